This is an optimization exercise on Yosys and OpenROAD, whose aim is small area, not a production implementation.
Only simulation tests tie the RTL to the original design; equivalence was not proved.
Order is by start time. A run may have started before the one above it ended, and the first run may already hold edits.
The series may have gaps, and a smaller design here may also do less where the tests do not look.
Power and IR drop assume default switching activity.

### design/flow/config.mk
export PLATFORM = sky130hd
export DESIGN_NAME = cpe_cpu
export DESIGN_NICKNAME = cpe_cpu
export VERILOG_FILES = /design/flow/design.v
export SDC_FILE = /design/flow/constraint.sdc
export NUM_CORES = 4
export LEC_CHECK = 0
export CAP_MARGIN = 20
export CORE_MARGIN = 2
export CORE_UTILIZATION = 30
export PLACE_DENSITY = 0.45
export SLEW_MARGIN = 20
### design/flow/constraint.sdc
create_clock -name core_clock -period 20.0 [get_ports {clk_w_i}]
set_input_delay 4.0000 -clock core_clock [delete_from_list [all_inputs] [get_ports {clk_w_i}]]
set_output_delay 4.0000 -clock core_clock [all_outputs]
set_load 0.01 [all_outputs]
### design/flow/design.v
module alu ( 
   alu_res_w_o,
   a_data_w_i, b_data_w_i, alu_control_w_i, addi_sub_flag_w_i,
   store_force_add_flag_w_i, branch_force_add_flag_w_i
   ) ;
   input wire [31:0] a_data_w_i;
   input wire [31:0] b_data_w_i;
   input wire [3:0]  alu_control_w_i;
   input wire        addi_sub_flag_w_i;
   input wire        store_force_add_flag_w_i;
   input wire        branch_force_add_flag_w_i;
   output wire [31:0] alu_res_w_o;
   reg [31:0] alu_res_r;
   always @ (*) begin
      if (store_force_add_flag_w_i | branch_force_add_flag_w_i) begin
         alu_res_r = a_data_w_i + b_data_w_i;  
      end else begin
         case (alu_control_w_i)
            4'b0000: alu_res_r = a_data_w_i + b_data_w_i;  
            4'b0001: alu_res_r = a_data_w_i << b_data_w_i[4:0];  
            4'b0010: alu_res_r = ($signed(a_data_w_i) < $signed(b_data_w_i)) ? 1 : 0;  
            4'b0011: alu_res_r = (a_data_w_i < b_data_w_i) ? 1 : 0;  
            4'b0100: alu_res_r = a_data_w_i ^ b_data_w_i;  
            4'b0101: alu_res_r = a_data_w_i >> b_data_w_i[4:0];  
            4'b0110: alu_res_r = a_data_w_i | b_data_w_i;  
            4'b0111: alu_res_r = a_data_w_i & b_data_w_i;  
            4'b1000: begin
               if (addi_sub_flag_w_i) begin
                  alu_res_r = a_data_w_i - b_data_w_i;  
               end else begin
                  alu_res_r = a_data_w_i + b_data_w_i;  
               end
            end
            4'b1001: alu_res_r = a_data_w_i << b_data_w_i[4:0];  
            4'b1010: alu_res_r = ($signed(a_data_w_i) < $signed(b_data_w_i)) ? 1 : 0;  
            4'b1011: alu_res_r = (a_data_w_i < b_data_w_i) ? 1 : 0;  
            4'b1100: alu_res_r = a_data_w_i ^ b_data_w_i;  
            4'b1101: alu_res_r = $signed(a_data_w_i) >>> b_data_w_i[4:0];  
            4'b1110: alu_res_r = a_data_w_i | b_data_w_i;  
            4'b1111: alu_res_r = a_data_w_i & b_data_w_i;  
            default: alu_res_r = a_data_w_i + b_data_w_i;  
         endcase
      end
   end
   assign alu_res_w_o = alu_res_r;
endmodule  
module cmp_gen ( 
   eq_w_o_h, gteu_w_o_h, ltu_w_o_h, gtes_w_o_h, lts_w_o_h,
   rd_data_1_w_i, rd_data_2_w_i
   ) ;
   input wire [31:0] rd_data_1_w_i;
   input wire [31:0] rd_data_2_w_i;
   output wire        eq_w_o_h;
   output wire        gteu_w_o_h;
   output wire        ltu_w_o_h;
   output wire        gtes_w_o_h;
   output wire        lts_w_o_h;
   assign eq_w_o_h = (rd_data_1_w_i == rd_data_2_w_i);
   assign gteu_w_o_h = ((rd_data_1_w_i >= rd_data_2_w_i) ? 1 : 0);
   assign ltu_w_o_h = ((rd_data_1_w_i < rd_data_2_w_i) ? 1 : 0);
   assign gtes_w_o_h = (($signed(rd_data_1_w_i) >= $signed(rd_data_2_w_i)) ? 1 : 0);
   assign lts_w_o_h = (($signed(rd_data_1_w_i) < $signed(rd_data_2_w_i)) ? 1 : 0);
endmodule  
module cond_branch_control ( 
   cond_branch_w_o_h,
   funct_3_w_i, eq_w_i_h, gteu_w_i_h, gtes_w_i_h, ltu_w_i_h, lts_w_i_h,
   cmp_branch_w_i_h
   ) ;
   input wire [2:0] funct_3_w_i;
   input wire        eq_w_i_h;
   input wire        gteu_w_i_h;
   input wire        gtes_w_i_h;
   input wire        ltu_w_i_h;
   input wire        lts_w_i_h;
   input wire        cmp_branch_w_i_h;
   output wire       cond_branch_w_o_h;
   wire [5:0]        internal_value;
   wire              inter_res;
   reg [5:0]        compare_mask;
   always @ (*) begin
      case (funct_3_w_i)
         3'b000: begin           
            compare_mask = 6'b10_0000;
         end
         3'b001: begin           
            compare_mask = 6'b01_0000;
         end
         3'b100: begin           
            compare_mask = 6'b00_1000;
         end
         3'b101: begin           
            compare_mask = 6'b00_0100;
         end
         3'b110: begin           
            compare_mask = 6'b00_0010;
         end
         3'b111: begin           
            compare_mask = 6'b00_0001;
         end
         default: begin
            compare_mask = 6'b00_0000;
         end
      endcase  
   end
   assign internal_value[5] = (compare_mask[5] & eq_w_i_h);
   assign internal_value[4] = (compare_mask[4] & (~eq_w_i_h));
   assign internal_value[3] = (compare_mask[3] & lts_w_i_h);
   assign internal_value[2] = (compare_mask[2] & gtes_w_i_h);
   assign internal_value[1] = (compare_mask[1] & ltu_w_i_h);
   assign internal_value[0] = (compare_mask[0] & gteu_w_i_h);
   assign inter_res = |internal_value;
   assign cond_branch_w_o_h = inter_res & cmp_branch_w_i_h;
endmodule  
module control ( 
   reg_write_w_o_h, alu_src_a_w_o, alu_src_b_w_o, mem_wr_w_o_h, mem_rd_w_o_h,
   branch_w_o_h, mem_to_reg_w_o_h, jal_w_o_h, imm_to_reg_w_o_h, pc_to_reg_w_o,
   cmp_branch_w_o_h,
   opcode_w_i
   ) ;
   input wire [6:0] opcode_w_i;
   output wire      reg_write_w_o_h;
   output wire      alu_src_a_w_o;
   output wire      alu_src_b_w_o;
   output wire      mem_wr_w_o_h;
   output wire      mem_rd_w_o_h;
   output wire      branch_w_o_h;
   output wire      mem_to_reg_w_o_h;
   output wire      jal_w_o_h;
   output wire      imm_to_reg_w_o_h;
   output wire      pc_to_reg_w_o;
   output wire      cmp_branch_w_o_h;
   reg reg_write_r_h;
   reg alu_src_a_r;
   reg alu_src_b_r;
   reg mem_wr_r_h;
   reg mem_rd_r_h;
   reg branch_r_h;
   reg mem_to_reg_r_h;
   reg jal_r_h;
   reg imm_to_reg_r_h;
   reg pc_to_reg_r;
   reg cmp_branch_r_h;
   always @ (*) begin
      case (opcode_w_i)
         7'b1101111: begin       
            reg_write_r_h  = 1'b1;
            mem_wr_r_h     = 1'b0;
            mem_rd_r_h     = 1'b0;
            branch_r_h     = 1'b1;
            mem_to_reg_r_h = 1'b0;
            jal_r_h        = 1'b1;
            imm_to_reg_r_h = 1'b0;
            alu_src_a_r    = 1'b1;
            alu_src_b_r    = 1'b1;
            pc_to_reg_r    = 1'b1;
            cmp_branch_r_h = 1'b0;
         end
         7'b0110111: begin       
            reg_write_r_h  = 1'b1;
            mem_wr_r_h     = 1'b0;
            mem_rd_r_h     = 1'b0;
            branch_r_h     = 1'b0;
            mem_to_reg_r_h = 1'b0;
            jal_r_h        = 1'b0;
            imm_to_reg_r_h = 1'b1;
            alu_src_a_r    = 1'b0;
            alu_src_b_r    = 1'b1;
            pc_to_reg_r    = 1'b0;
            cmp_branch_r_h = 1'b0;
         end
         7'b0010111: begin       
            reg_write_r_h = 1'b1;
            mem_wr_r_h = 1'b0;
            mem_rd_r_h = 1'b0;
            branch_r_h = 1'b0;
            mem_to_reg_r_h = 1'b0;
            jal_r_h = 1'b0;
            imm_to_reg_r_h = 1'b0;
            alu_src_a_r    = 1'b1;
            alu_src_b_r    = 1'b1;
            pc_to_reg_r    = 1'b0;
            cmp_branch_r_h = 1'b0;
         end
         7'b1100011: begin       
            reg_write_r_h = 1'b0;
            mem_wr_r_h = 1'b0;
            mem_rd_r_h = 1'b0;
            branch_r_h = 1'b1;
            mem_to_reg_r_h = 1'b0;
            jal_r_h = 1'b0;
            imm_to_reg_r_h = 1'b0;
            alu_src_a_r    = 1'b1;
            alu_src_b_r    = 1'b1;
            pc_to_reg_r    = 1'b0;
            cmp_branch_r_h = 1'b1;
         end
         7'b0100011: begin       
            reg_write_r_h = 1'b0;
            mem_wr_r_h = 1'b1;
            mem_rd_r_h = 1'b0;
            branch_r_h = 1'b0;
            mem_to_reg_r_h = 1'b0;
            jal_r_h = 1'b0;
            imm_to_reg_r_h = 1'b0;
            alu_src_a_r    = 1'b0;
            alu_src_b_r    = 1'b1;
            pc_to_reg_r    = 1'b0;
            cmp_branch_r_h = 1'b0;
         end
         7'b1100111: begin       
            reg_write_r_h = 1'b1;
            mem_wr_r_h = 1'b0;
            mem_rd_r_h = 1'b0;
            branch_r_h = 1'b1;
            mem_to_reg_r_h = 1'b0;
            jal_r_h = 1'b1;
            imm_to_reg_r_h = 1'b0;
            alu_src_a_r    = 1'b0;
            alu_src_b_r    = 1'b1;
            pc_to_reg_r    = 1'b1;
            cmp_branch_r_h = 1'b0;
         end
         7'b0000011: begin       
            reg_write_r_h = 1'b1;
            mem_wr_r_h = 1'b0;
            mem_rd_r_h = 1'b1;
            branch_r_h = 1'b0;
            mem_to_reg_r_h = 1'b1;
            jal_r_h = 1'b0;
            imm_to_reg_r_h = 1'b0;
            alu_src_a_r    = 1'b0;
            alu_src_b_r    = 1'b1;
            pc_to_reg_r    = 1'b0;
            cmp_branch_r_h = 1'b0;
         end
         7'b0010011: begin       
            reg_write_r_h = 1'b1;
            mem_wr_r_h = 1'b0;
            mem_rd_r_h = 1'b0;
            branch_r_h = 1'b0;
            mem_to_reg_r_h = 1'b0;
            jal_r_h = 1'b0;
            imm_to_reg_r_h = 1'b0;
            alu_src_a_r    = 1'b0;
            alu_src_b_r    = 1'b1;
            pc_to_reg_r    = 1'b0;
            cmp_branch_r_h = 1'b0;
         end
         7'b0110011: begin       
            reg_write_r_h = 1'b1;
            mem_wr_r_h = 1'b0;
            mem_rd_r_h = 1'b0;
            branch_r_h = 1'b0;
            mem_to_reg_r_h = 1'b0;
            jal_r_h = 1'b0;
            imm_to_reg_r_h = 1'b0;
            alu_src_a_r    = 1'b0;
            alu_src_b_r    = 1'b0;
            pc_to_reg_r    = 1'b0;
            cmp_branch_r_h = 1'b0;
         end
         default: begin
            reg_write_r_h = 1'b0;
            mem_wr_r_h = 1'b0;
            mem_rd_r_h = 1'b0;
            branch_r_h = 1'b0;
            mem_to_reg_r_h = 1'b0;
            jal_r_h = 1'b0;
            imm_to_reg_r_h = 1'b0;
            alu_src_a_r    = 1'b0;
            alu_src_b_r    = 1'b0;
            pc_to_reg_r    = 1'b0;
            cmp_branch_r_h = 1'b0;
         end
      endcase  
   end
   assign reg_write_w_o_h = reg_write_r_h;
   assign mem_wr_w_o_h = mem_wr_r_h;
   assign mem_rd_w_o_h = mem_rd_r_h;
   assign branch_w_o_h = branch_r_h;
   assign mem_to_reg_w_o_h = mem_to_reg_r_h;
   assign jal_w_o_h = jal_r_h;
   assign imm_to_reg_w_o_h = imm_to_reg_r_h;
   assign alu_src_a_w_o = alu_src_a_r;
   assign alu_src_b_w_o = alu_src_b_r;
   assign pc_to_reg_w_o = pc_to_reg_r;
   assign cmp_branch_w_o_h = cmp_branch_r_h;
endmodule  
module imm_gen ( 
   imm_w_o,
   instr_w_i
   ) ;
   input [31:0] instr_w_i;
   output [31:0] imm_w_o;
   parameter J_TYPE = 7'b1101111,  
      U_TYPE      = 6'b010111,
      S_TYPE      = 7'b0100011,
      B_TYPE      = 7'b1100011,
      I_TYPE      = 2'b11;            
   parameter SLLI = 4'b0001,
      SRLI = 4'b0101,
      SRAI = 4'b1101;
   reg [6:0]    opcode_r;
   reg [31:0]   imm_r;
   always @ (*) begin
      opcode_r = instr_w_i[6:0];
      if (opcode_r == J_TYPE) begin
         imm_r = {{11{instr_w_i[31]}}, instr_w_i[31], instr_w_i[19:12], instr_w_i[20], instr_w_i[30:21], 1'b0};
      end else if ({opcode_r[6], opcode_r[4:0]} == U_TYPE) begin
         imm_r = {instr_w_i[31:12], {12{1'b0}}};
      end else if (opcode_r == S_TYPE) begin
         imm_r = {{20{instr_w_i[31]}}, instr_w_i[31:25], instr_w_i[11:7]};
      end else if (opcode_r == B_TYPE) begin
         imm_r = {{19{instr_w_i[31]}}, instr_w_i[31], instr_w_i[7], instr_w_i[30:25], instr_w_i[11:8], 1'b0};
      end else begin  
         imm_r = {{20{instr_w_i[31]}}, instr_w_i[31:20]};
      end
   end  
   assign imm_w_o = imm_r;
 endmodule  
module pc ( 
   instr_w_o,
   pc_w_i, clk_w_i, res_w_i_h
   ) ;
   input wire [31:0] pc_w_i;
   input wire        clk_w_i;
   input wire        res_w_i_h;
   output wire [31:0] instr_w_o;
   reg [31:0] curr_instr_r;
   always @ (posedge clk_w_i or posedge res_w_i_h) begin
      if (res_w_i_h) begin
         curr_instr_r <= 0;
      end else begin
         curr_instr_r <= pc_w_i;
      end
   end
   assign instr_w_o = curr_instr_r;
endmodule  
module registers ( 
   rd_data_1_w_o, rd_data_2_w_o,
   clk_w_i, res_w_i_h, rd_reg_1_w_i, rd_reg_2_w_i, wr_reg_w_i, wr_data_w_i,
   reg_wr_flag_w_i
   ) ;
   input wire clk_w_i;
   input wire res_w_i_h;
   input wire [4:0] rd_reg_1_w_i;
   input wire [4:0] rd_reg_2_w_i;
   input wire [4:0] wr_reg_w_i;
   input wire [31:0] wr_data_w_i;
   input wire        reg_wr_flag_w_i;
   output wire [31:0] rd_data_1_w_o;
   output wire [31:0] rd_data_2_w_o;
   reg [31:0]         register [31:0];
   integer            i;
   always @ (posedge clk_w_i or posedge res_w_i_h) begin
      if (res_w_i_h) begin
         for (i = 0; i < 32; i = i + 1) begin
            register[i] <= 0;
         end
      end else begin
         if (reg_wr_flag_w_i) begin
            if (wr_reg_w_i != 0) begin 
               register[wr_reg_w_i] <= wr_data_w_i;
            end
         end
      end
   end
   assign rd_data_1_w_o = register[rd_reg_1_w_i];
   assign rd_data_2_w_o = register[rd_reg_2_w_i];
endmodule  
module cpe_cpu ( 
   mem_data_in_w_o, mem_addr_in_w_o, instr_w_o, mem_wr_w_o_h, mem_rd_w_o_h,
   mem_wr_byte_sel_w_o, mem_rd_byte_sel_w_o,
   clk_w_i, res_w_i_h, instr_w_i, mem_data_w_i
   ) ;
   input wire clk_w_i;
   input wire res_w_i_h;
   input wire [31:0] instr_w_i;
   input wire [31:0] mem_data_w_i;
   output wire [31:0] mem_data_in_w_o;
   output wire [31:0] mem_addr_in_w_o;
   output wire [31:0] instr_w_o;
   output wire                             mem_wr_w_o_h;
   output wire                             mem_rd_w_o_h;
   output wire [1:0]                       mem_wr_byte_sel_w_o;
   output wire [2:0]                       mem_rd_byte_sel_w_o;
   wire [31:0]                             pc_w_i;
   wire [4:0]                              rd_reg_1_w_i;
   wire [4:0]                              rd_reg_2_w_i;
   wire [4:0]                              wr_reg_w_i;
   wire [31:0]                             wr_data_w_i;
   wire [31:0]                             rd_data_1_w_o;
   wire [31:0]                             rd_data_2_w_o;
   wire [31:0]                             imm_w_o;
   wire [6:0]                              opcode_w_i;
   wire                                    reg_write_w_o_h;
   wire                                    reg_wr_flag_w_i;
   wire                                    branch_res;
   wire                                    alu_src_a_w_o;
   wire                                    alu_src_b_w_o;
   wire                                    branch_w_o_h;
   wire                                    mem_to_reg_w_o_h;
   wire                                    jal_w_o_h;
   wire                                    imm_to_reg_w_o_h;
   wire                                    pc_to_reg_w_o;
   wire                                    cmp_branch_w_o_h;
   wire [31:0]                             a_data_w_i;
   wire [31:0]                             b_data_w_i;
   wire [3:0]                              alu_control_w_i;
   wire                                    addi_sub_flag_w_i;
   wire                                    store_force_add_flag_w_i;
   wire                                    branch_force_add_flag_w_i;
   wire [31:0]                             alu_res_w_o;
   wire [31:0] rd_data_1_w_i;
   wire [31:0] rd_data_2_w_i;
   wire                                    eq_w_o_h;
   wire                                    gteu_w_o_h;
   wire                                    ltu_w_o_h;
   wire                                    gtes_w_o_h;
   wire                                    lts_w_o_h;
   wire [2:0]                              funct_3_w_i;
   wire                                    eq_w_i_h;
   wire                                    gteu_w_i_h;
   wire                                    gtes_w_i_h;
   wire                                    ltu_w_i_h;
   wire                                    lts_w_i_h;
   wire                                    cmp_branch_w_i_h;
   wire                                    cond_branch_w_o_h;
   wire [31:0]                             alu_mem_w_i;
   wire [31:0]                             imm_or_res_w_i;
   alu alu_0( 
             .alu_res_w_o               (alu_res_w_o),
             .a_data_w_i                (a_data_w_i),
             .b_data_w_i                (b_data_w_i),
             .alu_control_w_i           (alu_control_w_i),
             .addi_sub_flag_w_i         (addi_sub_flag_w_i),
             .store_force_add_flag_w_i  (store_force_add_flag_w_i),
             .branch_force_add_flag_w_i (branch_force_add_flag_w_i));
   cmp_gen cmp_gen_0( 
                     .eq_w_o_h          (eq_w_o_h),
                     .gteu_w_o_h        (gteu_w_o_h),
                     .ltu_w_o_h         (ltu_w_o_h),
                     .gtes_w_o_h        (gtes_w_o_h),
                     .lts_w_o_h         (lts_w_o_h),
                     .rd_data_1_w_i     (rd_data_1_w_i),
                     .rd_data_2_w_i     (rd_data_2_w_i));
   cond_branch_control cbc_0( 
                             .cond_branch_w_o_h (cond_branch_w_o_h),
                             .funct_3_w_i       (funct_3_w_i),
                             .eq_w_i_h          (eq_w_i_h),
                             .gteu_w_i_h        (gteu_w_i_h),
                             .gtes_w_i_h        (gtes_w_i_h),
                             .ltu_w_i_h         (ltu_w_i_h),
                             .lts_w_i_h         (lts_w_i_h),
                             .cmp_branch_w_i_h  (cmp_branch_w_i_h));
   imm_gen imm_gen_0( 
                     .imm_w_o           (imm_w_o),
                     .instr_w_i         (instr_w_i));
   pc pc_0( 
           .instr_w_o                   (instr_w_o),
           .pc_w_i                      (pc_w_i),
           .clk_w_i                     (clk_w_i),
           .res_w_i_h                   (res_w_i_h));
   registers registers_0( 
                         .rd_data_1_w_o         (rd_data_1_w_o),
                         .rd_data_2_w_o         (rd_data_2_w_o),
                         .clk_w_i               (clk_w_i),
                         .res_w_i_h             (res_w_i_h),
                         .rd_reg_1_w_i          (rd_reg_1_w_i),
                         .rd_reg_2_w_i          (rd_reg_2_w_i),
                         .wr_reg_w_i            (wr_reg_w_i),
                         .wr_data_w_i           (wr_data_w_i),
                         .reg_wr_flag_w_i       (reg_wr_flag_w_i));
   control control_0( 
                     .reg_write_w_o_h   (reg_write_w_o_h),
                     .alu_src_a_w_o     (alu_src_a_w_o),
                     .alu_src_b_w_o     (alu_src_b_w_o),
                     .mem_wr_w_o_h      (mem_wr_w_o_h),
                     .mem_rd_w_o_h      (mem_rd_w_o_h),
                     .branch_w_o_h      (branch_w_o_h),
                     .mem_to_reg_w_o_h  (mem_to_reg_w_o_h),
                     .jal_w_o_h         (jal_w_o_h),
                     .imm_to_reg_w_o_h  (imm_to_reg_w_o_h),
                     .pc_to_reg_w_o     (pc_to_reg_w_o),
                     .cmp_branch_w_o_h  (cmp_branch_w_o_h),
                     .opcode_w_i        (opcode_w_i));
   assign pc_w_i = branch_res ? {alu_res_w_o[31:1], 1'b0} : (instr_w_o + 4);
   assign branch_res = branch_w_o_h & (jal_w_o_h | cond_branch_w_o_h);
   assign rd_reg_1_w_i = instr_w_i[19:15];
   assign rd_reg_2_w_i = instr_w_i[24:20];
   assign wr_reg_w_i = instr_w_i[11:7];
   assign opcode_w_i = instr_w_i[6:0];
   assign reg_wr_flag_w_i = reg_write_w_o_h;
   assign a_data_w_i = alu_src_a_w_o ? instr_w_o : rd_data_1_w_o;
   assign b_data_w_i = alu_src_b_w_o ? imm_w_o : rd_data_2_w_o;
   assign alu_control_w_i = {instr_w_i[30], instr_w_i[14:12]};
   assign addi_sub_flag_w_i = instr_w_i[5];
   assign store_force_add_flag_w_i = ((instr_w_i[6:0] == 7'b0100011) |
                                      (instr_w_i[6:0] == 7'b0000011) |
                                      (instr_w_i[6:0] == 7'b0110111) |
                                      (instr_w_i[6:0] == 7'b0010111));
   assign branch_force_add_flag_w_i = branch_res;
   assign rd_data_1_w_i = rd_data_1_w_o;
   assign rd_data_2_w_i = rd_data_2_w_o;
   assign funct_3_w_i = instr_w_i[14:12];
   assign eq_w_i_h = eq_w_o_h;
   assign gteu_w_i_h = gteu_w_o_h;
   assign gtes_w_i_h = gtes_w_o_h;
   assign ltu_w_i_h = ltu_w_o_h;
   assign lts_w_i_h = lts_w_o_h;
   assign cmp_branch_w_i_h = cmp_branch_w_o_h;
   assign wr_data_w_i = imm_to_reg_w_o_h ? imm_w_o : imm_or_res_w_i;
   assign imm_or_res_w_i = pc_to_reg_w_o ? (instr_w_o + 4) : alu_mem_w_i;
   assign alu_mem_w_i = mem_to_reg_w_o_h ? mem_data_w_i : alu_res_w_o;
   assign mem_wr_byte_sel_w_o = instr_w_i[13:12];
   assign mem_rd_byte_sel_w_o = instr_w_i[14:12];
   assign mem_addr_in_w_o = alu_res_w_o;
   assign mem_data_in_w_o = rd_data_2_w_o;
endmodule  
### design/flow/run.sh
#!/bin/bash
# synth_recipe.tcl (not shown) runs the flow's synth.tcl, then flattens the netlist and writes it again
# the make line also repeats each setting of config.mk as NAME=value (left out here)
make -C /OpenROAD-flow-scripts/flow DESIGN_CONFIG=/design/flow/config.mk WORK_HOME=/design/flow/orfs CLKGATE_MAP_FILE= SYNTH_SCRIPT=/design/flow/synth_recipe.tcl finish
==> summary.txt, run 1 <==
status=timing/DRC/antenna clean; Worst-Skew Late Latency=0.87 ns; Root Driver=clkbuf_16; Seq pwr share=38.2%; Setup TNS=0 ns; die width=474 µm; CTS Buffer Depth=3; Chip Height=474 µm; CP Class=primary input to output pin; IO Pins=169; drt wl/cell=45.5 µm; H-tree depth=4; CP Launch Type=primary input; Cells after Synth=7627; Psw=2.10 mW; Post-Syn Nets=7825; reg-to-reg slack, setup=10.98 ns; Internal Power=3.98 mW; Sw Ratio=34.5%; row count=172; worst r2r path cells=22; clk slew on worst S/H paths=0.06 ns; CP arrival=14.13 ns; initial core utilization=30.2%; setup violators final=0; Synth top area share=38.7%; mapped cell area=66200 µm²; Seq cells post-synth=1023; Port-buffer cells=167; P&R area growth vs syn=15.5%; initial antenna violation count=64; CP endpoint kind=output pin; total grt overflow=0; post-route ant nets=0; most frequent cell after synthesis=dfrtp_1; clock power share=41.7%; Via density=6.96; Combinational Power Share=20.1%; HP Start=registers_0.register[11][11]$_DFFE_PP0P_; Ys Warns=7; CTS-repair resized insts=0; worst hold path class=register to register; postcts setup bufs=0; Mapped Avg Cell Area=8.68 µm²; Total Power=6.08 mW; Netlist cell types=115; clk sinks=1023; Synth async-reset ratio=100%; RSZ-0062 raised after global routing=no; worst r2r dst=registers_0.register[15][19]$_DFFE_PP0P_; largest net degree at the start of global routing=150; Hold Path Sink=registers_0.register[11][11]$_DFFE_PP0P_; hold slack final=0.502 ns; Max Clock Skew=0.0609 ns; Post-DP HPWL=330000 µm; synth top area cells=dfrtp_1 39%, a22oi_1 5.9%, nand2_1 5.4%; fin nets=7703; number of global-route vias before repair=67400; Worst-Margin Slew=1.32 ns; Max Fclk=0.0552 GHz; final design utilization=34.9%; Synth area leader=dfrtp_1; first-pass GRT wire length=631000 µm; die area=225000 µm²; ys flop type=dfrtp_1; Power per Cell Area=79.5 nW/µm²; Max-slew headroom=11.9%; sequential area share after synthesis=38.7%; Max Slew Vio Count=0; Fin. Hold Viols=0; Post-synth EDFFs=0; CP max FO=15; hold_buf cts=0; LEAKAGE=34.0 nW; Max Cap Viol=0; required time worst endpoint=16.00 ns; gr usage total=41.2%; Initial DRC Count=13400; GPL Wtd Cong=1.06; synth cell count leaders=1023 x dfrtp_1, 945 x nand2_1, 524 x a22oi_1, 524 x clkbuf_1, 508 x and3_1; CTS tree=done; final cycle utilization of the critical path=90.6%; layout cell share with drive strength beyond 1=14.8%; VDD IR-drop max=0.0883 mV; Reg2Reg Launch Point=registers_0.register[9][21]$_DFFE_PP0P_; CTS buffer count=132; hold path depth=2; Min Clock Period, post-route=18.13 ns; DRC errors left=0; Routed Wire Length=478000 µm; DR vias=73100; Initial DRT Pass Iterations=12; Core ar.=220000 µm²
==> worst max-delay path by stage <==
| stage | start | end | slack (ns) | cells past startpoint |
|---|---|---|---|---|
| 2_1_floorplan | res_w_i_h | pc_0.curr_instr_r[10]$_DFF_PP0_ | 1.90 | 1 |
| 3_3_place_gp | instr_w_i[21] | mem_addr_in_w_o[19] | 2.34 | 23 |
| 3_5_place_dp | instr_w_i[21] | mem_addr_in_w_o[19] | 2.67 | 24 |
| 4_1_cts | instr_w_i[21] | mem_addr_in_w_o[19] | 2.63 | 24 |
| 5_1_grt | instr_w_i[21] | mem_addr_in_w_o[19] | 2.16 | 24 |
| 6_report | instr_w_i[21] | mem_addr_in_w_o[19] | 1.87 | 24 |
==> cells in the final DEF (no fill, tap or decap), drive strengths merged, types with 197 or more instances in the layout <==
| master | count |
|---|---|
| nor2 | 513 |
| nand3 | 325 |
| mux2 | 273 |
| dfrtp | 1023 |
| clkbuf | 197 |
| o21ai | 449 |
| a22oi | 524 |
| buf | 349 |
| nand2 | 947 |
| a21oi | 265 |
| and3 | 508 |
| a31oi | 198 |
==> area by class of cell <==
class	instances	area [µm²]
flip-flops and latches	1023	25600
well taps	2871	3590
clock buffers	197	3960
inverters	167	633
multi-input cells	5673	37800
clock inverters	36	538
fillers	22600	143000
repair buffers	508	4280
diodes	31	77.6
==> critical path, stage by stage <==
cell and delay, ns:
clkdlybuf4s50_1 0.86, or3b_1 0.73, nor2_4 0.93, buf_4 0.58
a22oi_1 0.12, and3_1 0.19, nand3_1 0.54, inv_1 0.29
ha_1 0.40, and4_1 0.21, nand4_1 0.23, a21oi_1 0.10
a2111oi_1 0.78, buf_4 0.24, o21ai_0 0.12, mux2i_1 0.18
nand3b_1 0.61, buf_8 0.40, buf_4 0.18, a31oi_1 0.50
o221ai_1 0.23, a2111oi_0 0.56, a22oi_1 0.47, clkdlybuf4s50_1 0.60
==> per-stage QoR <==
| stage | setup slack [ns] | instances | area (µm²) |
|---|---|---|---|
| global route | 2.16 | 10500 | 76500 |
| floorplan | 1.90 | 7627 | 66200 |
| CTS | 2.63 | 10500 | 76400 |
| global placement | 2.34 | 10200 | 71900 |
| detailed placement | 2.67 | 10200 | 71900 |
| finish | 1.87 | 10500 | 76500 |
==> registers in the layout, summed over array words and instances (netlist names) <==
signal and count:
registers_0.register 992, pc_0.curr_instr_r 31
==> metal layers <==
metal	vias up	track usage, %	share of wire, %
li1	28200	-	-
met1	36600	51.7	38
met2	6377	57.6	40
met3	1833	16.1	13
met4	32	28.4	8.3
met5	-	0.757	0.074
==> power by group through the flow <==
stage	clock network [mW]	logic, mW	registers, mW
after floorplan	0	0.611	2.28
after global placement	0	1.16	2.35
after detailed placement	0	1.16	2.35
after CTS	2.55	1.16	2.31
after global routing	2.63	1.24	2.32
final	2.54	1.22	2.32
==> cells by family (layout without fill, tap and decap cells) <==
group                    count (synthesis)  in the layout  share of synthesized area [%]
other                                    1             32                        0.00566
flip-flops                            1023           1023                           38.7
XOR/XNOR                                84             84                           1.11
multiplexers                           417            417                           6.84
AO/OA/AOI/OAI                         2292           2292                           24.7
adder cells (fa/ha/maj)                132            132                           2.52
AND/OR/NAND/NOR                       2747           2747                           20.4
buffers and inverters                  931            908                           5.83
==> inputs of run 2 (changes only) <==
==> design/flow/design.v (replaced) <==
module alu (
   input  wire [31:0] a_data_w_i,
   input  wire [31:0] b_data_w_i,
   input  wire [2:0]  funct_3_w_i,
   input  wire        sub_w_i,      
   input  wire        arith_w_i,    
   input  wire        logic_w_i,    
   output wire [31:0] sum_w_o,
   output reg  [31:0] alu_res_w_o,
   output wire        eq_w_o,
   output wire        lts_w_o,
   output wire        ltu_w_o
   );
   wire [31:0] b_inv = b_data_w_i ^ {32{sub_w_i}};
   wire [32:0] sum   = {1'b0, a_data_w_i} + {1'b0, b_inv} + {32'd0, sub_w_i};
   assign sum_w_o = sum[31:0];
   assign ltu_w_o = ~sum[32];
   assign lts_w_o = (a_data_w_i[31] ^ b_data_w_i[31]) ? a_data_w_i[31] : sum[31];
   wire [31:0] x = a_data_w_i ^ b_data_w_i;
   assign eq_w_o = ~|x;
   wire        left = ~funct_3_w_i[2];
   reg  [31:0] a_rev;
   reg  [31:0] sh_rev;
   integer     i;
   always @ (*)
      for (i = 0; i < 32; i = i + 1) a_rev[i] = a_data_w_i[31-i];
   wire [31:0] sh_in  = left ? a_rev : a_data_w_i;
   wire        fill   = arith_w_i & a_data_w_i[31];
   wire [31:0] sh_out = $signed({fill, sh_in}) >>> b_data_w_i[4:0];
   always @ (*)
      for (i = 0; i < 32; i = i + 1) sh_rev[i] = sh_out[31-i];
   wire [31:0] sh = left ? sh_rev : sh_out;
   always @ (*) begin
      if (!logic_w_i)
         alu_res_w_o = sum_w_o;
      else
         case (funct_3_w_i)
            3'b000: alu_res_w_o = sum_w_o;
            3'b001: alu_res_w_o = sh;
            3'b010: alu_res_w_o = {31'd0, lts_w_o};
            3'b011: alu_res_w_o = {31'd0, ltu_w_o};
            3'b100: alu_res_w_o = x;
            3'b101: alu_res_w_o = sh;
            3'b110: alu_res_w_o = a_data_w_i | b_data_w_i;
            default: alu_res_w_o = a_data_w_i & b_data_w_i;
         endcase
   end
endmodule  
module cmp_gen (
   input  wire [2:0] funct_3_w_i,
   input  wire       eq_w_i,
   input  wire       lts_w_i,
   input  wire       ltu_w_i,
   output wire       cond_w_o
   );
   wire c = funct_3_w_i[2] ? (funct_3_w_i[1] ? ltu_w_i : lts_w_i) : eq_w_i;
   assign cond_w_o = c ^ funct_3_w_i[0];
endmodule  
module cond_branch_control (
   input  wire        branch_w_i,
   input  wire        cond_w_i,
   input  wire        jal_w_i,
   input  wire        jalr_w_i,
   input  wire [31:1] pc_plus_imm_w_i,
   input  wire [31:1] pc_plus_4_w_i,
   input  wire [31:1] jalr_target_w_i,
   output wire [31:1] next_pc_w_o
   );
   assign next_pc_w_o = jalr_w_i ? jalr_target_w_i :
                        ((branch_w_i & cond_w_i) | jal_w_i) ? pc_plus_imm_w_i :
                        pc_plus_4_w_i;
endmodule  
module control (
   input  wire [6:0] opcode_w_i,
   output wire       lui_w_o,
   output wire       auipc_w_o,
   output wire       jal_w_o,
   output wire       jalr_w_o,
   output wire       branch_w_o,
   output wire       load_w_o,
   output wire       store_w_o,
   output wire       op_imm_w_o,
   output wire       op_w_o,
   output wire       reg_write_w_o
   );
   assign lui_w_o    = (opcode_w_i == 7'b0110111);
   assign auipc_w_o  = (opcode_w_i == 7'b0010111);
   assign jal_w_o    = (opcode_w_i == 7'b1101111);
   assign jalr_w_o   = (opcode_w_i == 7'b1100111);
   assign branch_w_o = (opcode_w_i == 7'b1100011);
   assign load_w_o   = (opcode_w_i == 7'b0000011);
   assign store_w_o  = (opcode_w_i == 7'b0100011);
   assign op_imm_w_o = (opcode_w_i == 7'b0010011);
   assign op_w_o     = (opcode_w_i == 7'b0110011);
   assign reg_write_w_o = lui_w_o | auipc_w_o | jal_w_o | jalr_w_o |
                          load_w_o | op_imm_w_o | op_w_o;
endmodule  
module imm_gen (
   input  wire [31:0] instr_w_i,
   input  wire        store_w_i,
   input  wire        branch_w_i,
   input  wire        jal_w_i,
   output wire [31:0] alu_imm_w_o,
   output reg  [31:0] pc_imm_w_o
   );
   assign alu_imm_w_o = {{20{instr_w_i[31]}}, instr_w_i[31:25],
                         store_w_i ? instr_w_i[11:7] : instr_w_i[24:20]};
   always @ (*) begin
      if (branch_w_i)
         pc_imm_w_o = {{20{instr_w_i[31]}}, instr_w_i[7], instr_w_i[30:25], instr_w_i[11:8], 1'b0};
      else if (jal_w_i)
         pc_imm_w_o = {{12{instr_w_i[31]}}, instr_w_i[19:12], instr_w_i[20], instr_w_i[30:21], 1'b0};
      else
         pc_imm_w_o = {instr_w_i[31:12], 12'd0};
   end
endmodule  
module pc (
   input  wire        clk_w_i,
   input  wire        res_w_i_h,
   input  wire [31:1] pc_w_i,
   output wire [31:0] instr_w_o
   );
   reg [31:1] curr_instr_r;
   always @ (posedge clk_w_i or posedge res_w_i_h) begin
      if (res_w_i_h)
         curr_instr_r <= 31'd0;
      else
         curr_instr_r <= pc_w_i;
   end
   assign instr_w_o = {curr_instr_r, 1'b0};
endmodule  
module registers (
   input  wire        clk_w_i,
   input  wire        res_w_i_h,
   input  wire [4:0]  rd_reg_1_w_i,
   input  wire [4:0]  rd_reg_2_w_i,
   input  wire [4:0]  wr_reg_w_i,
   input  wire [31:0] wr_data_w_i,
   input  wire        reg_wr_flag_w_i,
   output reg  [31:0] rd_data_1_w_o,
   output reg  [31:0] rd_data_2_w_o
   );
   reg [31:0] register [1:31];
   reg [31:1] valid_r;
   integer    i;
   wire [31:1] wr_sel;
   wire [31:1] rd_sel_1;
   wire [31:1] rd_sel_2;
   genvar g;
   generate
      for (g = 1; g < 32; g = g + 1) begin : sel
         assign wr_sel[g]   = reg_wr_flag_w_i & (wr_reg_w_i == g);
         assign rd_sel_1[g] = valid_r[g] & (rd_reg_1_w_i == g);
         assign rd_sel_2[g] = valid_r[g] & (rd_reg_2_w_i == g);
      end
   endgenerate
   always @ (posedge clk_w_i or posedge res_w_i_h) begin
      if (res_w_i_h)
         valid_r <= 31'd0;
      else
         valid_r <= valid_r | wr_sel;
   end
   always @ (posedge clk_w_i) begin
      for (i = 1; i < 32; i = i + 1)
         if (wr_sel[i])
            register[i] <= wr_data_w_i;
   end
   always @ (*) begin
      rd_data_1_w_o = 32'd0;
      rd_data_2_w_o = 32'd0;
      for (i = 1; i < 32; i = i + 1) begin
         rd_data_1_w_o = rd_data_1_w_o | ({32{rd_sel_1[i]}} & register[i]);
         rd_data_2_w_o = rd_data_2_w_o | ({32{rd_sel_2[i]}} & register[i]);
      end
   end
endmodule  
module cpe_cpu (
   input  wire        clk_w_i,
   input  wire        res_w_i_h,
   input  wire [31:0] instr_w_i,
   input  wire [31:0] mem_data_w_i,
   output wire [31:0] mem_data_in_w_o,
   output wire [31:0] mem_addr_in_w_o,
   output wire [31:0] instr_w_o,
   output wire        mem_wr_w_o_h,
   output wire        mem_rd_w_o_h,
   output wire [1:0]  mem_wr_byte_sel_w_o,
   output wire [2:0]  mem_rd_byte_sel_w_o
   );
   wire lui, auipc, jal, jalr, branch, load, store, op_imm, op, reg_write;
   wire [2:0] f3 = instr_w_i[14:12];
   control control_0 (
      .opcode_w_i(instr_w_i[6:0]), .lui_w_o(lui), .auipc_w_o(auipc),
      .jal_w_o(jal), .jalr_w_o(jalr), .branch_w_o(branch), .load_w_o(load),
      .store_w_o(store), .op_imm_w_o(op_imm), .op_w_o(op),
      .reg_write_w_o(reg_write));
   wire [31:0] alu_imm, pc_imm;
   imm_gen imm_gen_0 (
      .instr_w_i(instr_w_i), .store_w_i(store), .branch_w_i(branch),
      .jal_w_i(jal), .alu_imm_w_o(alu_imm), .pc_imm_w_o(pc_imm));
   wire [31:0] rs1, rs2, wr_data;
   registers registers_0 (
      .clk_w_i(clk_w_i), .res_w_i_h(res_w_i_h),
      .rd_reg_1_w_i(instr_w_i[19:15]), .rd_reg_2_w_i(instr_w_i[24:20]),
      .wr_reg_w_i(instr_w_i[11:7]), .wr_data_w_i(wr_data),
      .reg_wr_flag_w_i(reg_write),
      .rd_data_1_w_o(rs1), .rd_data_2_w_o(rs2));
   wire reg_b = op | branch;
   wire [31:0] b = reg_b ? rs2 : alu_imm;
   wire sub = branch | ((op | op_imm) & ~f3[2] & f3[1]) |
              (op & instr_w_i[30] & (f3 == 3'b000));
   wire [31:0] sum, alu_res;
   wire eq, lts, ltu;
   alu alu_0 (
      .a_data_w_i(rs1), .b_data_w_i(b), .funct_3_w_i(f3), .sub_w_i(sub),
      .arith_w_i(instr_w_i[30]), .logic_w_i(op | op_imm),
      .sum_w_o(sum), .alu_res_w_o(alu_res), .eq_w_o(eq), .lts_w_o(lts),
      .ltu_w_o(ltu));
   wire cond;
   cmp_gen cmp_gen_0 (
      .funct_3_w_i(f3), .eq_w_i(eq), .lts_w_i(lts), .ltu_w_i(ltu),
      .cond_w_o(cond));
   wire [31:0] pc;
   wire [31:1] next_pc;
   wire [31:0] pc_plus_4   = pc + 32'd4;
   wire [31:0] pc_plus_imm = pc + pc_imm;
   cond_branch_control cbc_0 (
      .branch_w_i(branch), .cond_w_i(cond), .jal_w_i(jal), .jalr_w_i(jalr),
      .pc_plus_imm_w_i(pc_plus_imm[31:1]), .pc_plus_4_w_i(pc_plus_4[31:1]),
      .jalr_target_w_i(sum[31:1]), .next_pc_w_o(next_pc));
   pc pc_0 (
      .clk_w_i(clk_w_i), .res_w_i_h(res_w_i_h), .pc_w_i(next_pc),
      .instr_w_o(pc));
   assign wr_data = load ? mem_data_w_i :
                    lui ? pc_imm :
                    auipc ? pc_plus_imm :
                    (jal | jalr) ? pc_plus_4 :
                    alu_res;
   assign instr_w_o           = pc;
   assign mem_wr_w_o_h        = store;
   assign mem_rd_w_o_h        = load;
   assign mem_addr_in_w_o     = sum;
   assign mem_data_in_w_o     = rs2;
   assign mem_wr_byte_sel_w_o = instr_w_i[13:12];
   assign mem_rd_byte_sel_w_o = instr_w_i[14:12];
endmodule  
==> run 2 against run 1 <==
Against the previous run: still clean on timing, DRC and antenna; worst setup slack better by 1.9 ns; final cell count is 29% lower; synthesized area is 16% lower; sequential share of layout area is 15 points higher; cell area is 15% lower; wire length is 32% lower; worst hold slack better by 0.15 ns; critical path type unchanged.
==> summary.txt, run 2 <==
Max-slew headroom=10.4% (was 11.9%); Synth async-reset ratio=5.88% (was 100%); Setup TNS=0 ns (unchanged); Max Cap Viol=0 (unchanged); final design utilization=35.1% (was 34.9%); cell at the slowest stage of the critical path=clkdlybuf4s50_1 (was nor2_4); Top Registers=registers_0.register: 992 flops, pc_0.curr_instr_r: 31 flops, registers_0.valid_r: 31 flops (was registers_0.register: 992 flops, pc_0.curr_instr_r: 31 flops); CP top delay family=compound AO/OA/AOI/OAI gates (was simple AND/OR/NAND/NOR gates); Chip Height=435 µm (was 474 µm); Synth area leader=edfxtp_1 (was dfrtp_1); sequential area share after synthesis=56.2% (was 38.7%); synth cell count leaders=992 x edfxtp_1, 735 x a22oi_1, 431 x nand2_1 (was 1023 x dfrtp_1, 945 x nand2_1, 524 x a22oi_1, 524 x clkbuf_1, 508 x and3_1); CTS buffer count=112 (was 132); Worst-Skew Late Latency=0.80 ns (was 0.87 ns); H-tree depth=3 (was 4); hold_buf cts=0 (unchanged); Mapped Avg Cell Area=11.7 µm² (was 8.68 µm²); CTS-repair resized insts=0 (unchanged); fin nets=5057 (was 7703); Buf/Inv on CP=4 (was 7); drt wl/cell=43.5 µm (was 45.5 µm); Power per Cell Area=90.6 nW/µm² (was 79.5 nW/µm²); register area=31300 µm² (was 25600 µm²); VDD IR-drop max=0.0744 mV (was 0.0883 mV); CP arrival=12.26 ns (was 14.13 ns); DRC errors left=0 (unchanged); initial core utilization=30.1% (was 30.2%); Cell Count, Final, Fillers Out=7461 (was 10500); required time worst endpoint=16.00 ns (about the same); commonest non-fill, non-tap cell in the layout=edfxtp_1 (was dfrtp_1); Max Slew Vio Count=0 (unchanged); most frequent cell after synthesis=edfxtp_1 (was dfrtp_1); Min Clock Period, post-route=16.26 ns (was 18.13 ns); Fin. Hold Viols=0 (unchanged); setup violators final=0 (unchanged); clk sinks=1054 (was 1023); mapped cell area=55700 µm² (was 66200 µm²); Top reg by flops=registers_0.register (unchanged); clk slew on worst S/H paths=0.06 ns (about the same); Post-synth EDFFs=992 (was 0); number of global-route vias before repair=47200 (was 67400); total grt overflow=0 (unchanged); Synth top area share=53.4% (was 38.7%); status=timing/DRC/antenna clean (unchanged); final cycle utilization of the critical path=81.3% (was 90.6%); CTS tree=done (unchanged); CTS Buffer Depth=3 (unchanged); layout cell share with drive strength beyond 1=13.0% (was 14.8%); IO Pins=169 (unchanged); Root Driver=clkbuf_16 (unchanged); initial antenna violation count=22 (was 64); gr usage total=33.0% (was 41.2%); LEAKAGE=22.6 nW (was 34.0 nW); Fillers=18300 (was 22600); Routed Wire Length=324000 µm (was 478000 µm); CP max FO=23 (was 15); CP endpoint kind=output pin (unchanged); P&R area growth vs syn=16.5% (was 15.5%); Post-DP HPWL=199000 µm (was 330000 µm); CP Class=primary input to output pin (unchanged); area of the multi-input gates=22900 µm² (was 37800 µm²); die area=189000 µm² (was 225000 µm²); Most Frequent Cell on Critical Path=o21ai_0 (was buf_4); placed cell area=60900 µm² (was 71900 µm²); Seq cells post-synth=1054 (was 1023); Core ar.=185000 µm² (was 220000 µm²); Post-Syn Nets=4950 (was 7825); first-pass GRT wire length=430000 µm (was 631000 µm); Initial DRT Pass Iterations=9 (was 12); Post-Place Cells=7229 (was 10200); Max Clock Skew=0.0538 ns (was 0.0609 ns); Max Fclk=0.0615 GHz (was 0.0552 GHz); DR vias=50900 (was 73100); Port-buffer cells=167 (unchanged); worst hold path class=register to register (unchanged); RSZ-0062 raised after global routing=no (unchanged); post-route ant nets=0 (unchanged); Initial DRC Count=10700 (was 13400); Ys Warns=5 (was 7); die width=435 µm (was 474 µm); CP Launch Type=primary input (unchanged); CP cell instances=clkdlybuf4s50_1 -> nor3b_1 -> and3_2 -> buf_4 -> a22oi_1 -> nand3_1 -> or4_1 -> ha_1 -> o21a_1 -> o21ai_0 -> a31oi_1 -> o21ai_0 -> a31oi_1 -> a41o_1 -> a21oi_1 -> o21ai_0 -> a211o_1 -> nand2_1 -> inv_1 -> clkdlybuf4s50_1 (was clkdlybuf4s50_1 -> or3b_1 -> nor2_4 -> buf_4 -> a22oi_1 -> and3_1 -> nand3_1 -> inv_1 -> ha_1 -> and4_1 -> nand4_1 -> a21oi_1 -> a2111oi_1 -> buf_4 -> o21ai_0 -> mux2i_1 -> nand3b_1 -> buf_8 -> buf_4 -> a31oi_1 -> o221ai_1 -> a2111oi_0 -> a22oi_1 -> clkdlybuf4s50_1); most frequent cells in the layout=992 x edfxtp_1, 735 x a22oi_1, 431 x nand2_1, 189 x buf_4, 180 x nand4_1 (was 1023 x dfrtp_1, 915 x nand2_1, 524 x a22oi_1, 507 x and3_1, 409 x nor2_1); Netlist cell types=101 (was 115); ys flop type=edfxtp_1 (was dfrtp_1); Worst-Margin Slew=1.34 ns (was 1.32 ns); max reg flops=992 (unchanged); synth top area cells=edfxtp_1 53%, a22oi_1 9.9%, nand2_1 2.9% (was dfrtp_1 39%, a22oi_1 5.9%, nand2_1 5.4%); largest net degree at the start of global routing=55 (was 150); GPL Wtd Cong=0.991 (was 1.06); Via density=6.83 (was 6.96); postcts setup bufs=0 (unchanged); max incr delay on CP=1.25 ns (was 0.93 ns); Post-Layout Inst Area=64900 µm² (was 76500 µm²); Total Power=5.89 mW (was 6.08 mW); row count=158 (was 172); Cells after Synth=4756 (was 7627)
## run 2: changes by cell type after synthesis, moves of 160 or more
cell / before / now
clkbuf_1: 524 / 216
nand3_1: 324 / 99
and3_1: 508 / 104
nand2_1: 945 / 431
a22oi_1: 524 / 735
a31oi_1: 193 / 33
edfxtp_1: 0 / 992
mux2_2: 272 / 15
nor2_1: 498 / 198
o21ai_0: 401 / 88
dfrtp_1: 1023 / 62
## run 2: logic make-up (layout without fill, tap and decap cells)
logic type,Yosys count,in the layout,synth area share (%)
adder cells (fa/ha/maj),128,128,2.90
XOR/XNOR,116,116,1.82
AO/OA/AOI/OAI,1444,1444,19.4
other,1,22,0.00673
multiplexers,152,152,3.53
buffers and inverters,491,695,3.64
flip-flops,1054,1054,56.2
AND/OR/NAND/NOR,1370,1370,12.5
## run 2: area by class of cell
cell class / count / share of cell area [%]
clock inverter: 76 / 1.62
antenna: 21 / 0.0809
timing repair buffer: 356 / 4.74
clock buffer: 135 / 4.53
tap: 2480 / 4.78
multi-input combinational: 3211 / 35.2
inverter: 128 / 0.744
sequential: 1054 / 48.3
## run 2: where the power goes
group / leakage, nW / internal (mW) / switching [mW]
clock network: 1.95 / 1.34 / 0.963
registers: 9.69 / 2.53 / 0.0763
logic: 11.0 / 0.326 / 0.648
## run 2: worst register-to-register path, delay by kind of cell (launching register included)
kind            cells  cell delay (ns)
compound gates     15             3.86
flops               1             0.61
simple gates        5             1.79
buf+inv             3             1.12
fa+ha+maj           1             0.36
xor+xnor            1             0.13
## run 2: worst paths after layout
| path | from | to | slack (ns) | cells past startpoint |
|---|---|---|---|---|
| worst max-delay path | instr_w_i[15] | mem_addr_in_w_o[30] | 3.74 | 20 |
| worst min-delay path | registers_0.valid_r[29]$_DFF_PP0_ | registers_0.valid_r[29]$_DFF_PP0_ | 0.65 | 2 |
| worst max register to register | registers_0.valid_r[10]$_DFF_PP0_ | pc_0.curr_instr_r[27]$_DFF_PP0_ | 12.06 | 25 |
| worst min register to register | registers_0.valid_r[29]$_DFF_PP0_ | registers_0.valid_r[29]$_DFF_PP0_ | 0.65 | 2 |
| max in group asynchronous | res_w_i_h | pc_0.curr_instr_r[2]$_DFF_PP0_ | 15.37 | 3 |
| min in group asynchronous | res_w_i_h | registers_0.valid_r[28]$_DFF_PP0_ | 3.58 | 2 |
## run 2: metal layers
layer	up-vias	share of wire, %	GRT usage, %	routed length, µm
met4	12	6.9	18.6	22300
met1	25500	38	42.9	122000
met2	4930	43	49.1	138000
met3	1195	13	9.26	42100
li1	19300	-	-	-
met5	-	0.065	0	212
## run 2: through the flow
stage	setup slack [ns]	hold WS (ns)
floorplan	7.08	0.501
global placement	3.83	0.636
detailed placement	4.19	0.625
CTS	4.17	0.640
global route	3.81	0.667
finish	3.74	0.647
==> inputs of run 3 (changes only) <==
==> design/flow/design.v (replaced) <==
module alu (
   input  wire [31:0] a_data_w_i,
   input  wire [31:0] b_n_w_i,
   input  wire        sub_w_i,      
   input  wire        left_w_i,     
   input  wire        arith_w_i,    
   output wire [31:0] sum_w_o,
   output wire [31:0] p_w_o,        
   output wire [31:0] g_w_o,        
   output wire [31:0] shr_w_o,      
   output wire        eq_w_o,       
   output wire        lts_w_o,
   output wire        ltu_w_o
   );
   wire [31:0] bx;    
   wire [32:0] c;     
   genvar i;
   generate
      for (i = 0; i < 32; i = i + 1) begin : add_g
         cell_xnor2 bx_0 (.a_i(b_n_w_i[i]), .b_i(sub_w_i), .y_o(bx[i]));
         cell_ha    pg_0 (.a_i(a_data_w_i[i]), .b_i(bx[i]), .s_o(p_w_o[i]), .c_o(g_w_o[i]));
         cell_xor2  s_0  (.a_i(p_w_o[i]), .b_i(c[i]), .y_o(sum_w_o[i]));
      end
   endgenerate
   bk_carry #(.N(32)) carry_0 (.p_i(p_w_o), .g_i(g_w_o), .c_i(sub_w_i), .c_o(c));
   assign ltu_w_o = ~c[32];
   assign lts_w_o = (a_data_w_i[31] == b_n_w_i[31]) ? a_data_w_i[31] : sum_w_o[31];
   assign eq_w_o  = &p_w_o;
   wire fill   = arith_w_i & a_data_w_i[31];
   wire fill_n = ~fill;
   wire [4:0] amt_n = b_n_w_i[4:0];
   wire [31:0] s0, s1, s2, s3, s4, s5;    
   generate
      for (i = 0; i < 32; i = i + 1) begin : sh_g
         cell_mux2i m0 (.a0_i(a_data_w_i[i]), .a1_i(a_data_w_i[31-i]), .s_i(left_w_i), .y_o(s0[i]));
         cell_mux2i m1 (.a1_i(s0[i]), .a0_i(i + 1  < 32 ? s0[i+1]  : fill_n), .s_i(amt_n[0]), .y_o(s1[i]));
         cell_mux2i m2 (.a1_i(s1[i]), .a0_i(i + 2  < 32 ? s1[i+2]  : fill),   .s_i(amt_n[1]), .y_o(s2[i]));
         cell_mux2i m3 (.a1_i(s2[i]), .a0_i(i + 4  < 32 ? s2[i+4]  : fill_n), .s_i(amt_n[2]), .y_o(s3[i]));
         cell_mux2i m4 (.a1_i(s3[i]), .a0_i(i + 8  < 32 ? s3[i+8]  : fill),   .s_i(amt_n[3]), .y_o(s4[i]));
         cell_mux2i m5 (.a1_i(s4[i]), .a0_i(i + 16 < 32 ? s4[i+16] : fill_n), .s_i(amt_n[4]), .y_o(s5[i]));
      end
   endgenerate
   assign shr_w_o = s5;
endmodule  
module bk_carry #(parameter N = 32) (
   input  wire [N-1:0] p_i,
   input  wire [N-1:0] g_i,
   input  wire         c_i,
   output wire [N:0]   c_o
   );
   reg [N-1:0] gg, pp;
   integer l, i;
   always @ (*) begin
      gg = g_i;
      pp = p_i;
      gg[0] = g_i[0] | (p_i[0] & c_i);
      pp[0] = 1'b0;
      for (l = 1; l < N; l = l * 2)
         for (i = 2 * l - 1; i < N; i = i + 2 * l) begin
            gg[i] = gg[i] | (pp[i] & gg[i-l]);
            pp[i] = pp[i] & pp[i-l];
         end
      for (l = N / 4; l >= 1; l = l / 2)
         for (i = 3 * l - 1; i < N; i = i + 2 * l) begin
            gg[i] = gg[i] | (pp[i] & gg[i-l]);
            pp[i] = pp[i] & pp[i-l];
         end
   end
   assign c_o = {gg, c_i};
endmodule  
module cmp_gen (
   input  wire [2:0] funct_3_w_i,
   input  wire       eq_w_i,
   input  wire       lts_w_i,
   input  wire       ltu_w_i,
   output wire       cond_w_o
   );
   wire c = funct_3_w_i[2] ? (funct_3_w_i[1] ? ltu_w_i : lts_w_i) : eq_w_i;
   assign cond_w_o = c ^ funct_3_w_i[0];
endmodule  
module cell_aoi222 (
   input  wire a1_i, a2_i, b1_i, b2_i, c1_i, c2_i,
   output wire y_o
   );
   assign y_o = ~((a1_i & a2_i) | (b1_i & b2_i) | (c1_i & c2_i));
endmodule  
module cell_aoi22 (
   input  wire a1_i, a2_i, b1_i, b2_i,
   output wire y_o
   );
   assign y_o = ~((a1_i & a2_i) | (b1_i & b2_i));
endmodule  
module cell_ao22 (
   input  wire a1_i, a2_i, b1_i, b2_i,
   output wire y_o
   );
   assign y_o = (a1_i & a2_i) | (b1_i & b2_i);
endmodule  
module cell_nand2 (input wire a_i, b_i, output wire y_o);
   assign y_o = ~(a_i & b_i);
endmodule  
module cell_nand3 (input wire a_i, b_i, c_i, output wire y_o);
   assign y_o = ~(a_i & b_i & c_i);
endmodule  
module cell_nand4 (input wire a_i, b_i, c_i, d_i, output wire y_o);
   assign y_o = ~(a_i & b_i & c_i & d_i);
endmodule  
module cell_and2 (input wire a_i, b_i, output wire y_o);
   assign y_o = a_i & b_i;
endmodule  
module cell_and3 (input wire a_i, b_i, c_i, output wire y_o);
   assign y_o = a_i & b_i & c_i;
endmodule  
module cell_or3 (input wire a_i, b_i, c_i, output wire y_o);
   assign y_o = a_i | b_i | c_i;
endmodule  
module cell_inv (input wire a_i, output wire y_o);
   assign y_o = ~a_i;
endmodule  
module cell_xor2 (input wire a_i, b_i, output wire y_o);
   assign y_o = a_i ^ b_i;
endmodule  
module cell_xnor2 (input wire a_i, b_i, output wire y_o);
   assign y_o = ~(a_i ^ b_i);
endmodule  
module cell_mux2 (input wire a0_i, a1_i, s_i, output wire y_o);
   assign y_o = s_i ? a1_i : a0_i;
endmodule  
module cell_mux2i (input wire a0_i, a1_i, s_i, output wire y_o);
   assign y_o = ~(s_i ? a1_i : a0_i);
endmodule  
module cell_ha (input wire a_i, b_i, output wire s_o, c_o);
   assign s_o = a_i ^ b_i;
   assign c_o = a_i & b_i;
endmodule  
module cond_branch_control (
   input  wire        branch_w_i,
   input  wire        cond_w_i,
   input  wire        jal_w_i,
   input  wire        jalr_w_i,
   input  wire [31:1] pc_plus_imm_w_i,
   input  wire [31:1] pc_plus_4_w_i,
   input  wire [31:1] jalr_target_w_i,
   output wire [31:1] next_pc_w_o
   );
   wire take = (branch_w_i & cond_w_i) | jal_w_i;
   wire seq  = ~take & ~jalr_w_i;
   genvar j;
   generate
      for (j = 1; j < 32; j = j + 1) begin : pc_g
         wire t;
         cell_aoi222 aoi_0 (.a1_i(jalr_w_i), .a2_i(jalr_target_w_i[j]),
                            .b1_i(take), .b2_i(pc_plus_imm_w_i[j]),
                            .c1_i(seq), .c2_i(pc_plus_4_w_i[j]), .y_o(t));
         cell_inv inv_0 (.a_i(t), .y_o(next_pc_w_o[j]));
      end
   endgenerate
endmodule  
module control (
   input  wire [6:0] opcode_w_i,
   output wire       lui_w_o,
   output wire       auipc_w_o,
   output wire       jal_w_o,
   output wire       jalr_w_o,
   output wire       branch_w_o,
   output wire       load_w_o,
   output wire       store_w_o,
   output wire       op_imm_w_o,
   output wire       op_w_o,
   output wire       reg_write_w_o
   );
   assign lui_w_o    = (opcode_w_i == 7'b0110111);
   assign auipc_w_o  = (opcode_w_i == 7'b0010111);
   assign jal_w_o    = (opcode_w_i == 7'b1101111);
   assign jalr_w_o   = (opcode_w_i == 7'b1100111);
   assign branch_w_o = (opcode_w_i == 7'b1100011);
   assign load_w_o   = (opcode_w_i == 7'b0000011);
   assign store_w_o  = (opcode_w_i == 7'b0100011);
   assign op_imm_w_o = (opcode_w_i == 7'b0010011);
   assign op_w_o     = (opcode_w_i == 7'b0110011);
   assign reg_write_w_o = lui_w_o | auipc_w_o | jal_w_o | jalr_w_o |
                          load_w_o | op_imm_w_o | op_w_o;
endmodule  
module imm_gen (
   input  wire [31:0] instr_w_i,
   input  wire        branch_w_i,
   input  wire        jal_w_i,
   output wire [31:1] pc_imm_w_o
   );
   wire u_type = ~branch_w_i & ~jal_w_i;
   wire bj_n   = ~(branch_w_i | jal_w_i);    
   genvar j;
   generate
      for (j = 20; j < 31; j = j + 1) begin : hi_g
         cell_mux2 m_0 (.a0_i(instr_w_i[31]), .a1_i(instr_w_i[j]), .s_i(u_type), .y_o(pc_imm_w_o[j]));
      end
      for (j = 12; j < 20; j = j + 1) begin : mid_g
         cell_mux2 m_0 (.a0_i(instr_w_i[j]), .a1_i(instr_w_i[31]), .s_i(branch_w_i), .y_o(pc_imm_w_o[j]));
      end
      for (j = 5; j < 11; j = j + 1) begin : lo_g
         cell_and2 a_0 (.a_i(instr_w_i[j+20]), .b_i(~bj_n), .y_o(pc_imm_w_o[j]));
      end
      for (j = 1; j < 5; j = j + 1) begin : low_g
         cell_ao22 a_0 (.a1_i(branch_w_i), .a2_i(instr_w_i[j+7]),
                        .b1_i(jal_w_i), .b2_i(instr_w_i[j+20]), .y_o(pc_imm_w_o[j]));
      end
   endgenerate
   assign pc_imm_w_o[31] = instr_w_i[31];
   cell_ao22 b11_0 (.a1_i(branch_w_i), .a2_i(instr_w_i[7]),
                    .b1_i(jal_w_i), .b2_i(instr_w_i[20]), .y_o(pc_imm_w_o[11]));
endmodule  
module pc (
   input  wire        clk_w_i,
   input  wire        res_w_i_h,
   input  wire [31:1] pc_w_i,
   output wire [31:0] instr_w_o
   );
   reg [31:1] curr_instr_r;
   always @ (posedge clk_w_i or posedge res_w_i_h) begin
      if (res_w_i_h)
         curr_instr_r <= 31'd0;
      else
         curr_instr_r <= pc_w_i;
   end
   assign instr_w_o = {curr_instr_r, 1'b0};
endmodule  
module registers (
   input  wire        clk_w_i,
   input  wire        res_w_i_h,
   input  wire [4:0]  rd_reg_1_w_i,
   input  wire [4:0]  rd_reg_2_w_i,
   input  wire [4:0]  wr_reg_w_i,
   input  wire [31:0] wr_data_w_i,
   input  wire        reg_wr_flag_w_i,
   output wire [31:0] rd_data_1_w_o,
   output wire [31:0] rd_data_2_w_o
   );
   reg [31:1] valid_r;
   genvar r, b;
   wire [3:0] rd1_lo = 4'b0001 << rd_reg_1_w_i[1:0];
   wire [7:0] rd1_hi = 8'b00000001 << rd_reg_1_w_i[4:2];
   wire [3:0] rd2_lo = 4'b0001 << rd_reg_2_w_i[1:0];
   wire [7:0] rd2_hi = 8'b00000001 << rd_reg_2_w_i[4:2];
   wire [3:0] wr_lo = {3'b000, reg_wr_flag_w_i} << wr_reg_w_i[1:0];
   wire [7:0] wr_hi = 8'b00000001 << wr_reg_w_i[4:2];
   wire [31:1] wr_sel;
   wire [31:1] wr_hold;
   wire [31:1] rd1_sel;
   wire [31:1] rd2_sel;
   wire [31:0] q [1:31];
   wire [31:1] qt [0:31];    
   generate
      for (r = 1; r < 32; r = r + 1) begin : reg_g
         cell_and2  we_0 (.a_i(wr_lo[r % 4]), .b_i(wr_hi[r / 4]), .y_o(wr_sel[r]));
         cell_nand2 ho_0 (.a_i(wr_lo[r % 4]), .b_i(wr_hi[r / 4]), .y_o(wr_hold[r]));
         cell_and3  rd1_0 (.a_i(valid_r[r]), .b_i(rd1_lo[r % 4]), .c_i(rd1_hi[r / 4]),
                           .y_o(rd1_sel[r]));
         cell_and3  rd2_0 (.a_i(valid_r[r]), .b_i(rd2_lo[r % 4]), .c_i(rd2_hi[r / 4]),
                           .y_o(rd2_sel[r]));
         wire [31:0] d;
         for (b = 0; b < 32; b = b + 1) begin : bit_g
            cell_ao22 hold_0 (.a1_i(wr_sel[r]), .a2_i(wr_data_w_i[b]),
                              .b1_i(wr_hold[r]), .b2_i(q[r][b]), .y_o(d[b]));
         end
         rf_word word_0 (.clk_w_i(clk_w_i), .d_i(d), .q_o(q[r]));
         for (b = 0; b < 32; b = b + 1) begin : t_g
            assign qt[b][r] = q[r][b];
         end
      end
      for (b = 0; b < 32; b = b + 1) begin : rd_g
         rf_read_bit rd1_0 (.sel_i(rd1_sel), .q_i(qt[b]), .y_o(rd_data_1_w_o[b]));
         rf_read_bit rd2_0 (.sel_i(rd2_sel), .q_i(qt[b]), .y_o(rd_data_2_w_o[b]));
      end
   endgenerate
   always @ (posedge clk_w_i or posedge res_w_i_h) begin
      if (res_w_i_h)
         valid_r <= 31'd0;
      else
         valid_r <= valid_r | wr_sel;
   end
endmodule  
module rf_word (
   input  wire        clk_w_i,
   input  wire [31:0] d_i,
   output reg  [31:0] q_o
   );
   always @ (posedge clk_w_i)
      q_o <= d_i;
endmodule  
module rf_read_bit (
   input  wire [31:1] sel_i,
   input  wire [31:1] q_i,
   output wire        y_o
   );
   wire [10:0] t;
   wire [2:0]  u;
   genvar r;
   generate
      for (r = 0; r < 10; r = r + 1) begin : aoi_g
         cell_aoi222 aoi_0 (
            .a1_i(sel_i[3*r+1]), .a2_i(q_i[3*r+1]),
            .b1_i(sel_i[3*r+2]), .b2_i(q_i[3*r+2]),
            .c1_i(sel_i[3*r+3]), .c2_i(q_i[3*r+3]),
            .y_o(t[r]));
      end
   endgenerate
   cell_nand2 nand_0 (.a_i(sel_i[31]), .b_i(q_i[31]), .y_o(t[10]));
   cell_nand4 n4_0 (.a_i(t[0]), .b_i(t[1]), .c_i(t[2]), .d_i(t[3]), .y_o(u[0]));
   cell_nand4 n4_1 (.a_i(t[4]), .b_i(t[5]), .c_i(t[6]), .d_i(t[7]), .y_o(u[1]));
   cell_nand3 n3_0 (.a_i(t[8]), .b_i(t[9]), .c_i(t[10]), .y_o(u[2]));
   cell_or3   or_0 (.a_i(u[0]), .b_i(u[1]), .c_i(u[2]), .y_o(y_o));
endmodule  
module cpe_cpu (
   input  wire        clk_w_i,
   input  wire        res_w_i_h,
   input  wire [31:0] instr_w_i,
   input  wire [31:0] mem_data_w_i,
   output wire [31:0] mem_data_in_w_o,
   output wire [31:0] mem_addr_in_w_o,
   output wire [31:0] instr_w_o,
   output wire        mem_wr_w_o_h,
   output wire        mem_rd_w_o_h,
   output wire [1:0]  mem_wr_byte_sel_w_o,
   output wire [2:0]  mem_rd_byte_sel_w_o
   );
   wire lui, auipc, jal, jalr, branch, load, store, op_imm, op, reg_write;
   wire [2:0] f3 = instr_w_i[14:12];
   control control_0 (
      .opcode_w_i(instr_w_i[6:0]), .lui_w_o(lui), .auipc_w_o(auipc),
      .jal_w_o(jal), .jalr_w_o(jalr), .branch_w_o(branch), .load_w_o(load),
      .store_w_o(store), .op_imm_w_o(op_imm), .op_w_o(op),
      .reg_write_w_o(reg_write));
   wire [31:1] pc_imm;
   imm_gen imm_gen_0 (
      .instr_w_i(instr_w_i), .branch_w_i(branch), .jal_w_i(jal),
      .pc_imm_w_o(pc_imm));
   wire [31:0] rs1, rs2, wr_data;
   registers registers_0 (
      .clk_w_i(clk_w_i), .res_w_i_h(res_w_i_h),
      .rd_reg_1_w_i(instr_w_i[19:15]), .rd_reg_2_w_i(instr_w_i[24:20]),
      .wr_reg_w_i(instr_w_i[11:7]), .wr_data_w_i(wr_data),
      .reg_wr_flag_w_i(reg_write),
      .rd_data_1_w_o(rs1), .rd_data_2_w_o(rs2));
   wire arith_op = op | op_imm;
   wire reg_b    = op | branch;
   wire [31:0] alu_imm = {{20{instr_w_i[31]}}, instr_w_i[31:25],
                          store ? instr_w_i[11:7] : instr_w_i[24:20]};
   wire [31:0] b_n;
   genvar j;
   generate
      for (j = 0; j < 32; j = j + 1) begin : b_g
         cell_mux2i m_0 (.a0_i(alu_imm[j]), .a1_i(rs2[j]), .s_i(reg_b), .y_o(b_n[j]));
      end
   endgenerate
   wire sub = branch | (arith_op & ~f3[2] & f3[1]) |
              (op & instr_w_i[30] & (f3 == 3'b000));
   wire [31:0] sum, p, g, shr;
   wire eq, lts, ltu;
   alu alu_0 (
      .a_data_w_i(rs1), .b_n_w_i(b_n), .sub_w_i(sub),
      .left_w_i(~f3[2]), .arith_w_i(instr_w_i[30]),
      .sum_w_o(sum), .p_w_o(p), .g_w_o(g), .shr_w_o(shr),
      .eq_w_o(eq), .lts_w_o(lts), .ltu_w_o(ltu));
   wire cond;
   cmp_gen cmp_gen_0 (
      .funct_3_w_i(f3), .eq_w_i(eq), .lts_w_i(lts), .ltu_w_i(ltu),
      .cond_w_o(cond));
   wire [31:0] pc;
   wire [31:1] pc_plus_4;
   wire [31:1] pc_plus_imm;
   pc_adders pc_adders_0 (
      .pc_i(pc[31:1]), .imm_i(pc_imm), .pc_plus_4_o(pc_plus_4),
      .pc_plus_imm_o(pc_plus_imm));
   wire [31:1] next_pc;
   cond_branch_control cbc_0 (
      .branch_w_i(branch), .cond_w_i(cond), .jal_w_i(jal), .jalr_w_i(jalr),
      .pc_plus_imm_w_i(pc_plus_imm), .pc_plus_4_w_i(pc_plus_4),
      .jalr_target_w_i(sum[31:1]), .next_pc_w_o(next_pc));
   pc pc_0 (
      .clk_w_i(clk_w_i), .res_w_i_h(res_w_i_h), .pc_w_i(next_pc),
      .instr_w_o(pc));
   wire s_ld   = load;
   wire s_lui  = lui;
   wire s_aui  = auipc;
   wire s_link = jal | jalr;
   wire s_sum  = arith_op & (f3 == 3'b000);
   wire s_p    = arith_op & f3[2] & ~f3[0];             
   wire s_g    = arith_op & f3[2] & f3[1];              
   wire s_shr  = arith_op & (f3 == 3'b101);
   wire s_shl  = arith_op & (f3 == 3'b001);
   wire s_slt  = arith_op & (f3 == 3'b010);
   wire s_sltu = arith_op & (f3 == 3'b011);
   wire slt_n  = ~((s_slt & lts) | (s_sltu & ltu));
   generate
      for (j = 0; j < 32; j = j + 1) begin : wb_g
         wire t0, t1, t2;
         cell_aoi222 aoi_0 (.a1_i(s_sum), .a2_i(sum[j]), .b1_i(s_p), .b2_i(p[j]),
                            .c1_i(s_g), .c2_i(g[j]), .y_o(t0));
         cell_aoi222 aoi_1 (.a1_i(s_shr), .a2_i(shr[j]), .b1_i(s_shl), .b2_i(shr[31-j]),
                            .c1_i(s_ld), .c2_i(mem_data_w_i[j]), .y_o(t1));
         if (j == 0) begin : b0
            cell_nand3 n_0 (.a_i(t0), .b_i(t1), .c_i(slt_n), .y_o(wr_data[j]));
         end else if (j == 1) begin : b1
            cell_aoi22 aoi_2 (.a1_i(s_aui), .a2_i(pc_plus_imm[j]),
                              .b1_i(s_link), .b2_i(pc[j]), .y_o(t2));
            cell_nand3 n_0 (.a_i(t0), .b_i(t1), .c_i(t2), .y_o(wr_data[j]));
         end else if (j < 12) begin : bl
            cell_aoi22 aoi_2 (.a1_i(s_aui), .a2_i(pc_plus_imm[j]),
                              .b1_i(s_link), .b2_i(pc_plus_4[j]), .y_o(t2));
            cell_nand3 n_0 (.a_i(t0), .b_i(t1), .c_i(t2), .y_o(wr_data[j]));
         end else begin : bh
            cell_aoi222 aoi_2 (.a1_i(s_aui), .a2_i(pc_plus_imm[j]),
                               .b1_i(s_link), .b2_i(pc_plus_4[j]),
                               .c1_i(s_lui), .c2_i(instr_w_i[j]), .y_o(t2));
            cell_nand3 n_0 (.a_i(t0), .b_i(t1), .c_i(t2), .y_o(wr_data[j]));
         end
      end
   endgenerate
   assign instr_w_o           = pc;
   assign mem_wr_w_o_h        = store;
   assign mem_rd_w_o_h        = load;
   assign mem_addr_in_w_o     = sum;
   assign mem_data_in_w_o     = rs2;
   assign mem_wr_byte_sel_w_o = instr_w_i[13:12];
   assign mem_rd_byte_sel_w_o = instr_w_i[14:12];
endmodule  
module pc_adders (
   input  wire [31:1] pc_i,
   input  wire [31:1] imm_i,
   output wire [31:1] pc_plus_4_o,
   output wire [31:1] pc_plus_imm_o
   );
   wire [31:2] inc_c;
   wire [31:1] add_c;
   assign inc_c[2] = 1'b1;
   assign add_c[1] = 1'b0;
   genvar k;
   generate
      for (k = 2; k < 32; k = k + 1) begin : inc_g
         assign pc_plus_4_o[k] = pc_i[k] ^ inc_c[k];
         if (k < 31) assign inc_c[k+1] = pc_i[k] & inc_c[k];
      end
      for (k = 1; k < 32; k = k + 1) begin : add_g
         assign pc_plus_imm_o[k] = pc_i[k] ^ imm_i[k] ^ add_c[k];
         if (k < 31) assign add_c[k+1] = (pc_i[k] & imm_i[k]) | (add_c[k] & (pc_i[k] ^ imm_i[k]));
      end
   endgenerate
   assign pc_plus_4_o[1] = pc_i[1];
endmodule  
--- a/design/flow/config.mk
+++ b/design/flow/config.mk
@@ -12 +12,3 @@
 export SLEW_MARGIN = 20
+export SYNTH_HIERARCHICAL = 1
+export SYNTH_MINIMUM_KEEP_SIZE = 0
==> run 3 against run 2 <==
Against the previous run: worst hold slack got worse by 0.17 ns; first-iteration DRC count decreased by 2.8%; combinational power decreased by 62%; synthesized area decreased by 16%; fmax decreased by 10%; final cell count decreased by 12%; critical path depth increased by 18; utilization increased by 1.4 points; clock skew decreased by 0.0090 ns; global-route usage decreased by 0.59 points; cell area decreased by 13%; sequential share of layout area decreased by 10 points; largest cell class is now multi-input gates.
==> summary.txt, run 3 <==
Core ar.=154000 µm² (was 185000 µm²); Most Frequent Cell on Critical Path=fa_1 (was o21ai_0); DR vias=47400 (was 50900); Reg2Reg Launch Point=pc_0.curr_instr_r[1]$_DFF_PP0_ (was registers_0.valid_r[10]$_DFF_PP0_); Top Registers=registers_0.reg_g.word_0.q_o: 992 flops, pc_0.curr_instr_r: 31 flops, registers_0.valid_r: 31 flops (was registers_0.register: 992 flops, pc_0.curr_instr_r: 31 flops, registers_0.valid_r: 31 flops); Via density=7.22 (was 6.83); GPL Wtd Cong=0.983 (was 0.991); most frequent cell after synthesis=a22o_1 (was edfxtp_1); Post-DP HPWL=164000 µm (was 199000 µm); H-tree depth=3 (unchanged); cell at the slowest stage of the critical path=nand3_2 (was clkdlybuf4s50_1); mapped cell area=46600 µm² (was 55700 µm²); Max Slew Vio Count=0 (unchanged); RSZ-0062 raised after global routing=no (unchanged); start point of the critical path=instr_w_i[5] (was instr_w_i[15]); Ys Warns=10 (was 5); ys flop type=dfxtp_1 (was edfxtp_1); die area=159000 µm² (was 189000 µm²); IO Pins=169 (unchanged); Min Clock Period, post-route=18.14 ns (was 16.26 ns); largest net degree at the start of global routing=43 (was 55); Top reg by flops=registers_0.reg_g.word_0.q_o (was registers_0.register); Port-buffer cells=167 (unchanged); synth top area cells=dfxtp_1 43%, a22o_1 19%, a222oi_1 16% (was edfxtp_1 53%, a22oi_1 9.9%, nand2_1 2.9%); VDD IR-drop max=0.0698 mV (was 0.0744 mV); Fillers=15200 (was 18300); Max Clock Skew=0.0449 ns (was 0.0538 ns); Synth top area share=42.6% (was 53.4%); Post-Syn Nets=4113 (was 4950); Synth area leader=dfxtp_1 (was edfxtp_1); post-route ant nets=0 (unchanged); Seq cells post-synth=1054 (unchanged); Max Fclk=0.0551 GHz (was 0.0615 GHz); die width=398 µm (was 435 µm); layout cell share with drive strength beyond 1=12.8% (was 13.0%); Synth async-reset ratio=5.88% (unchanged); Setup TNS=0 ns (unchanged); clk slew on worst S/H paths=0.06 ns (about the same); max reg flops=992 (unchanged); CP Class=primary input to register (was primary input to output pin); status=timing/DRC/antenna clean (unchanged); Cells after Synth=3957 (was 4756); final cycle utilization of the critical path=90.7% (was 81.3%); Power per Cell Area=84.6 nW/µm² (was 90.6 nW/µm²); DRC errors left=0 (unchanged); Initial DRT Pass Iterations=13 (was 9); sequential area share after synthesis=45.9% (was 56.2%); Mapped Avg Cell Area=11.8 µm² (was 11.7 µm²); worst hold path class=register to register (unchanged); Total Power=4.77 mW (was 5.89 mW); Netlist cell types=63 (was 101); Post-synth EDFFs=0 (was 992); Max-slew headroom=15.1% (was 10.4%); Buf/Inv on CP=2 (was 4); initial core utilization=30.2% (was 30.1%); CP top delay family=adder cells (was compound AO/OA/AOI/OAI gates); required time worst endpoint=20.62 ns (was 16.00 ns); drt wl/cell=41.2 µm (was 43.5 µm); Root Driver=clkbuf_16 (unchanged); initial antenna violation count=32 (was 22); most frequent cells in the layout=997 x a22o_1, 992 x dfxtp_1, 755 x a222oi_1, 221 x mux2i_1, 166 x clkdlybuf4s50_1 (was 992 x edfxtp_1, 735 x a22oi_1, 431 x nand2_1, 189 x buf_4, 180 x nand4_1); CP arrival=18.76 ns (was 12.26 ns); CP endpoint kind=register (was output pin); CTS-repair resized insts=0 (unchanged); Initial DRC Count=10400 (was 10700); postcts setup bufs=0 (unchanged); clk sinks=1054 (unchanged); HP Start=registers_0.valid_r[5]$_DFF_PP0_ (was registers_0.valid_r[29]$_DFF_PP0_); total grt overflow=0 (unchanged); fin nets=4534 (was 5057); row count=144 (was 158); P&R area growth vs syn=20.8% (was 16.5%); commonest non-fill, non-tap cell in the layout=a22o_1 (was edfxtp_1); number of global-route vias before repair=43700 (was 47200); CTS buffer count=115 (was 112); max incr delay on CP=0.69 ns (was 1.25 ns); CP Launch Type=primary input (unchanged); Fin. Hold Viols=0 (unchanged); setup violators final=0 (unchanged); Chip Height=398 µm (was 435 µm); first-pass GRT wire length=364000 µm (was 430000 µm); Max Cap Viol=0 (unchanged); LEAKAGE=21.9 nW (was 22.6 nW); gr usage total=32.4% (was 33.0%); synth cell count leaders=997 x a22o_1, 992 x dfxtp_1, 755 x a222oi_1 (was 992 x edfxtp_1, 735 x a22oi_1, 431 x nand2_1); CTS tree=done (unchanged); Worst-Skew Late Latency=0.77 ns (was 0.80 ns); Routed Wire Length=271000 µm (was 324000 µm); Worst-Margin Slew=1.27 ns (was 1.34 ns); hold_buf cts=0 (unchanged); CTS Buffer Depth=3 (unchanged); CP max FO=31 (was 23)
## run 3: cell types whose count changed in the layout (fill, tap and decap cells not counted), moves of 65 or more
cell,change
o21ai_0,-75
a22o_1,+971
ha_1,-65
a22oi_1,-735
dfxtp_1,+992
inv_1,-78
a21oi_1,-137
mux2i_1,+119
nor2_1,-165
nor3_1,-110
edfxtp_1,-992
a222oi_1,+691
nand2_1,-345
## run 3: per-layer routing
layer	routed length, µm	GRT usage [%]	vias up
met5	362	1.73	-
met4	18100	20.2	26
met3	34100	10.3	752
met2	114000	47.7	3795
met1	104000	40.7	23900
li1	-	-	18900
## run 3: modules after synthesis, one instance, submodules excluded, a selection
module / times used / cells inside / flops+latches / area (µm²)
registers: 1 / 99 / 31 / 1240
pc_adders: 1 / 62 / 0 / 987
cpe_cpu: 1 / 28 / 0 / 188
cell_aoi22: 11 / 1 / 0 / 12.5
cell_aoi222: 755 / 1 / 0 / 10.0
cell_or3: 64 / 1 / 0 / 6.26
cell_nand3: 96 / 1 / 0 / 5.00
## run 3: final timing paths
path	endpoint	slack, ns	cells past startpoint
max	registers_0.reg_g[27].word_0.q_o[30]$_DFF_P_	1.86	38
min	registers_0.valid_r[5]$_DFF_PP0_	0.48	1
max reg2reg	registers_0.reg_g[27].word_0.q_o[30]$_DFF_P_	5.99	33
min reg2reg	registers_0.valid_r[5]$_DFF_PP0_	0.48	1
max in group asynchronous	pc_0.curr_instr_r[28]$_DFF_PP0_	15.79	3
min in group asynchronous	pc_0.curr_instr_r[19]$_DFF_PP0_	3.80	3
## run 3: final cells by class
type | instances | area [µm²] | area share (%)
clock buffers | 178 | 3560 | 6.32
multi-input cells | 2847 | 25400 | 45.1
flip-flops and latches | 1054 | 21400 | 38.0
well taps | 2044 | 2560 | 4.54
diodes | 45 | 113 | 0.200
repair buffers | 316 | 2820 | 5.00
inverters | 44 | 165 | 0.293
clock inverters | 35 | 319 | 0.566
## run 3: cell families (layout without fill, tap and decap cells)
logic type	Yosys count	after routing	share of synthesized area, %
xor+xnor	67	67	1.29
fa+ha+maj	91	91	2.90
other cells	1	46	0.00804
compound gates	1828	1828	36.2
mux	250	250	5.58
simple gates	610	610	7.53
buf+inv	56	573	0.545
flops	1054	1054	45.9
## run 3: report_power, final
group | switching (mW) | internal (mW)
Clock | 0.968 | 1.24
Sequential | 0.0596 | 2.14
Combinational | 0.202 | 0.165
Total | 1.23 | 3.54
## run 3: stage by stage
step | cell area, µm² | util, % | setup slack (ns) | std cells | hold WS [ns]
2_1_floorplan | 46600 | - | 2.27 | 3957 | 0.444
5_1_grt | 56300 | 36.5 | 1.47 | 6557 | 0.497
4_1_cts | 56100 | 36.4 | 2.00 | 6515 | 0.479
3_3_place_gp | 52200 | 33.9 | 1.22 | 6299 | 0.458
6_report | 56300 | 36.5 | 1.86 | 6563 | 0.480
3_5_place_dp | 52300 | 33.9 | 1.22 | 6302 | 0.460
==> inputs of run 4 (changes only) <==
==> design/flow/flow/run.sh (new file) <==
#!/bin/bash
# Layout flow: the standard flow (standard.sh: standard synthesis, then
# ORFS floorplan to finish) with two placement/CTS options changed:
#  - port buffers use the smallest buffer cell (every port still gets one);
#  - clock tree synthesis inserts no dummy balancing loads.
# ORFS writes each step's full tool output under orfs/logs/; the make output
# goes to flow_make.log.
set -euo pipefail
export BUFFER_PORTS_ARGS="-buffer_cell sky130_fd_sc_hd__buf_1"
export CTS_ARGS="-sink_clustering_enable -repair_clock_nets -dont_use_dummy_load"
bash standard.sh finish > flow_make.log 2>&1
==> design/flow/standard.sh (new file) <==
#!/bin/bash
# synth_recipe.tcl (not shown) runs the flow's synth.tcl, then flattens the netlist and writes it again
# the make line also repeats each setting of config.mk as NAME=value (left out here)
make -C /OpenROAD-flow-scripts/flow DESIGN_CONFIG=/design/flow/config.mk WORK_HOME=/design/flow/orfs CLKGATE_MAP_FILE= SYNTH_SCRIPT=/design/flow/synth_recipe.tcl "${@:-finish}"
removed: design/flow/run.sh
==> run 4 against run 3 <==
Against the previous run: still clean on timing, DRC and antenna; count of clock-buffer cells in the layout is 62 lower; utilization is 1.3 points lower; wire length is 0.69% lower; via count hardly changed; clock power is 15% lower; non-clock buffer count is 1 higher; sequential cell count stayed put; sequential share of layout area is 1.4 points higher; die area stayed put; critical path type unchanged; largest cell class unchanged.
==> summary.txt, run 4 <==
status=timing/DRC/antenna clean (unchanged); Port-buffer cells=167 (unchanged); placed cell area=51200 µm² (was 52300 µm²); DR vias=47400 (about the same); Post-DP HPWL=159000 µm (was 164000 µm); H-tree depth=3 (unchanged); Max-slew headroom=12.0% (was 15.1%); mapped cell area=46600 µm² (unchanged); largest net degree at the start of global routing=43 (unchanged); Cells after Synth=3957 (unchanged); CTS-repair resized insts=0 (unchanged); CTS Buffer Depth=3 (unchanged); hold_buf cts=0 (unchanged); Seq cells post-synth=1054 (unchanged); VDD IR-drop max=0.0706 mV (was 0.0698 mV); sequential area share after synthesis=45.9% (unchanged); Cell Count, Final, Fillers Out=6480 (was 6563); IO Pins=169 (unchanged); Most Frequent Cell on Critical Path=fa_1 (unchanged); P&R area growth vs syn=16.6% (was 20.8%); post-route ant nets=0 (unchanged); max reg flops=992 (unchanged); Synth area leader=dfxtp_1 (unchanged); CP arrival=18.31 ns (was 18.76 ns); number of cells on the critical path=39 (was 38); Synth top area share=42.6% (unchanged); ys flop type=dfxtp_1 (unchanged); most frequent cell after synthesis=a22o_1 (unchanged); Top reg by flops=registers_0.reg_g.word_0.q_o (unchanged); Fillers=15400 (was 15200); most frequent cells in the layout=997 x a22o_1, 992 x dfxtp_1, 755 x a222oi_1, 221 x mux2i_1, 166 x buf_1 (was 997 x a22o_1, 992 x dfxtp_1, 755 x a222oi_1, 221 x mux2i_1, 166 x clkdlybuf4s50_1); clk slew on worst S/H paths=0.06 ns (about the same); Fin. Hold Viols=0 (unchanged); Routed Wire Length=269000 µm (was 271000 µm); Mapped Avg Cell Area=11.8 µm² (unchanged); HP Start=registers_0.valid_r[10]$_DFF_PP0_ (was registers_0.valid_r[5]$_DFF_PP0_); hold path depth=1 (unchanged); worst r2r dst=registers_0.reg_g[11].word_0.q_o[31]$_DFF_P_ (was registers_0.reg_g[27].word_0.q_o[30]$_DFF_P_); Post-Syn Nets=4113 (unchanged); CTS tree=done (unchanged); Worst-Skew Late Latency=0.77 ns (about the same); pre-CTS setup slack=1.65 ns (was 1.22 ns); Hold Path Sink=registers_0.valid_r[10]$_DFF_PP0_ (was registers_0.valid_r[5]$_DFF_PP0_); Post-Place Cells=6302 (unchanged); Max Slew Vio Count=0 (unchanged); Post-synth EDFFs=0 (unchanged); fin nets=4536 (was 4534); CP Class=primary input to register (unchanged); RSZ-0062 raised after global routing=no (unchanged); required time worst endpoint=20.61 ns (was 20.62 ns); GPL Wtd Cong=0.957 (was 0.983); CP endpoint kind=register (unchanged); Power per Cell Area=80.7 nW/µm² (was 84.6 nW/µm²); Synth async-reset ratio=5.88% (unchanged); total grt overflow=0 (unchanged); die area=159000 µm² (unchanged); Worst-Margin Slew=1.32 ns (was 1.27 ns); Max Fclk=0.0565 GHz (was 0.0551 GHz); Netlist cell types=63 (unchanged); Total Power=4.39 mW (was 4.77 mW); Core ar.=154000 µm² (unchanged); die width=398 µm (unchanged); CP top delay family=adder cells (unchanged); Reg2Reg Launch Point=pc_0.curr_instr_r[1]$_DFF_PP0_ (unchanged); gr usage total=32.2% (was 32.4%); Initial DRC Count=10500 (was 10400); number of global-route vias before repair=43600 (was 43700); Min Clock Period, post-route=17.70 ns (was 18.14 ns); initial core utilization=30.2% (unchanged); Root Driver=clkbuf_16 (unchanged); drt wl/cell=41.5 µm (was 41.2 µm); Chip Height=398 µm (unchanged); Max Cap Viol=0 (unchanged); worst hold path class=register to register (unchanged); worst r2r path cells=35 (was 33); Setup TNS=0 ns (unchanged); final cycle utilization of the critical path=88.5% (was 90.7%); CP Launch Type=primary input (unchanged); first-pass GRT wire length=361000 µm (was 364000 µm); synth top area cells=dfxtp_1 43%, a22o_1 19%, a222oi_1 16% (unchanged); DRC errors left=0 (unchanged); setup violators final=0 (unchanged); layout cell share with drive strength beyond 1=11.5% (was 12.8%); row count=144 (unchanged); Post-Layout Inst Area=54400 µm² (was 56300 µm²); Initial DRT Pass Iterations=14 (was 13); commonest non-fill, non-tap cell in the layout=a22o_1 (unchanged); Buf/Inv on CP=3 (was 2); Via density=7.31 (was 7.22); clk sinks=1054 (unchanged); Ys Warns=10 (unchanged); Max Clock Skew=0.0961 ns (was 0.0449 ns); CTS buffer count=116 (was 115); Top Registers=registers_0.reg_g.word_0.q_o: 992 flops, pc_0.curr_instr_r: 31 flops, registers_0.valid_r: 31 flops (unchanged); initial antenna violation count=37 (was 32); reg-to-reg slack, setup=6.13 ns (was 5.99 ns); cell at the slowest stage of the critical path=fa_1 (was nand3_2); postcts setup bufs=0 (unchanged); CP max FO=31 (unchanged); synth cell count leaders=997 x a22o_1, 992 x dfxtp_1, 755 x a222oi_1 (unchanged); Final WS setup=2.30 ns (was 1.86 ns); LEAKAGE=20.9 nW (was 21.9 nW); max incr delay on CP=0.43 ns (was 0.69 ns)
==> run 4: cell counts after synthesis <==
Identical to the previous run, type by type.
==> run 4: worst max path at each step <==
| stage | start | endpoint | slack (ns) |
|---|---|---|---|
| after floorplan | instr_w_i[2] | registers_0.reg_g[12].word_0.q_o[31]$_DFF_P_ | 2.27 |
| after global placement | instr_w_i[2] | registers_0.reg_g[1].word_0.q_o[31]$_DFF_P_ | 1.78 |
| after detailed placement | instr_w_i[2] | registers_0.reg_g[1].word_0.q_o[31]$_DFF_P_ | 1.65 |
| after CTS | instr_w_i[2] | registers_0.reg_g[11].word_0.q_o[31]$_DFF_P_ | 2.41 |
| after global routing | instr_w_i[2] | registers_0.reg_g[14].word_0.q_o[31]$_DFF_P_ | 1.89 |
| final | instr_w_i[2] | registers_0.reg_g[11].word_0.q_o[31]$_DFF_P_ | 2.30 |
==> run 4: power breakdown <==
part	leakage, nW	internal (mW)	switching, mW
clock	1.43	1.01	0.863
combinational	10.7	0.122	0.206
sequential	8.80	2.14	0.0546
total	20.9	3.26	1.12
==> run 4: kinds of logic (layout without fill, tap and decap cells) <==
group / count (synthesis) / count (layout) / share of synthesized area, %
multiplexers: 250 / 250 / 5.58
buffers and inverters: 56 / 477 / 0.545
XOR/XNOR: 67 / 67 / 1.29
AO/OA/AOI/OAI: 1828 / 1828 / 36.2
AND/OR/NAND/NOR: 610 / 610 / 7.53
adder cells (fa/ha/maj): 91 / 91 / 2.90
other: 1 / 59 / 0.00804
flip-flops: 1054 / 1054 / 45.9
==> run 4: layout make-up <==
cell class / instances / area, µm² / share of cell area (%)
Tap cell: 2044 / 2560 / 4.70
Clock buffer: 116 / 2900 / 5.34
Timing Repair Buffer: 317 / 1810 / 3.33
Inverter: 44 / 165 / 0.304
Antenna cell: 58 / 145 / 0.267
Multi-Input combinational cell: 2847 / 25400 / 46.7
Sequential cell: 1054 / 21400 / 39.4
==> run 4: stage by stage <==
stage / utilization, % / hold WS (ns)
floorplan: - / 0.444
global placement: 33.2 / 0.457
detailed placement: 33.2 / 0.460
CTS: 35.1 / 0.474
global route: 35.2 / 0.490
finish: 35.2 / 0.478
==> run 4: Yosys stat by module (local to each module, per instance), excerpt <==
module      area [µm²]  cells
cmp_gen           27.5      4
pc_adders          987     62
cell_or3          6.26      1
cell_mux2i        10.0      1
cell_ao22         8.76      1
cell_and3         6.26      1
cell_and2         6.26      1
==> run 4: routing by layer <==
| metal | global-route usage (%) | up-vias | wire, µm |
|---|---|---|---|
| met5 | 0.0303 | - | 106 |
| met4 | 22.9 | 14 | 20400 |
| met2 | 46.4 | 3847 | 111000 |
| met1 | 40.3 | 23900 | 104000 |
| li1 | - | 18800 | - |
| met3 | 10.5 | 808 | 33500 |
==> inputs of run 5 (changes only) <==
==> design/flow/flow/run.sh (replaced) <==
#!/bin/bash
# Layout flow: the standard flow (standard.sh: standard synthesis, then
# ORFS floorplan to finish) with these options changed:
#  - port buffers use the smallest buffer cell (every port still gets one);
#  - clock tree synthesis inserts no dummy balancing loads and clusters up
#    to 24 flip-flops per leaf buffer;
#  - after global routing, gates off the critical paths are downsized.
# ORFS writes each step's full tool output under orfs/logs/; the make output
# goes to flow_make.log.
set -euo pipefail
export BUFFER_PORTS_ARGS="-buffer_cell sky130_fd_sc_hd__buf_1"
export CTS_ARGS="-sink_clustering_enable -repair_clock_nets -dont_use_dummy_load -sink_clustering_size 24 -sink_clustering_max_diameter 60"
export RECOVER_POWER=100
bash standard.sh finish > flow_make.log 2>&1
==> run 5 against run 4 <==
Against the previous run: the layout now fails its checks (max-capacitance violations, max-slew violations); critical path type unchanged; critical endpoint is now registers_0.reg_g[1].word_0.q_o[30]$_DFF_P_; sequential share of layout area increased by 0.55 points; largest power group unchanged; sequential power about the same; worst setup slack got worse by 0.77 ns.
==> summary.txt, run 5 <==
Max Cap Viol=63 (was 0); largest net degree at the start of global routing=43 (unchanged); Seq cells post-synth=1054 (unchanged); Routed Wire Length=268000 µm (was 269000 µm); CP Class=primary input to register (unchanged); status=finished with violations (was timing/DRC/antenna clean); Fin. Hold Viols=0 (unchanged); Power per Cell Area=79.0 nW/µm² (was 80.7 nW/µm²); clk slew on worst S/H paths=0.06 ns (about the same); Netlist cell types=63 (unchanged); Top Registers=registers_0.reg_g.word_0.q_o: 992 flops, pc_0.curr_instr_r: 31 flops, registers_0.valid_r: 31 flops (unchanged); Initial DRT Pass Iterations=14 (unchanged); Min Clock Period, post-route=18.46 ns (was 17.70 ns); hold path depth=1 (unchanged); worst r2r path cells=34 (was 35); synth cell count leaders=997 x a22o_1, 992 x dfxtp_1, 755 x a222oi_1 (unchanged); Fillers=15500 (was 15400); Max-slew headroom=-150% (was 12.0%); layout cell share with drive strength beyond 1=9.35% (was 11.5%); postcts setup bufs=0 (unchanged); Mapped Avg Cell Area=11.8 µm² (unchanged); total grt overflow=0 (unchanged); CP max FO=31 (unchanged); gr usage total=32.1% (was 32.2%); worst hold path class=register to register (unchanged); Max Fclk=0.0542 GHz (was 0.0565 GHz); Core ar.=154000 µm² (unchanged); Post-Place Cells=6302 (unchanged); Failed Checks=max-capacitance violations, max-slew violations; clk sinks=1054 (unchanged); post-route ant nets=0 (unchanged); Post-Syn Nets=4113 (unchanged); max incr delay on CP=1.13 ns (was 0.43 ns); Chip Height=398 µm (unchanged); most frequent cell after synthesis=a22o_1 (unchanged); P&R area growth vs syn=14.9% (was 16.6%); most frequent cells in the layout=997 x a22o_1, 992 x dfxtp_1, 755 x a222oi_1, 221 x mux2i_1, 155 x buf_1 (was 997 x a22o_1, 992 x dfxtp_1, 755 x a222oi_1, 221 x mux2i_1, 166 x buf_1); synth top area cells=dfxtp_1 43%, a22o_1 19%, a222oi_1 16% (unchanged); Setup TNS=0 ns (unchanged); Top reg by flops=registers_0.reg_g.word_0.q_o (unchanged); Most Frequent Cell on Critical Path=fa_1 (unchanged); Max Clock Skew=0.0827 ns (was 0.0961 ns); Root Driver=clkbuf_16 (unchanged); GPL Wtd Cong=0.957 (unchanged); DR vias=47200 (was 47400); CP Launch Type=primary input (unchanged); Worst-Margin Slew=3.75 ns (was 1.32 ns); cell at the slowest stage of the critical path=clkbuf_1 (was fa_1); H-tree depth=3 (unchanged); RSZ-0062 raised after global routing=no (unchanged); ys flop type=dfxtp_1 (unchanged); HP Start=registers_0.valid_r[8]$_DFF_PP0_ (was registers_0.valid_r[10]$_DFF_PP0_); CP endpoint kind=register (unchanged); VDD IR-drop max=0.0748 mV (was 0.0706 mV); Synth async-reset ratio=5.88% (unchanged); setup violators final=0 (unchanged); LEAKAGE=20.4 nW (was 20.9 nW); Post-synth EDFFs=0 (unchanged); fin nets=4520 (was 4536); required time worst endpoint=20.63 ns (was 20.61 ns); commonest non-fill, non-tap cell in the layout=a22o_1 (unchanged); Initial DRC Count=10800 (was 10500); Post-DP HPWL=159000 µm (unchanged); DRC errors left=0 (unchanged); CTS-repair resized insts=0 (unchanged); die area=159000 µm² (unchanged); CP arrival=19.10 ns (was 18.31 ns); reg-to-reg slack, setup=5.77 ns (was 6.13 ns); Cells after Synth=3957 (unchanged); first-pass GRT wire length=360000 µm (was 361000 µm); CTS Buffer Depth=3 (unchanged); sequential area share after synthesis=45.9% (unchanged); CTS tree=done (unchanged); Max Slew Vio Count=1980 (was 0); drt wl/cell=41.6 µm (was 41.5 µm); CTS buffer count=102 (was 116); final cycle utilization of the critical path=92.3% (was 88.5%); row count=144 (unchanged); Cell Count, Final, Fillers Out=6450 (was 6480); IO Pins=169 (unchanged); Worst-Skew Late Latency=0.75 ns (was 0.77 ns); Synth top area share=42.6% (unchanged); max reg flops=992 (unchanged); Via density=7.32 (was 7.31); Ys Warns=10 (unchanged); Reg2Reg Launch Point=pc_0.curr_instr_r[1]$_DFF_PP0_ (unchanged); Port-buffer cells=167 (unchanged); worst r2r dst=registers_0.reg_g[1].word_0.q_o[30]$_DFF_P_ (was registers_0.reg_g[11].word_0.q_o[31]$_DFF_P_); mapped cell area=46600 µm² (unchanged); die width=398 µm (unchanged); initial core utilization=30.2% (unchanged); hold_buf cts=0 (unchanged); Synth area leader=dfxtp_1 (unchanged); Hold Path Sink=registers_0.valid_r[8]$_DFF_PP0_ (was registers_0.valid_r[10]$_DFF_PP0_); initial antenna violation count=29 (was 37); number of global-route vias before repair=43300 (was 43600)
-- run 5: cell type report --
class | instances | area (µm²) | share of cell area, %
multi-input cells | 2847 | 25200 | 47.0
flip-flops and latches | 1054 | 21400 | 39.9
well taps | 2044 | 2560 | 4.77
clock buffers | 102 | 2550 | 4.76
repair buffers | 315 | 1630 | 3.05
inverters | 44 | 165 | 0.308
diodes | 44 | 110 | 0.205
-- run 5: cells by family after synthesis --
family | Yosys count | synth area share, %
XOR/XNOR | 67 | 1.29
AND/OR/NAND/NOR | 610 | 7.53
buffers and inverters | 56 | 0.545
multiplexers | 250 | 5.58
flip-flops | 1054 | 45.9
other | 1 | 0.00804
AO/OA/AOI/OAI | 1828 | 36.2
adder cells (fa/ha/maj) | 91 | 2.90
-- run 5: worst max-delay path: cells and delay by family --
family,cells,cell delay (ns)
compound gates,3,0.85
fa+ha+maj,30,11.85
buf+inv,3,2.01
simple gates,2,0.35
-- run 5: Yosys stat by module (local to each module, per instance), excerpt --
| module | area, µm² | flip-flops and latches |
|---|---|---|
| cell_mux2 | 15.0 | 0 |
| imm_gen | 17.5 | 0 |
| cell_ha | 12.5 | 0 |
| rf_word | 641 | 32 |
| cell_ao22 | 8.76 | 0 |
| cell_aoi222 | 10.0 | 0 |
| cell_nand3 | 5.00 | 0 |
| control | 183 | 0 |
| cell_mux2i | 10.0 | 0 |
| cell_nand4 | 6.26 | 0 |
| cell_nand2 | 3.75 | 0 |
-- run 5: power breakdown --
group          switching [mW]  internal [mW]
Sequential             0.0546           2.14
Combinational           0.205          0.121
Clock                   0.830          0.888
Total                    1.09           3.15
-- run 5: stage by stage --
| step | util [%] | setup WS [ns] | area, µm² | hold WS (ns) | total power [mW] |
|---|---|---|---|---|---|
| finish | 34.8 | 1.54 | 53600 | 0.476 | 4.24 |
| global route | 34.8 | 1.07 | 53600 | 0.493 | 4.35 |
| CTS | 34.9 | 2.37 | 53800 | 0.474 | 4.24 |
| detailed placement | 33.2 | 1.65 | 51200 | 0.460 | 2.55 |
| global placement | 33.2 | 1.78 | 51200 | 0.457 | 2.55 |
| floorplan | - | 2.27 | 46600 | 0.444 | 2.41 |
-- run 5: how the worst max path moves through the flow --
stage / slack, ns / to / cells past startpoint / start
2_1_floorplan: 2.27 / registers_0.reg_g[12].word_0.q_o[31]$_DFF_P_ / 37 / instr_w_i[2]
3_5_place_dp: 1.65 / registers_0.reg_g[1].word_0.q_o[31]$_DFF_P_ / 39 / instr_w_i[2]
6_report: 1.54 / registers_0.reg_g[1].word_0.q_o[30]$_DFF_P_ / 38 / instr_w_i[2]
3_3_place_gp: 1.78 / registers_0.reg_g[1].word_0.q_o[31]$_DFF_P_ / 39 / instr_w_i[2]
4_1_cts: 2.37 / registers_0.reg_g[17].word_0.q_o[31]$_DFF_P_ / 39 / instr_w_i[2]
5_1_grt: 1.07 / registers_0.reg_g[4].word_0.q_o[30]$_DFF_P_ / 38 / instr_w_i[2]
-- run 5: routing by layer --
metal / share of wire (%) / up-vias / routed length [µm] / global-route usage [%]
li1: - / 18800 / - / -
met1: 39 / 23800 / 104000 / 40.5
met2: 41 / 3758 / 111000 / 46.9
met3: 12 / 787 / 33100 / 9.88
met4: 7.4 / 16 / 20000 / 21.6
met5: 0.050 / - / 135 / 0.0303
==> inputs of run 6 (changes only) <==
--- a/design/flow/flow/run.sh
+++ b/design/flow/flow/run.sh
@@ -5,4 +5,3 @@
 #  - clock tree synthesis inserts no dummy balancing loads and clusters up
-#    to 24 flip-flops per leaf buffer;
-#  - after global routing, gates off the critical paths are downsized.
+#    to 24 flip-flops per leaf buffer.
 # ORFS writes each step's full tool output under orfs/logs/; the make output
@@ -12,3 +11,2 @@
 export CTS_ARGS="-sink_clustering_enable -repair_clock_nets -dont_use_dummy_load -sink_clustering_size 24 -sink_clustering_max_diameter 60"
-export RECOVER_POWER=100
 bash standard.sh finish > flow_make.log 2>&1
--- a/design/flow/config.mk
+++ b/design/flow/config.mk
@@ -9,4 +9,4 @@
 export CORE_MARGIN = 2
-export CORE_UTILIZATION = 30
-export PLACE_DENSITY = 0.45
+export CORE_UTILIZATION = 50
+export PLACE_DENSITY = 0.6
 export SLEW_MARGIN = 20
==> run 6 against run 5 <==
Against the previous run: now clean on timing, DRC and antenna; clock power decreased by 12%; non-clock buffer count rose by 26; synthesized area unchanged; first-iteration DRC count is 11% higher; power down 4.7%; die area is 40% lower; clock skew up 0.018 ns; worst setup slack gained 0.77 ns; synthesized cell count unchanged; count of clock-buffer cells in the layout shrank 16; combinational power increased by 2%.
==> summary.txt, run 6 <==
synth top area cells=dfxtp_1 43%, a22o_1 19%, a222oi_1 16% (unchanged); LEAKAGE=20.5 nW (was 20.4 nW); layout cell share with drive strength beyond 1=9.90% (was 9.35%); CP arrival=18.20 ns (was 19.10 ns); P&R area growth vs syn=12.5% (was 14.9%); CTS tree=done (unchanged); Max Slew Vio Count=0 (was 1980); HP Start=registers_0.valid_r[31]$_DFF_PP0_ (was registers_0.valid_r[8]$_DFF_PP0_); post-route ant nets=0 (unchanged); cell at the slowest stage of the critical path=fa_1 (was clkbuf_1); Fin. Hold Viols=0 (unchanged); largest net degree at the start of global routing=43 (unchanged); Core ar.=92900 µm² (was 154000 µm²); sequential area share after synthesis=45.9% (unchanged); VDD IR-drop max=0.0686 mV (was 0.0748 mV); Final WS setup=2.31 ns (was 1.54 ns); Most Frequent Cell on Critical Path=fa_1 (unchanged); Worst-Skew Late Latency=0.70 ns (was 0.75 ns); Synth area leader=dfxtp_1 (unchanged); clk slew on worst S/H paths=0.05 ns (was 0.06 ns); H-tree depth=3 (unchanged); Netlist cell types=63 (unchanged); IO Pins=169 (unchanged); first-pass GRT wire length=321000 µm (was 360000 µm); Psw=1.02 mW (was 1.09 mW); mapped cell area=46600 µm² (unchanged); pre-CTS setup slack=1.76 ns (was 1.65 ns); Root Driver=clkbuf_16 (unchanged); worst hold path class=register to register (unchanged); Top reg by flops=registers_0.reg_g.word_0.q_o (unchanged); total grt overflow=0 (unchanged); Ys Warns=10 (unchanged); initial antenna violation count=5 (was 29); Synth top area share=42.6% (unchanged); Top Registers=registers_0.reg_g.word_0.q_o: 992 flops, pc_0.curr_instr_r: 31 flops, registers_0.valid_r: 31 flops (unchanged); Chip Height=309 µm (was 398 µm); most frequent cells in the layout=997 x a22o_1, 992 x dfxtp_1, 755 x a222oi_1, 221 x mux2i_1, 171 x buf_4 (was 997 x a22o_1, 992 x dfxtp_1, 755 x a222oi_1, 221 x mux2i_1, 155 x buf_1); Power per Cell Area=76.9 nW/µm² (was 79.0 nW/µm²); Sw Ratio=25.3% (was 25.7%); max reg flops=992 (unchanged); Min Clock Period, post-route=17.69 ns (was 18.46 ns); GPL Wtd Cong=1.04 (was 0.957); drt wl/cell=41.6 µm (about the same); clk sinks=1054 (unchanged); Post-Place Cells=5537 (was 6302); hold path depth=1 (unchanged); Seq pwr share=54.1% (was 51.7%); CP Launch Type=primary input (unchanged); die width=309 µm (was 398 µm); CP max FO=31 (unchanged); fin nets=4530 (was 4520); Max-slew headroom=12.9% (was -150%); Mapped Avg Cell Area=11.8 µm² (unchanged); DRC errors left=0 (unchanged); max incr delay on CP=0.43 ns (was 1.13 ns); clock power share=37.7% (was 40.6%); Initial DRT Pass Iterations=14 (unchanged); ys flop type=dfxtp_1 (unchanged); CTS buffer count=86 (was 102); Setup TNS=0 ns (unchanged); Cells after Synth=3957 (unchanged); RSZ-0062 raised after global routing=no (unchanged); Max Cap Viol=0 (was 63); Post-DP HPWL=140000 µm (was 159000 µm); Synth async-reset ratio=5.88% (unchanged); status=timing/DRC/antenna clean (was finished with violations); Cell Count, Final, Fillers Out=5633 (was 6450); Port-buffer cells=167 (unchanged); initial core utilization=50.2% (was 30.2%); Total Power=4.04 mW (was 4.24 mW); Post-Syn Nets=4113 (unchanged); CTS-repair resized insts=0 (unchanged); Buf/Inv on CP=3 (unchanged); Internal Power=3.01 mW (was 3.15 mW); Post-synth EDFFs=0 (unchanged); Seq cells post-synth=1054 (unchanged); worst r2r path cells=35 (was 34); Max Clock Skew=0.100 ns (was 0.0827 ns); most frequent cell after synthesis=a22o_1 (unchanged); CP endpoint kind=register (unchanged); Combinational Power Share=8.2% (was 7.7%); postcts setup bufs=0 (unchanged); required time worst endpoint=20.51 ns (was 20.63 ns); final design utilization=56.5% (was 34.8%); Initial DRC Count=12000 (was 10800); Reg2Reg Launch Point=pc_0.curr_instr_r[1]$_DFF_PP0_ (unchanged); CTS Buffer Depth=3 (unchanged); DR vias=46600 (was 47200); Hold Path Sink=registers_0.valid_r[31]$_DFF_PP0_ (was registers_0.valid_r[8]$_DFF_PP0_); Via density=8.27 (was 7.32); setup violators final=0 (unchanged); Worst-Margin Slew=1.31 ns (was 3.75 ns); worst r2r dst=registers_0.reg_g[15].word_0.q_o[31]$_DFF_P_ (was registers_0.reg_g[1].word_0.q_o[30]$_DFF_P_); row count=112 (was 144); synth cell count leaders=997 x a22o_1, 992 x dfxtp_1, 755 x a222oi_1 (unchanged); Routed Wire Length=234000 µm (was 268000 µm); commonest non-fill, non-tap cell in the layout=a22o_1 (unchanged); final cycle utilization of the critical path=88.5% (was 92.3%); CP top delay family=adder cells (unchanged); CP Class=primary input to register (unchanged); number of global-route vias before repair=42300 (was 43300); hold_buf cts=0 (unchanged); reg-to-reg slack, setup=6.17 ns (was 5.77 ns); gr usage total=46.6% (was 32.1%); die area=95700 µm² (was 159000 µm²); Max Fclk=0.0565 GHz (was 0.0542 GHz)
## run 6: worst max-delay path by stage
stage	from	end	slack (ns)	depth (start not counted)
2_1_floorplan	instr_w_i[2]	registers_0.reg_g[12].word_0.q_o[31]$_DFF_P_	2.27	37
3_3_place_gp	instr_w_i[2]	registers_0.reg_g[12].word_0.q_o[31]$_DFF_P_	1.95	40
3_5_place_dp	instr_w_i[2]	registers_0.reg_g[9].word_0.q_o[31]$_DFF_P_	1.76	40
4_1_cts	instr_w_i[2]	registers_0.reg_g[18].word_0.q_o[31]$_DFF_P_	2.45	40
5_1_grt	instr_w_i[2]	registers_0.reg_g[16].word_0.q_o[31]$_DFF_P_	1.96	40
6_report	instr_w_i[2]	registers_0.reg_g[15].word_0.q_o[31]$_DFF_P_	2.31	40
## run 6: kinds of logic (layout without fill, tap and decap cells)
group           count (synthesis)  in the layout  share of synthesized area [%]
fa+ha+maj                      91             91                           2.90
buf+inv                        56            471                          0.545
simple gates                  610            610                           7.53
flops                        1054           1054                           45.9
other cells                     1              8                        0.00804
mux                           250            250                           5.58
xor+xnor                       67             67                           1.29
compound gates               1828           1828                           36.2
## run 6: per-module statistics from Yosys (local to each module, per instance), a selection
module,times used,cells inside
cpe_cpu,1,28
cell_nand3,96,1
registers,1,99
cell_nand2,95,1
cell_ha,32,1
cell_ao22,997,1
cell_xor2,32,1
cell_mux2,19,1
cell_and2,37,1
rf_word,31,32
cell_inv,31,1
## run 6: final cells by class
| class | count | area [µm²] |
|---|---|---|
| sequential | 1054 | 21400 |
| timing repair buffer | 341 | 1960 |
| antenna | 7 | 17.5 |
| fill | 8145 | 40400 |
| inverter | 44 | 165 |
| tap | 1254 | 1570 |
| clock buffer | 86 | 2150 |
| multi-input combinational | 2847 | 25200 |
## run 6: power by group through the flow
stage / Sequential, mW / Clock (mW) / Combinational (mW)
floorplan: 2.23 / 0 / 0.190
global placement: 2.23 / 0 / 0.313
detailed placement: 2.23 / 0 / 0.314
CTS: 2.18 / 1.52 / 0.316
global route: 2.19 / 1.59 / 0.352
finish: 2.18 / 1.52 / 0.332
## run 6: routing by layer
layer	track usage (%)	vias to the layer above	routed length [µm]
li1	-	18800	-
met2	64.1	4384	93200
met4	31.9	13	18900
met5	1.06	-	115
met3	18.1	840	38100
met1	59.6	22600	83900
## run 6: metrics by stage
stage,hold WS [ns],cell area (µm²)
3_3_place_gp,0.459,50200
2_1_floorplan,0.444,46600
6_report,0.480,52500
4_1_cts,0.477,52400
5_1_grt,0.486,52400
3_5_place_dp,0.460,50200
==> inputs of run 7 (changes only) <==
==> design/flow/flow/run.sh (replaced) <==
#!/bin/bash
# Layout flow: the standard flow (standard.sh: standard synthesis, then
# ORFS floorplan to finish) with these options changed:
#  - port buffers use the smallest buffer cell (every port still gets one);
#  - clock tree synthesis inserts no dummy balancing loads and clusters up
#    to 30 flip-flops per leaf buffer.
# ORFS writes each step's full tool output under orfs/logs/; the make output
# goes to flow_make.log.
set -euo pipefail
export BUFFER_PORTS_ARGS="-buffer_cell sky130_fd_sc_hd__buf_1"
export CTS_ARGS="-sink_clustering_enable -repair_clock_nets -dont_use_dummy_load -sink_clustering_size 30 -sink_clustering_max_diameter 80"
bash standard.sh finish > flow_make.log 2>&1
--- a/design/flow/config.mk
+++ b/design/flow/config.mk
@@ -7,7 +7,7 @@
 export LEC_CHECK = 0
-export CAP_MARGIN = 20
+export CAP_MARGIN = 5
 export CORE_MARGIN = 2
-export CORE_UTILIZATION = 50
-export PLACE_DENSITY = 0.6
-export SLEW_MARGIN = 20
+export CORE_UTILIZATION = 60
+export PLACE_DENSITY = 0.7
+export SLEW_MARGIN = 5
 export SYNTH_HIERARCHICAL = 1
==> run 7 against run 6 <==
Against the previous run: clock skew up 0.064 ns; still clean on timing, DRC and antenna; final cell count is 4.3% lower; power shrank 11%; largest power group unchanged; count of clock-buffer cells in the layout down 40; sequential cell count unchanged; wire length down 1.7%.
==> summary.txt, run 7 <==
Routed Wire Length=230000 µm (was 234000 µm); P&R area growth vs syn=9.56% (was 12.5%); CP max FO=31 (unchanged); Worst-Skew Late Latency=0.70 ns (about the same); Most Frequent Cell on Critical Path=fa_1 (unchanged); hold_buf cts=0 (unchanged); clk sinks=1054 (unchanged); Cells after Synth=3957 (unchanged); die area=80000 µm² (was 95700 µm²); worst hold path class=register to register (unchanged); Max-slew headroom=13.3% (was 12.9%); drt wl/cell=42.7 µm (was 41.6 µm); Post-DP HPWL=136000 µm (was 140000 µm); fin nets=4479 (was 4530); CP arrival=18.24 ns (was 18.20 ns); row count=102 (was 112); pre-CTS setup slack=1.70 ns (was 1.76 ns); mapped cell area=46600 µm² (unchanged); RSZ-0062 raised after global routing=no (unchanged); H-tree depth=2 (was 3); die width=283 µm (was 309 µm); Power per Cell Area=70.4 nW/µm² (was 76.9 nW/µm²); Max Cap Viol=0 (unchanged); Mapped Avg Cell Area=11.8 µm² (unchanged); CTS buffer count=46 (was 86); Final WS setup=2.24 ns (was 2.31 ns); max incr delay on CP=0.44 ns (was 0.43 ns); CTS-repair resized insts=0 (unchanged); max reg flops=992 (unchanged); Buf/Inv on CP=3 (unchanged); postcts setup bufs=0 (unchanged); DRC errors left=0 (unchanged); Root Driver=clkbuf_16 (unchanged); CP top delay family=adder cells (unchanged); synth cell count leaders=997 x a22o_1, 992 x dfxtp_1, 755 x a222oi_1 (unchanged); DR vias=48500 (was 46600); Ys Warns=10 (unchanged); CP endpoint kind=register (unchanged); Setup TNS=0 ns (unchanged); GPL Wtd Cong=1.05 (was 1.04); Top reg by flops=registers_0.reg_g.word_0.q_o (unchanged); CP Launch Type=primary input (unchanged); most frequent cell after synthesis=a22o_1 (unchanged); Post-Syn Nets=4113 (unchanged); first-pass GRT wire length=314000 µm (was 321000 µm); Core ar.=77200 µm² (was 92900 µm²); Worst-Margin Slew=1.30 ns (was 1.31 ns); VDD IR-drop max=0.0744 mV (was 0.0686 mV); Top Registers=registers_0.reg_g.word_0.q_o: 992 flops, pc_0.curr_instr_r: 31 flops, registers_0.valid_r: 31 flops (unchanged); Via density=8.99 (was 8.27); gr usage total=54.5% (was 46.6%); hold slack final=0.493 ns (was 0.480 ns); Max Fclk=0.0563 GHz (was 0.0565 GHz); Seq cells post-synth=1054 (unchanged); ys flop type=dfxtp_1 (unchanged); required time worst endpoint=20.48 ns (was 20.51 ns); IO Pins=169 (unchanged); CP Class=primary input to register (unchanged); Chip Height=283 µm (was 309 µm); LEAKAGE=20.0 nW (was 20.5 nW); clk slew on worst S/H paths=0.08 ns (was 0.05 ns); setup violators final=0 (unchanged); Post-synth EDFFs=0 (unchanged); commonest non-fill, non-tap cell in the layout=a22o_1 (unchanged); CTS tree=done (unchanged); synth top area cells=dfxtp_1 43%, a22o_1 19%, a222oi_1 16% (unchanged); sequential area share after synthesis=45.9% (unchanged); Synth top area share=42.6% (unchanged); Min Clock Period, post-route=17.76 ns (was 17.69 ns); Initial DRT Pass Iterations=20 (was 14); Max Slew Vio Count=0 (unchanged); number of global-route vias before repair=42500 (was 42300); Max Clock Skew=0.164 ns (was 0.100 ns); Synth area leader=dfxtp_1 (unchanged); status=timing/DRC/antenna clean (unchanged); initial antenna violation count=43 (was 5); initial core utilization=60.4% (was 50.2%); Initial DRC Count=14200 (was 12000); cell at the slowest stage of the critical path=fa_1 (unchanged); most frequent cells in the layout=997 x a22o_1, 992 x dfxtp_1, 755 x a222oi_1, 221 x mux2i_1, 166 x buf_1 (was 997 x a22o_1, 992 x dfxtp_1, 755 x a222oi_1, 221 x mux2i_1, 171 x buf_4); Fin. Hold Viols=0 (unchanged); layout cell share with drive strength beyond 1=7.82% (was 9.90%); total grt overflow=0 (unchanged); final cycle utilization of the critical path=88.8% (was 88.5%); Synth async-reset ratio=5.88% (unchanged); largest net degree at the start of global routing=43 (unchanged); Netlist cell types=63 (unchanged); CTS Buffer Depth=3 (unchanged); post-route ant nets=0 (unchanged); Port-buffer cells=167 (unchanged)
-- run 7: cell counts after synthesis --
Identical to the previous run, type by type.
-- run 7: logic make-up (layout without fill, tap and decap cells) --
logic type	count (synthesis)	count (layout)	share of synthesized area (%)
other	1	31	0.00804
buffers and inverters	56	420	0.545
AOI/OAI and AO/OA	1828	1828	36.2
DFF	1054	1054	45.9
muxes	250	250	5.58
xor gates and xnor gates	67	67	1.29
adders and majority gates	91	91	2.90
and+or+nand+nor	610	610	7.53
-- run 7: layout make-up --
type / instances / area [µm²]
repair buffers: 330 / 1850
inverters: 44 / 165
clock buffers: 46 / 1150
flip-flops and latches: 1054 / 21400
multi-input cells: 2847 / 25100
diodes: 30 / 75.1
fillers: 6129 / 26100
well taps: 1040 / 1300
-- run 7: worst paths after layout --
kind                                                                 to  cells past startpoint                         startpoint  slack [ns]
hold reg to reg                       registers_0.valid_r[13]$_DFF_PP0_                      1  registers_0.valid_r[13]$_DFF_PP0_        0.49
hold / removal                        registers_0.valid_r[13]$_DFF_PP0_                      1  registers_0.valid_r[13]$_DFF_PP0_        0.49
max in group asynchronous             registers_0.valid_r[25]$_DFF_PP0_                      3                          res_w_i_h       16.11
min in group asynchronous             registers_0.valid_r[10]$_DFF_PP0_                      3                          res_w_i_h        3.41
setup / recovery           registers_0.reg_g[29].word_0.q_o[31]$_DFF_P_                     39                       instr_w_i[2]        2.24
setup reg to reg           registers_0.reg_g[29].word_0.q_o[31]$_DFF_P_                     35     pc_0.curr_instr_r[1]$_DFF_PP0_        6.22
-- run 7: power breakdown --
group	total, mW	internal (mW)	leakage [nW]	switching, mW
Clock	1.09	0.414	0.567	0.679
Sequential	2.18	2.14	8.80	0.0498
Combinational	0.322	0.122	10.6	0.200
Total	3.60	2.67	20.0	0.928
-- run 7: layer usage --
layer	track usage [%]	wire length [µm]
met1	66.3	76800
met2	72.0	87400
met3	29.5	44200
met4	39.4	21300
met5	2.75	541
-- run 7: modules after synthesis (local to each module, per instance), excerpt --
module | times used | cells | area [µm²]
control | 1 | 21 | 183
imm_gen | 1 | 3 | 17.5
cell_mux2 | 19 | 1 | 15.0
cell_nand4 | 128 | 1 | 6.26
cell_aoi222 | 755 | 1 | 10.0
pc | 1 | 34 | 791
-- run 7: stage by stage --
step | cells | instance area [µm²] | power [mW] | util [%]
after floorplan | 3957 | 46600 | 2.41 | -
after global placement | 5315 | 49900 | 2.53 | 64.6
after detailed placement | 5315 | 49900 | 2.54 | 64.6
after CTS | 5361 | 51000 | 3.56 | 66.1
after global routing | 5365 | 51000 | 3.68 | 66.1
final | 5391 | 51100 | 3.60 | 66.2
-- run 7: worst register-to-register path: cells and delay by family (launching register included) --
| kind | cells | cell delay [ns] |
|---|---|---|
| flip-flops | 1 | 0.45 |
| XOR/XNOR | 1 | 0.39 |
| adder cells (fa/ha/maj) | 30 | 11.74 |
| buffers and inverters | 1 | 0.29 |
| AO/OA/AOI/OAI | 2 | 0.70 |
| AND/OR/NAND/NOR | 1 | 0.13 |
==> inputs of run 8 (changes only) <==
--- a/design/flow/config.mk
+++ b/design/flow/config.mk
@@ -9,4 +9,4 @@
 export CORE_MARGIN = 2
-export CORE_UTILIZATION = 60
-export PLACE_DENSITY = 0.7
+export CORE_UTILIZATION = 50
+export PLACE_DENSITY = 0.6
 export SLEW_MARGIN = 5
==> run 8 against run 7 <==
Against the previous run: cell area rose by 0.81%; fmax up 0.26%; synthesized cell count unchanged; global-route usage decreased by 8.2 points; via count shrank 4.3%; non-clock buffer count is 9 higher; power rose by 1.7%; critical path depth rose by 1; register-to-register slack got worse by 0.07 ns; clock skew is 0.069 ns lower.
==> summary.txt, run 8 <==
status=timing/DRC/antenna clean (unchanged); Synth async-reset ratio=5.88% (unchanged); Worst-Skew Late Latency=0.71 ns (was 0.70 ns); CTS-repair resized insts=0 (unchanged); Netlist cell types=63 (unchanged); worst r2r dst=registers_0.reg_g[27].word_0.q_o[31]$_DFF_P_ (was registers_0.reg_g[29].word_0.q_o[31]$_DFF_P_); initial core utilization=50.2% (was 60.4%); clk sinks=1054 (unchanged); LEAKAGE=20.0 nW (about the same); CP arrival=18.23 ns (was 18.24 ns); number of global-route vias before repair=41900 (was 42500); gr usage total=46.3% (was 54.5%); Post-Syn Nets=4113 (unchanged); Max Cap Viol=0 (unchanged); drt wl/cell=41.7 µm (was 42.7 µm); Routed Wire Length=233000 µm (was 230000 µm); Setup TNS=0 ns (unchanged); fin nets=4492 (was 4479); Min Clock Period, post-route=17.71 ns (was 17.76 ns); GPL Wtd Cong=1.04 (was 1.05); Post-DP HPWL=140000 µm (was 136000 µm); CTS Buffer Depth=3 (unchanged); Power per Cell Area=71.1 nW/µm² (was 70.4 nW/µm²); Synth Area in XOR/XNOR=1.29% (unchanged); Most Frequent Cell on Critical Path=fa_1 (unchanged); CP max FO=31 (unchanged); cell at the slowest stage of the critical path=fa_1 (unchanged); Port-buffer cells=167 (unchanged); largest net degree at the start of global routing=43 (unchanged); met1 wire length=84500 µm (was 76800 µm); CP Class=primary input to register (unchanged); final cycle utilization of the critical path=88.6% (was 88.8%); row count=112 (was 102); routed wl met3=37300 µm (was 44200 µm); Final WS setup=2.29 ns (was 2.24 ns); Synth top area share=42.6% (unchanged); Max Clock Skew=0.0953 ns (was 0.164 ns); layout cell share with drive strength beyond 1=9.11% (was 7.82%); mux contribution to synthesized area=5.58% (unchanged); DR vias=46400 (was 48500); area of the multi-input gates=25200 µm² (was 25100 µm²); mapped cell area=46600 µm² (unchanged); Initial DRT Pass Iterations=12 (was 20); Initial DRC Count=11800 (was 14200); commonest non-fill, non-tap cell in the layout=a22o_1 (unchanged); worst hold path class=register to register (unchanged); synth top area cells=dfxtp_1 43%, a22o_1 19%, a222oi_1 16% (unchanged); Fillers=8248 (was 6129); CP Launch Type=primary input (unchanged); CTS tree=done (unchanged); Synth area leader=dfxtp_1 (unchanged); Mapped Avg Cell Area=11.8 µm² (unchanged); total grt overflow=0 (unchanged); die width=309 µm (was 283 µm); sequential area share after synthesis=45.9% (unchanged); Seq cells post-synth=1054 (unchanged); Post-synth EDFFs=0 (unchanged); Post-Synth Simple-Gate Area=7.53% (unchanged); RSZ-0062 raised after global routing=no (unchanged); postcts setup bufs=0 (unchanged); Chip Height=309 µm (was 283 µm); first-pass GRT wire length=319000 µm (was 314000 µm); CP endpoint kind=register (unchanged); die area=95700 µm² (was 80000 µm²); required time worst endpoint=20.52 ns (was 20.48 ns); most frequent cells in the layout=997 x a22o_1, 992 x dfxtp_1, 755 x a222oi_1, 221 x mux2i_1, 171 x buf_4 (was 997 x a22o_1, 992 x dfxtp_1, 755 x a222oi_1, 221 x mux2i_1, 166 x buf_1); Worst-Margin Slew=1.33 ns (was 1.30 ns); H-tree depth=2 (unchanged); P&R area growth vs syn=10.4% (was 9.56%); Ys Warns=10 (unchanged); DRC errors left=0 (unchanged); Max Slew Vio Count=0 (unchanged); post-route ant nets=0 (unchanged); synth cell count leaders=997 x a22o_1, 992 x dfxtp_1, 755 x a222oi_1 (unchanged); pre-CTS setup slack=1.76 ns (was 1.70 ns); max reg flops=992 (unchanged); Max Fclk=0.0565 GHz (was 0.0563 GHz); Total Power=3.66 mW (was 3.60 mW); max incr delay on CP=0.45 ns (was 0.44 ns); Root Driver=clkbuf_16 (unchanged); Max-slew headroom=10.8% (was 13.3%); Worst Setup EP=registers_0.reg_g[27].word_0.q_o[31]$_DFF_P_ (was registers_0.reg_g[29].word_0.q_o[31]$_DFF_P_); ys flop type=dfxtp_1 (unchanged); Top reg by flops=registers_0.reg_g.word_0.q_o (unchanged); Cells after Synth=3957 (unchanged); CTS buffer count=50 (was 46); highest routed layer=met5 (unchanged); post-synthesis compound-gate area fraction=36.2% (unchanged); adder-cell share of the synthesized area=2.90% (unchanged); most frequent cell after synthesis=a22o_1 (unchanged); Via density=8.29 (was 8.99); reg-to-reg slack, setup=6.15 ns (was 6.22 ns); clk slew on worst S/H paths=0.06 ns (was 0.08 ns); Top Registers=registers_0.reg_g.word_0.q_o: 992 flops, pc_0.curr_instr_r: 31 flops, registers_0.valid_r: 31 flops (unchanged); Core ar.=92900 µm² (was 77200 µm²); start point of the critical path=instr_w_i[2] (unchanged); worst r2r path cells=35 (unchanged); Fin. Hold Viols=0 (unchanged); Reg2Reg Launch Point=pc_0.curr_instr_r[1]$_DFF_PP0_ (unchanged); register area=21400 µm² (unchanged); largest family of logic cells by synthesized area=compound AO/OA/AOI/OAI gates (unchanged); IO Pins=169 (unchanged); hold_buf cts=0 (unchanged); setup violators final=0 (unchanged); initial antenna violation count=7 (was 43); met2 wire length=92900 µm (was 87400 µm); VDD IR-drop max=0.0741 mV (was 0.0744 mV)
[run 8: cell types whose count changed in the layout (fill, tap and decap cells not counted), moves of 2 or more]
| cell | previous run | this run |
|---|---|---|
| and3_1 | 63 | 24 |
| and3_2 | 3 | 42 |
| diode_2 | 30 | 8 |
| and2_1 | 28 | 17 |
| and2_2 | 13 | 24 |
| buf_4 | 163 | 171 |
| nand3_1 | 91 | 97 |
| nand3_2 | 6 | 0 |
| clkbuf_16 | 46 | 50 |
| nor3b_2 | 2 | 0 |
[run 8: stage by stage]
stage,utilization (%),instance area [µm²],hold WS (ns),std cells
floorplan,-,46600,0.444,3957
detailed placement,54.1,50200,0.460,5537
finish,55.4,51500,0.486,5596
CTS,55.4,51500,0.482,5587
global placement,54.1,50200,0.459,5537
global route,55.4,51500,0.493,5590
[run 8: worst min-delay path by stage]
stage / start / end / slack (ns) / cells past startpoint
finish: registers_0.valid_r[31]$_DFF_PP0_ / registers_0.valid_r[31]$_DFF_PP0_ / 0.49 / 1
detailed placement: registers_0.valid_r[5]$_DFF_PP0_ / registers_0.valid_r[5]$_DFF_PP0_ / 0.46 / 1
global placement: registers_0.valid_r[24]$_DFF_PP0_ / registers_0.valid_r[24]$_DFF_PP0_ / 0.46 / 1
floorplan: registers_0.valid_r[10]$_DFF_PP0_ / registers_0.valid_r[10]$_DFF_PP0_ / 0.44 / 1
global route: registers_0.valid_r[10]$_DFF_PP0_ / registers_0.valid_r[10]$_DFF_PP0_ / 0.49 / 1
CTS: registers_0.valid_r[31]$_DFF_PP0_ / registers_0.valid_r[31]$_DFF_PP0_ / 0.48 / 1
[run 8: layer usage]
layer / up-vias / global-route usage (%)
met1: 22600 / 59.2
met4: 8 / 32.2
met2: 4342 / 63.7
met3: 801 / 18.0
met5: - / 0.556
li1: 18700 / -
[run 8: area by class of cell]
class,instances,area share [%]
Multi-Input combinational cell,2847,48.9
Sequential cell,1054,41.6
Timing Repair Buffer,339,3.72
Tap cell,1254,3.05
Clock buffer,50,2.43
Inverter,44,0.321
Antenna cell,8,0.0389
[run 8: where the power goes]
group / switching, mW / internal (mW) / total, mW / leakage, nW
logic: 0.207 / 0.123 / 0.331 / 10.6
clock network: 0.700 / 0.447 / 1.15 / 0.616
registers: 0.0464 / 2.14 / 2.18 / 8.80
total: 0.954 / 2.71 / 3.66 / 20.0
[run 8: logic make-up after synthesis]
family                   Yosys count
AO/OA/AOI/OAI                   1828
flip-flops                      1054
AND/OR/NAND/NOR                  610
multiplexers                     250
adder cells (fa/ha/maj)           91
XOR/XNOR                          67
buffers and inverters             56
other                              1
[run 8: modules after synthesis, one instance, submodules excluded, a selection]
module	flip-flops and latches	area, µm²	cells inside
cpe_cpu	0	188	28
cell_nand4	0	6.26	1
registers	31	1240	99
cell_ao22	0	8.76	1
cond_branch_control	0	21.3	2
imm_gen	0	17.5	3
cell_xor2	0	8.76	1
cell_mux2	0	15.0	1
cell_nand2	0	3.75	1
cell_or3	0	6.26	1
cell_and3	0	6.26	1
cell_nand3	0	5.00	1
rf_word	32	641	32
[run 8: worst max-delay path, delay by kind of cell]
family / cells / cell delay [ns]
compound gates: 3 / 0.78
fa+ha+maj: 30 / 11.87
xor+xnor: 1 / 0.40
buf+inv: 3 / 0.73
simple gates: 3 / 0.45

[separate check: timing with driven ports]
Ports are ideal in the flow. The routed layouts listed here were re-timed in OpenROAD.
Step 1 (the two cells are an assumption about what drives the block):
set clk [get_ports {clk_w_i}]
set_driving_cell -lib_cell sky130_fd_sc_hd__clkbuf_16 $clk
set_driving_cell -lib_cell sky130_fd_sc_hd__buf_2 [delete_from_list [all_inputs] $clk]
Step 2 moves the port delays by t, midway between the first and last clock arrival at a register: inputs arrive t later, outputs are due t later. That takes back most of the time a late clock gives input paths.
Slacks: ideal ports / drivers / drivers and shift; pairs: ideal ports / drivers.
run	t (ns)	setup WS [ns]	worst setup path at the end	slew at the worst register clock pin (ns)	cell pins on the clock port's net
run 1	0.936	1.873 / 1.850 / 1.850	input to output	0.07 / 0.07	1
run 2	0.865	3.745 / 3.707 / 3.707	input to output	0.07 / 0.07	1
run 3	0.827	1.858 / 1.906 / 1.080	input to register	0.07 / 0.07	1
run 4	0.809	2.303 / 2.357 / 1.548	input to register	0.07 / 0.07	1
run 5	0.786	1.538 / 1.592 / 0.806	input to register	0.09 / 0.09	1
run 6	0.729	2.306 / 2.348 / 1.619	input to register	0.10 / 0.10	1
run 7	0.690	2.243 / 2.292 / 1.602	input to register	0.12 / 0.12	1
run 8	0.738	2.290 / 2.333 / 1.595	input to register	0.12 / 0.12	1
The setup slack of run 3, which loses most, moves by +0.048 ns with the drivers and by -0.778 ns with both steps.
